What follows belongs to an exercise in optimizing a design on an open flow for small area; a production flow would make more cautious choices.
Function was checked by simulation only, so behaviour that the tests miss may differ from the original.
Order is by start time. A run may have started before the one above it ended, and the first run may already hold edits.
The series may have gaps, and a smaller design here may also do less where the tests do not look.
No activity file was given, so power comes from the tool's default toggle rates.

==> design/flow/design.v <==
module tb_dp #(
    parameter BHT_ENTERIES    = 128,
    parameter BTB_ENTERIES    = 32,
    parameter INSTR_SIZE_BYTE = 4
) 
(
    clk,
    rst_n,
    in_fetch_pc,
    in_fetch_nop,
    in_exe_pc,
    in_exe_nop,
    in_exe_branch_taken,
    in_exe_branch_offset,
    out_pc_offset,
    out_fetch_branch_taken
);
input clk;
input rst_n;
input in_fetch_nop;
input [INSTR_SIZE_BYTE*8-1 :0] in_fetch_pc;
input in_exe_nop;
input [INSTR_SIZE_BYTE*8-1 :0] in_exe_pc;
input in_exe_branch_taken;
input [INSTR_SIZE_BYTE*8-1 :0] in_exe_branch_offset;
output [INSTR_SIZE_BYTE*8-1 :0] out_pc_offset;
output out_fetch_branch_taken;
reg [1:0] bht_entry [0:BHT_ENTERIES-1];
reg [INSTR_SIZE_BYTE*8-1 :0] btb_entry [0:BTB_ENTERIES-1];
reg [24:0] btb_tag [0:BTB_ENTERIES-1];
assign out_pc_offset = btb_entry[in_fetch_pc[6:2]];
assign out_fetch_branch_taken = bht_entry[in_fetch_pc[8:2]][1]&&(btb_tag[in_fetch_pc[6:2]]==in_fetch_pc[31:7]);
always@(posedge clk or negedge rst_n) begin
    if(rst_n) begin
        if(!in_exe_nop) begin
            if(in_exe_branch_taken) begin
                bht_entry[in_exe_pc[8:2]]  <= (bht_entry[in_exe_pc[8:2]]==2'b11) ? bht_entry[in_exe_pc[8:2]] : bht_entry[in_exe_pc[8:2]] + 1'b1   ;
                btb_entry[in_exe_pc[6:2]]  <=  in_exe_branch_offset;
                btb_tag[in_exe_pc[6:2]]    <=  in_exe_pc[31:7];
            end
            else if(!in_exe_branch_taken) begin
                bht_entry[in_exe_pc[8:2]]  <= (bht_entry[in_exe_pc[8:2]]==2'b00) ? bht_entry[in_exe_pc[8:2]] : bht_entry[in_exe_pc[8:2]] - 1'b1   ;
            end
        end
    end
    else if(!rst_n) begin
        bht_entry[0]  <=   0 ;bht_entry[1]  <=   0 ;bht_entry[2]  <=   0 ;bht_entry[3]  <=   0 ;bht_entry[4]  <=   0 ;bht_entry[5]  <=   0 ;bht_entry[6]  <=   0 ;bht_entry[7]  <=   0 ;bht_entry[8]  <=   0 ;bht_entry[9]  <=   0 ;
        bht_entry[10]  <=   0 ;bht_entry[11]  <=   0 ;bht_entry[12]  <=   0 ;bht_entry[13]  <=   0 ;bht_entry[14]  <=   0 ;bht_entry[15]  <=   0 ;bht_entry[16]  <=   0 ;bht_entry[17]  <=   0 ;bht_entry[18]  <=   0 ;bht_entry[19]  <=   0 ;
        bht_entry[20]  <=   0 ;bht_entry[21]  <=   0 ;bht_entry[22]  <=   0 ;bht_entry[23]  <=   0 ;bht_entry[24]  <=   0 ;bht_entry[25]  <=   0 ;bht_entry[26]  <=   0 ;bht_entry[27]  <=   0 ;bht_entry[28]  <=   0 ;bht_entry[29]  <=   0 ;
        bht_entry[30]  <=   0 ;bht_entry[31]  <=   0 ;bht_entry[32]  <=   0 ;bht_entry[33]  <=   0 ;bht_entry[34]  <=   0 ;bht_entry[35]  <=   0 ;bht_entry[36]  <=   0 ;bht_entry[37]  <=   0 ;bht_entry[38]  <=   0 ;bht_entry[39]  <=   0 ;
        bht_entry[40]  <=   0 ;bht_entry[41]  <=   0 ;bht_entry[42]  <=   0 ;bht_entry[43]  <=   0 ;bht_entry[44]  <=   0 ;bht_entry[45]  <=   0 ;bht_entry[46]  <=   0 ;bht_entry[47]  <=   0 ;bht_entry[48]  <=   0 ;bht_entry[49]  <=   0 ;
        bht_entry[50]  <=   0 ;bht_entry[51]  <=   0 ;bht_entry[52]  <=   0 ;bht_entry[53]  <=   0 ;bht_entry[54]  <=   0 ;bht_entry[55]  <=   0 ;bht_entry[56]  <=   0 ;bht_entry[57]  <=   0 ;bht_entry[58]  <=   0 ;bht_entry[59]  <=   0 ;
        bht_entry[60]  <=   0 ;bht_entry[61]  <=   0 ;bht_entry[62]  <=   0 ;bht_entry[63]  <=   0 ;bht_entry[64]  <=   0 ;bht_entry[65]  <=   0 ;bht_entry[66]  <=   0 ;bht_entry[67]  <=   0 ;bht_entry[68]  <=   0 ;bht_entry[69]  <=   0 ;
        bht_entry[70]  <=   0 ;bht_entry[71]  <=   0 ;bht_entry[72]  <=   0 ;bht_entry[73]  <=   0 ;bht_entry[74]  <=   0 ;bht_entry[75]  <=   0 ;bht_entry[76]  <=   0 ;bht_entry[77]  <=   0 ;bht_entry[78]  <=   0 ;bht_entry[79]  <=   0 ;
        bht_entry[80]  <=   0 ;bht_entry[81]  <=   0 ;bht_entry[82]  <=   0 ;bht_entry[83]  <=   0 ;bht_entry[84]  <=   0 ;bht_entry[85]  <=   0 ;bht_entry[86]  <=   0 ;bht_entry[87]  <=   0 ;bht_entry[88]  <=   0 ;bht_entry[89]  <=   0 ;
        bht_entry[90]  <=   0 ;bht_entry[91]  <=   0 ;bht_entry[92]  <=   0 ;bht_entry[93]  <=   0 ;bht_entry[94]  <=   0 ;bht_entry[95]  <=   0 ;bht_entry[96]  <=   0 ;bht_entry[97]  <=   0 ;bht_entry[98]  <=   0 ;bht_entry[99]  <=   0 ;
        bht_entry[100]  <=   0 ;bht_entry[101]  <=   0 ;bht_entry[102]  <=   0 ;bht_entry[103]  <=   0 ;bht_entry[104]  <=   0 ;bht_entry[105]  <=   0 ;bht_entry[106]  <=   0 ;bht_entry[107]  <=   0 ;bht_entry[108]  <=   0 ;bht_entry[109]  <=   0 ;
        bht_entry[110]  <=   0 ;bht_entry[111]  <=   0 ;bht_entry[112]  <=   0 ;bht_entry[113]  <=   0 ;bht_entry[114]  <=   0 ;bht_entry[115]  <=   0 ;bht_entry[116]  <=   0 ;bht_entry[117]  <=   0 ;bht_entry[118]  <=   0 ;bht_entry[119]  <=   0 ;
        bht_entry[120]  <=   0 ;bht_entry[121]  <=   0 ;bht_entry[122]  <=   0 ;bht_entry[123]  <=   0 ;bht_entry[124]  <=   0 ;bht_entry[125]  <=   0 ;bht_entry[126]  <=   0 ;bht_entry[127]  <=   0 ;
        btb_entry[0]  <=   0;
        btb_tag[0]    <=   0;
        btb_entry[1]  <=   0;
        btb_tag[1]    <=   0;
        btb_entry[2]  <=   0;
        btb_tag[2]    <=   0;
        btb_entry[3]  <=   0;
        btb_tag[3]    <=   0;
        btb_entry[4]  <=   0;
        btb_tag[4]    <=   0;
        btb_entry[5]  <=   0;
        btb_tag[5]    <=   0;
        btb_entry[6]  <=   0;
        btb_tag[6]    <=   0;
        btb_entry[7]  <=   0;
        btb_tag[7]    <=   0;
        btb_entry[8]  <=   0;
        btb_tag[8]    <=   0;
        btb_entry[9]  <=   0;
        btb_tag[9]    <=   0;
        btb_entry[10]  <=   0;
        btb_tag[10]    <=   0;
        btb_entry[11]  <=   0;
        btb_tag[11]    <=   0;
        btb_entry[12]  <=   0;
        btb_tag[12]    <=   0;
        btb_entry[13]  <=   0;
        btb_tag[13]    <=   0;
        btb_entry[14]  <=   0;
        btb_tag[14]    <=   0;
        btb_entry[15]  <=   0;
        btb_tag[15]    <=   0;
        btb_entry[16]  <=   0;
        btb_tag[16]    <=   0;
        btb_entry[17]  <=   0;
        btb_tag[17]    <=   0;
        btb_entry[18]  <=   0;
        btb_tag[18]    <=   0;
        btb_entry[19]  <=   0;
        btb_tag[19]    <=   0;
        btb_entry[20]  <=   0;
        btb_tag[20]    <=   0;
        btb_entry[21]  <=   0;
        btb_tag[21]    <=   0;
        btb_entry[22]  <=   0;
        btb_tag[22]    <=   0;
        btb_entry[23]  <=   0;
        btb_tag[23]    <=   0;
        btb_entry[24]  <=   0;
        btb_tag[24]    <=   0;
        btb_entry[25]  <=   0;
        btb_tag[25]    <=   0;
        btb_entry[26]  <=   0;
        btb_tag[26]    <=   0;
        btb_entry[27]  <=   0;
        btb_tag[27]    <=   0;
        btb_entry[28]  <=   0;
        btb_tag[28]    <=   0;
        btb_entry[29]  <=   0;
        btb_tag[29]    <=   0;
        btb_entry[30]  <=   0;
        btb_tag[30]    <=   0;
        btb_entry[31]  <=   0;
        btb_tag[31]    <=   0;
    end
end
endmodule
==> design/flow/run.sh <==
#!/bin/bash
# synth_recipe.tcl (not shown) runs the flow's synth.tcl, then flattens the netlist and writes it again
# the make line also repeats each setting of config.mk as NAME=value (left out here)
make -C /OpenROAD-flow-scripts/flow DESIGN_CONFIG=/design/flow/config.mk WORK_HOME=/design/flow/orfs CLKGATE_MAP_FILE= SYNTH_SCRIPT=/design/flow/synth_recipe.tcl finish
==> design/flow/config.mk <==
export PLATFORM = sky130hd
export DESIGN_NAME = tb_dp
export DESIGN_NICKNAME = tb_dp
export VERILOG_FILES = /design/flow/design.v
export SDC_FILE = /design/flow/constraint.sdc
export NUM_CORES = 4
export LEC_CHECK = 0
export CAP_MARGIN = 20
export CORE_MARGIN = 2
export CORE_UTILIZATION = 30
export SETUP_SLACK_MARGIN = 0.5
export SLEW_MARGIN = 20
==> design/flow/constraint.sdc <==
create_clock -name core_clock -period 10.0 [get_ports {clk}]
set_input_delay 2.0000 -clock core_clock [delete_from_list [all_inputs] [get_ports {clk}]]
set_output_delay 2.0000 -clock core_clock [all_outputs]
set_load 0.01 [all_outputs]
==> results of run 1 <==
layout make-up:
cell class | count | area, µm² | share of cell area
multi-input cells | 4773 | 38900 | 0.362
repair buffers | 398 | 3440 | 0.0320
well taps | 4120 | 5150 | 0.0480
clock inverters | 86 | 1350 | 0.0126
diodes | 11 | 27.5 | 0.000256
flip-flops and latches | 2080 | 52000 | 0.484
inverters | 24 | 90.1 | 0.000838
clock buffers | 320 | 6490 | 0.0604
logic make-up after synthesis:
kind of cell,Yosys count,synth area share
DFF,2080,0.559
muxes,1874,0.226
and+or+nand+nor,1476,0.0767
AOI/OAI and AO/OA,1413,0.105
buffers and inverters,737,0.0317
xor gates and xnor gates,9,0.000847
adders and majority gates,1,0.000107
synthesized netlist by cell type, types with 43 or more instances:
master	instances	share of area
a21oi_1	107	0.0058
nor3_1	50	0.0027
and3_1	126	0.0085
a22oi_1	702	0.057
nor2_1	144	0.0058
buf_2	74	0.0040
nand3_1	169	0.0091
dfrtp_1	2080	0.56
clkbuf_1	362	0.015
nand2_1	669	0.027
a2111oi_0	43	0.0040
o21ai_0	310	0.017
nor4_1	68	0.0046
nand4_1	103	0.0069
buf_1	253	0.010
mux2i_1	44	0.0047
mux2_2	1827	0.22
power by group through the flow:
| stage | Clock (W) | Combinational (W) | Sequential (W) |
|---|---|---|---|
| CTS | 0.00894 | 0.00214 | 0.0100 |
| floorplan | 0 | 0.00134 | 0.00998 |
| global route | 0.00929 | 0.00230 | 0.0101 |
| global placement | 0 | 0.00205 | 0.0101 |
| detailed placement | 0 | 0.00213 | 0.0102 |
| finish | 0.00888 | 0.00214 | 0.0100 |
metrics by stage:
step / cell area, µm² / utilization
finish: 107000 / 0.348
global route: 107000 / 0.348
CTS: 107000 / 0.348
detailed placement: 99600 / 0.322
global placement: 99500 / 0.322
floorplan: 93100 / -
cell usage in the layout (no fill, tap or decap), drive strengths merged, types with 19 or more instances in the layout:
cell type,Yosys,routed
dfrtp,2080,2080
mux2,1827,1827
a22oi,702,702
nand2,670,670
clkbuf,373,321
o21ai,313,313
buf,340,308
nand3,169,169
nor2,145,145
and3,127,127
a21oi,107,107
nand4,103,103
clkdlybuf4s50,0,89
nor4,68,68
nor3,50,50
mux2i,44,44
a2111oi,44,44
clkinv,0,42
a22o,40,40
a221oi,37,37
o22ai,35,35
inv,24,32
bufinv,0,31
nand3b,25,25
nor2b,25,25
a222oi,19,19
worst paths after layout:
path                       slack, ns                     startpoint                            end  cells after the start
min in group asynchronous       1.03                          rst_n  btb_entry[19][16]$_DFFE_PN0P_                      1
setup reg to reg                5.52    bht_entry[7][1]$_DFFE_PN0P_  bht_entry[120][1]$_DFFE_PN0P_                     10
hold / removal                  0.48  bht_entry[125][0]$_DFFE_PN0P_  bht_entry[125][0]$_DFFE_PN0P_                      2
hold reg to reg                 0.48  bht_entry[125][0]$_DFFE_PN0P_  bht_entry[125][0]$_DFFE_PN0P_                      2
max in group asynchronous       6.59                          rst_n    btb_tag[22][24]$_DFFE_PN0P_                      3
setup / recovery                0.45                 in_fetch_pc[6]         out_fetch_branch_taken                     13
worst max-delay path: stages:
cell             delay (ns)
clkbuf_4               0.36
or3b_1                 0.74
nor2_4                 0.95
buf_4                  0.48
a22oi_1                0.12
nand2_1                0.12
nor4_1                 0.05
a31oi_1                0.62
xor2_1                 0.12
or4_1                  0.54
nor4_2                 0.61
buf_4                  0.21
clkdlybuf4s50_1        0.53
per-layer routing:
metal,share of wire,up-vias,wire length [µm],global-route usage
met3,0.084,970,30900,0.0450
met1,0.40,36600,147000,0.296
met2,0.46,3600,171000,0.366
met4,0.053,16,19500,0.112
met5,0.00025,-,92,0
li1,-,27700,-,-
what timing repair did:
item | CTS | global route
hold buffers | 0 | 0
hold endpoints to repair | 0 | 0
setup buffers | 7 | 0
gates cloned | 0 | 0
gates resized for setup | 1 | 3
pin swaps | 3 | 0
setup endpoints to repair | 1 | 1
flip-flops by register name, summed over array words and instances (netlist names):
register   count
btb_entry   1024
btb_tag      800
bht_entry    256
==> results.yml, run 1 <==
global_routing:
  grtUsageTotal: 0.229
  grt_first_pass_wirelength_mm: 522
  grt_max_degree: 179
  grt_pass1_vias: 68800
  overflow: 0
  antenna_found_initial: 28
critical_path:
  worst_ep_arrival_time_ns: 7.55
  crit_required_ns: 8.00
  critPathLaunchType: "primary input"
  endpoint_kind: "output pin"
  worst-setup-path-type: "in2out"
  cp_max_fo: 29
placement:
  io_buffers: 128
  dp_hpwl_mm: 216
  dp_cells: 11400
  post-place-ws_ns: 0.216
  place.gp.congestion: 0.941
timing:
  relSlewSlack: 0.158
  skew_ns: 0.0355
  rsz0062_at_grt: "false"
  tns_ns: 0
  max_freq_mhz: 105
  setup_violations: 0
  period_share: 0.955
  period_needed_ns: 9.55
  slew_violations: 0
  hold_slack_ns: 0.475
  hold_viol: 0
  layout_setup_ws_ns: 0.451
  worstMarginPinSlew_ns: 1.26
power:
  p_seq_frac: 0.477
  p_int_w: 0.0158
  share_clk_of_total_power: 0.422
  power_w: 0.0210
  power.density_nw_per_um2: 196
  switchingPower_w: 0.00529
  p_sw_frac: 0.252
  ir_worst_vdd_v: 0.000170
  cellLeakagePower_nw: 48.9
  comb_power_share: 0.102
drt:
  routed_wl_mm: 369
  drc: 0
  drtAntennaViolNets: 0
  dr.pass1.iters: 8
  via_count: 68800
  routedWlPerCell_um: 31.2
  drt_iter0_markers: 7907
  via_per_inst: 5.83
yosys:
  ys_warn_count: 4
  syn_avg_cell_area_um2: 12.3
  ys_seq_area_frac: 0.559
  synth-async-reset-ratio: 1.00
  synth_nets: 7691
  netlist_area_um2: 93100
  synthCells: 7590
  ys_types: 83
  synth-edff-count: 0
  synth_seq_cells: 2080
  synth_flop_cell: "dfrtp_1"
finish:
  area_delta_synth_final_pct: 15.4
  final_layout_size_suffix_gt1_frac: 0.341
  nNetsFinal: 7597
  nFillCells: 30200
  final_cells: 11800
min_path:
  hp-class: "reg2reg"
floorplan:
  num_rows: 204
  die_area_um2: 315000
  coreArea_um2: 309000
  start_util: 0.302
  die_x_um: 561
  ios: 134
  die_h_um: 561
run_status:
  outcome: "finished clean"
clock_network:
  cts_buffer_depth: 3
  cts_tree: "yes"
  cts.sinks: 2080
  cts.reportedPaths.clkPinSlew_ns: 0.05
  root_buffer: "clkbuf_16"
  insertion_delay_ns: 0.90
  h-tree-depth: 4
  cts_buffers: 219
run:
  drv_cap: 0
==> inputs of run 2 (changes only) <==
==> design/flow/design.v (replaced) <==
module tb_dp (
    clk,
    rst_n,
    in_fetch_pc,
    in_fetch_nop,
    in_exe_pc,
    in_exe_nop,
    in_exe_branch_taken,
    in_exe_branch_offset,
    out_pc_offset,
    out_fetch_branch_taken
);
input clk;
input rst_n;
input in_fetch_nop;
input [31:0] in_fetch_pc;
input in_exe_nop;
input [31:0] in_exe_pc;
input in_exe_branch_taken;
input [31:0] in_exe_branch_offset;
output [31:0] out_pc_offset;
output out_fetch_branch_taken;
reg [1:0]  bht_entry [0:127];
reg [31:0] btb_entry [0:31];
reg [24:0] btb_tag   [0:31];
wire upd   = !in_exe_nop;
wire taken = in_exe_branch_taken;
genvar i;
generate
    for (i = 0; i < 128; i = i + 1) begin : g_bht
        wire sel = upd && (in_exe_pc[8:2] == i);
        always @(posedge clk or negedge rst_n) begin
            if (!rst_n)
                bht_entry[i] <= 2'b00;
            else if (sel) begin
                if (taken) begin
                    if (bht_entry[i] != 2'b11) bht_entry[i] <= bht_entry[i] + 2'b01;
                end else begin
                    if (bht_entry[i] != 2'b00) bht_entry[i] <= bht_entry[i] - 2'b01;
                end
            end
        end
    end
    for (i = 0; i < 32; i = i + 1) begin : g_btb
        wire we = upd && taken && (in_exe_pc[6:2] == i);
        always @(posedge clk) begin
            if (we) begin
                btb_entry[i] <= in_exe_branch_offset;
                btb_tag[i]   <= in_exe_pc[31:7];
            end
        end
    end
endgenerate
assign out_pc_offset = btb_entry[in_fetch_pc[6:2]];
assign out_fetch_branch_taken = bht_entry[in_fetch_pc[8:2]][1] && (btb_tag[in_fetch_pc[6:2]] == in_fetch_pc[31:7]);
endmodule
--- a/design/flow/config.mk
+++ b/design/flow/config.mk
@@ -8,5 +8,5 @@
 export CAP_MARGIN = 20
 export CORE_MARGIN = 2
-export CORE_UTILIZATION = 30
+export CORE_UTILIZATION = 60
 export SETUP_SLACK_MARGIN = 0.5
 export SLEW_MARGIN = 20
==> run 2 against run 1 <==
  * Still clean on timing, DRC and antenna
  * Global-route usage rose by 17 points
  * Fmax increased by 5.2%
  * Sequential share of layout area increased by 18 points
  * Critical path type unchanged
==> results.yml, run 2 <==
timing:
  max_freq_mhz: 110
  hold_viol: 0
  setup_violations: 0
  period_share: 0.908
  worstMarginPinSlew_ns: 1.25
  rsz0062_at_grt: "false"
  slew_violations: 0
  relSlewSlack: 0.163
  period_needed_ns: 9.08
  tns_ns: 0
  skew_ns: 0.0264
critical_path:
  worstPathCellList: "buf_4, or3b_2, nor2_4, buf_4, a22oi_1, o2111ai_1, or3_1, a2bb2o_1, a2111o_1, nor4_1, o2111a_1, clkdlybuf4s50_1"
  endpoint_kind: "output pin"
  cp_max_fo: 43
  worst_ep_arrival_time_ns: 7.08
  cpMostUsedCell: "buf_4"
  slowest_delay_ns: 0.69
  worst-setup-path-type: "in2out"
  r2r_end: "bht_entry[61][0]$_DFFE_PN0P_"
  rrSetupSlack_ns: 8.96
  critPathLaunchType: "primary input"
  slowest_stage: "or3b_2"
  reg2reg_from: "bht_entry[61][1]$_DFFE_PN0P_"
  crit_required_ns: 8.00
  rr_worst_depth: 3
power:
  comb_power_share: 0.048
  ir_worst_vdd_v: 0.000208
  share_clk_of_total_power: 0.417
  cellLeakagePower_nw: 30.4
  p_int_w: 0.0139
  power.density_nw_per_um2: 193
  p_seq_frac: 0.536
  p_sw_frac: 0.224
  switchingPower_w: 0.00399
finish:
  nNetsFinal: 6015
  largest_registers: "btb_entry: 1024 flops, btb_tag: 800 flops, bht_entry: 256 flops"
  multi_input_area_um2: 19700
  top_register: "btb_entry"
  largest_register_ffs: 1024
  postLayoutCellArea_um2: 92700
  mostFrequentLayoutCells: "edfxtp_1, a22oi_1, nand2_1"
  final_common_cell: "edfxtp_1"
  nFillCells: 9286
  seqCellArea_um2: 61200
  final_layout_size_suffix_gt1_frac: 0.107
  area_delta_synth_final_pct: 13.3
min_path:
  min_to: "bht_entry[73][1]$_DFFE_PN0P_"
  hp-class: "reg2reg"
  hold_path.startpoint: "bht_entry[73][0]$_DFFE_PN0P_"
  hold_depth: 2
global_routing:
  grt_pass1_vias: 52300
  overflow: 0
  busiest_layer: "met2"
  grtUsageTotal: 0.402
  grtUsageMet3: 0.0887
  gr-usage-met1: 0.573
  antenna_found_initial: 12
  grt_first_pass_wirelength_mm: 393
  met2_usage: 0.610
  grt_max_degree: 112
yosys:
  ys_top_cells_by_area: "edfxtp_1, dfrtp_1, a22oi_1"
  yosys.area.top_type: "edfxtp_1"
  synth-edff-count: 1824
  synthCells: 5680
  synthMuxAreaShare: 0.00979
  synth_common_cells: "edfxtp_1, a22oi_1, nand2_1"
  synth-async-reset-ratio: 0.123
  ys_seq_area_frac: 0.748
  synth_seq_cells: 2080
  synthAdderAreaFrac: 0
  synth_simple_gate_area_frac: 0.0836
  netlist_area_um2: 81800
  synth_top_family_by_area: "compound AO/OA/AOI/OAI gates"
  synth_xor_area_frac: 0.000964
  syn_avg_cell_area_um2: 14.4
  synth_nets: 5781
  synth.most_common_cell: "edfxtp_1"
  synth_compound_area_frac: 0.140
  synth_flop_cell: "edfxtp_1"
  synth_top_area_frac: 0.670
  ys_warn_count: 4
  ys_types: 80
floorplan:
  die_x_um: 373
  start_util: 0.604
  die_area_um2: 139000
  coreArea_um2: 135000
  num_rows: 135
  ios: 134
  die_h_um: 373
placement:
  io_buffers: 128
  place.gp.congestion: 0.918
  dpl_cell_area_um2: 86300
  dp_hpwl_mm: 155
drt:
  via_per_inst: 7.25
  routed_wl_mm: 283
  via_count: 57100
  drc: 0
  drt_iter0_markers: 9299
  routedWlPerCell_um: 35.9
  dr.pass1.iters: 6
  drtAntennaViolNets: 0
clock_network:
  cts_setup_buffers: 0
  cts-resized-gates: 0
  cts_buffers: 205
  cts.reportedPaths.clkPinSlew_ns: 0.06
  root_buffer: "clkbuf_16"
  cts.sinks: 2080
  insertion_delay_ns: 0.86
  cts_tree: "yes"
  cts_buffer_depth: 3
  hold_buffers: 0
  h-tree-depth: 4
run:
  drv_cap: 0
run_status:
  outcome: "finished clean"
[run 2: cell types whose count changed after synthesis, moves of 188 or more]
cell	before	now
nor2_1	144	334
dfrtp_1	2080	256
buf_1	253	65
mux2_2	1827	24
a21oi_1	107	342
edfxtp_1	0	1824
[run 2: layout make-up]
class,count,share of cell area
clock buffers,269,0.0591
repair buffers,355,0.0329
flip-flops and latches,2080,0.660
inverters,21,0.000905
multi-input cells,3251,0.213
well taps,1781,0.0241
diodes,5,0.000135
clock inverters,110,0.00983
[run 2: through the flow]
stage / util / hold WS [ns] / cells / worst slack [ns] / power [W]
detailed placement: 0.638 / 0.542 / 7487 / 1.22 / 0.0106
CTS: 0.685 / 0.556 / 7866 / 1.21 / 0.0178
global placement: 0.637 / 0.521 / 7483 / 1.24 / 0.0105
finish: 0.685 / 0.556 / 7872 / 0.919 / 0.0178
global route: 0.685 / 0.605 / 7869 / 1.06 / 0.0182
floorplan: - / 0.513 / 5680 / 3.51 / 0.0101
[run 2: critical path: cells and delay by family]
family,cells,cell delay (ns)
buf+inv,3,1.63
simple gates,4,2.03
compound gates,5,1.36
[run 2: cell families (layout without fill, tap and decap cells)]
kind of cell | Yosys count | after routing
DFF | 2080 | 2080
AOI/OAI and AO/OA | 1764 | 1764
and+or+nand+nor | 1401 | 1401
buffers and inverters | 349 | 755
muxes | 77 | 77
xor gates and xnor gates | 9 | 9
other | 0 | 5
[run 2: how the worst max path moves through the flow]
stage              startpoint                      to  slack [ns]  cells past startpoint
2_1_floorplan  in_fetch_pc[4]  out_fetch_branch_taken        3.51                     14
3_3_place_gp   in_fetch_pc[4]  out_fetch_branch_taken        1.24                     12
3_5_place_dp   in_fetch_pc[4]  out_fetch_branch_taken        1.22                     12
4_1_cts        in_fetch_pc[4]  out_fetch_branch_taken        1.21                     12
5_1_grt        in_fetch_pc[2]  out_fetch_branch_taken        1.06                     12
6_report       in_fetch_pc[4]  out_fetch_branch_taken        0.92                     12
[run 2: power by group through the flow]
stage | Clock (W) | Combinational (W) | Sequential (W)
global route | 0.00777 | 0.000881 | 0.00956
detailed placement | 0 | 0.000823 | 0.00974
CTS | 0.00743 | 0.000828 | 0.00956
global placement | 0 | 0.000814 | 0.00973
floorplan | 0 | 0.000338 | 0.00973
finish | 0.00744 | 0.000852 | 0.00956
[run 2: routing by layer]
| layer | up-vias | part of all wire |
|---|---|---|
| met1 | 28700 | 0.36 |
| met3 | 798 | 0.14 |
| li1 | 23000 | - |
| met4 | 8 | 0.046 |
| met5 | - | 0.00016 |
| met2 | 4558 | 0.45 |
==> inputs of run 3 (changes only) <==
==> design/flow/design.v (replaced) <==
module bp_dec5 (
    input  [4:0]  a,
    output [31:0] y
);
assign y = 32'd1 << a;
endmodule
module bp_aoi3 (
    input  [2:0] s,
    input  [2:0] d,
    output       y
);
assign y = ~|(s & d);
endmodule
module bp_aoi2 (
    input  [1:0] s,
    input  [1:0] d,
    output       y
);
assign y = ~|(s & d);
endmodule
module bp_ao32 (
    input  [31:0] s,
    input  [31:0] d,
    output        q
);
wire [10:0] n;
genvar g;
generate
    for (g = 0; g < 10; g = g + 1) begin : g_t
        bp_aoi3 u_t (.s(s[3*g +: 3]), .d(d[3*g +: 3]), .y(n[g]));
    end
endgenerate
bp_aoi2 u_l (.s(s[31:30]), .d(d[31:30]), .y(n[10]));
assign q = ~&n;
endmodule
module bp_bht_upd (
    input  [1:0] q,
    input        lo,
    input        hi,
    input  [1:0] hn,
    output [1:0] d
);
wire ns = ~(lo & hi);
assign d = (q & {2{ns}}) | ({2{lo}} & hn);
endmodule
module tb_dp (
    clk,
    rst_n,
    in_fetch_pc,
    in_fetch_nop,
    in_exe_pc,
    in_exe_nop,
    in_exe_branch_taken,
    in_exe_branch_offset,
    out_pc_offset,
    out_fetch_branch_taken
);
input clk;
input rst_n;
input in_fetch_nop;
input [31:0] in_fetch_pc;
input in_exe_nop;
input [31:0] in_exe_pc;
input in_exe_branch_taken;
input [31:0] in_exe_branch_offset;
output [31:0] out_pc_offset;
output out_fetch_branch_taken;
reg [1:0]  bht_entry [0:127];
reg [31:0] btb_entry [0:31];
reg [24:0] btb_tag   [0:31];
wire upd   = !in_exe_nop;
wire taken = in_exe_branch_taken;
wire [31:0] f_dec;
bp_dec5 u_fdec (.a(in_fetch_pc[6:2]), .y(f_dec));
wire [31:0] rd_tgt;
wire [24:0] rd_tag;
wire [3:0]  rd_bht;
genvar i, b;
generate
    for (b = 0; b < 32; b = b + 1) begin : g_rtgt
        wire [31:0] col;
        for (i = 0; i < 32; i = i + 1) begin : g_c
            assign col[i] = btb_entry[i][b];
        end
        bp_ao32 u_ao (.s(f_dec), .d(col), .q(rd_tgt[b]));
    end
    for (b = 0; b < 25; b = b + 1) begin : g_rtag
        wire [31:0] col;
        for (i = 0; i < 32; i = i + 1) begin : g_c
            assign col[i] = btb_tag[i][b];
        end
        bp_ao32 u_ao (.s(f_dec), .d(col), .q(rd_tag[b]));
    end
    for (b = 0; b < 4; b = b + 1) begin : g_rbht
        wire [31:0] col;
        for (i = 0; i < 32; i = i + 1) begin : g_c
            assign col[i] = bht_entry[b*32+i][1];
        end
        bp_ao32 u_ao (.s(f_dec), .d(col), .q(rd_bht[b]));
    end
endgenerate
assign out_pc_offset = rd_tgt;
assign out_fetch_branch_taken = rd_bht[in_fetch_pc[8:7]] && (rd_tag == in_fetch_pc[31:7]);
wire [31:0] e_dec;
bp_dec5 u_edec (.a(in_exe_pc[6:2]), .y(e_dec));
wire [7:0] e_grp;
generate
    for (b = 0; b < 8; b = b + 1) begin : g_ebht
        wire [31:0] col;
        for (i = 0; i < 32; i = i + 1) begin : g_c
            assign col[i] = bht_entry[(b>>1)*32+i][b&1];
        end
        bp_ao32 u_ao (.s(e_dec), .d(col), .q(e_grp[b]));
    end
endgenerate
wire [1:0] e_cnt = {e_grp[{in_exe_pc[8:7], 1'b1}], e_grp[{in_exe_pc[8:7], 1'b0}]};
wire [1:0] e_nxt = taken ? ((e_cnt == 2'b11) ? e_cnt : e_cnt + 2'b01)
                         : ((e_cnt == 2'b00) ? e_cnt : e_cnt - 2'b01);
wire [3:0] e_hi = {4{upd}} & (4'd1 << in_exe_pc[8:7]);
generate
    for (i = 0; i < 128; i = i + 1) begin : g_bht
        wire [1:0] d;
        bp_bht_upd u_upd (.q(bht_entry[i]), .lo(e_dec[i%32]), .hi(e_hi[i/32]),
                          .hn({2{e_hi[i/32]}} & e_nxt), .d(d));
        always @(posedge clk or negedge rst_n) begin
            if (!rst_n)
                bht_entry[i] <= 2'b00;
            else
                bht_entry[i] <= d;
        end
    end
    for (i = 0; i < 32; i = i + 1) begin : g_btb
        always @(posedge clk) begin
            if (upd && taken && e_dec[i]) begin
                btb_entry[i] <= in_exe_branch_offset;
                btb_tag[i]   <= in_exe_pc[31:7];
            end
        end
    end
endgenerate
endmodule
--- a/design/flow/config.mk
+++ b/design/flow/config.mk
@@ -9,4 +9,6 @@
 export CORE_MARGIN = 2
 export CORE_UTILIZATION = 60
-export SETUP_SLACK_MARGIN = 0.5
+export CTS_BUF_LIST = sky130_fd_sc_hd__clkbuf_4 sky130_fd_sc_hd__clkbuf_8
+export SETUP_SLACK_MARGIN = 0.1
 export SLEW_MARGIN = 20
+export SYNTH_HIERARCHICAL = 1
==> run 3 against run 2 <==
  * Wire length is 20% lower
  * Clock power down 7.3%
  * First-iteration DRC count is 3.1% higher
  * Global-route usage decreased by 4.7 points
  * Sequential share of layout area increased by 5.4 points
  * Design area is 7.6% lower
  * Critical endpoint unchanged
==> results.yml, run 3 <==
floorplan:
  die_x_um: 356
  die_area_um2: 127000
  start_util: 0.603
  ios: 134
  num_rows: 129
  die_h_um: 356
  coreArea_um2: 123000
clock_network:
  h-tree-depth: 5
  root_buffer: "clkbuf_8"
  cts.sinks: 2080
  cts-resized-gates: 0
  insertion_delay_ns: 0.98
  hold_buffers: 0
  cts_buffers: 335
  cts_buffer_depth: 4
  cts_tree: "yes"
  cts.reportedPaths.clkPinSlew_ns: 0.05
  cts_setup_buffers: 0
yosys:
  yosys.area.top_type: "edfxtp_1"
  ys_seq_area_frac: 0.822
  synth_top_area_frac: 0.736
  syn_avg_cell_area_um2: 20.2
  synth_common_cells: "edfxtp_1, a222oi_1, a22o_1, dfrtp_1, nand4_1"
  synth-async-reset-ratio: 0.123
  synth.most_common_cell: "edfxtp_1"
  synth-edff-count: 1824
  synth_nets: 3792
  ys_top_cells_by_area: "edfxtp_1, a222oi_1, dfrtp_1"
  ys_warn_count: 13
  synth_seq_cells: 2080
  ys_types: 28
  netlist_area_um2: 74400
  synth_flop_cell: "edfxtp_1"
  synthCells: 3691
drt:
  drt_iter0_markers: 9591
  dr.pass1.iters: 13
  routed_wl_mm: 225
  drtAntennaViolNets: 0
  drc: 0
  routedWlPerCell_um: 36.5
  via_per_inst: 7.44
  via_count: 45900
timing:
  period_share: 0.934
  hold_slack_ns: 0.498
  setup_violations: 0
  period_needed_ns: 9.34
  skew_ns: 0.0190
  max_freq_mhz: 107
  worstMarginPinSlew_ns: 1.12
  tns_ns: 0
  rsz0062_at_grt: "false"
  slew_violations: 0
  relSlewSlack: 0.254
  hold_viol: 0
critical_path:
  slowest_delay_ns: 0.80
  cp_max_fo: 16
  worstPathCellList: "clkdlybuf4s50_1, nand2b_1, nor2_4, buf_4, a222oi_1, nand4_1, or3_1, xor2_1, nor4_1, nand3_1, nor3_1, clkdlybuf4s50_1"
  slowest_stage: "nor4_1"
  worst_ep_arrival_time_ns: 7.34
  endpoint_kind: "output pin"
  cpMostUsedCell: "clkdlybuf4s50_1"
  critPathBufInv: 3
  worst-setup-path-type: "in2out"
  crit_required_ns: 8.00
  crit_family: "simple AND/OR/NAND/NOR gates"
  critPathLaunchType: "primary input"
placement:
  dp_cells: 5614
  io_buffers: 128
  place.gp.congestion: 0.916
  dp_hpwl_mm: 126
finish:
  largest_register_ffs: 1024
  final_common_cell: "edfxtp_1"
  final_cells: 6170
  utilization: 0.694
  nFillCells: 7862
  area_delta_synth_final_pct: 15.0
  nNetsFinal: 4415
  largest_registers: "btb_entry: 1024 flops, btb_tag: 800 flops, bht_entry: 256 flops"
  mostFrequentLayoutCells: "edfxtp_1, a222oi_1, clkbuf_8"
  top_register: "btb_entry"
  final_layout_size_suffix_gt1_frac: 0.184
global_routing:
  grt_max_degree: 95
  grt_first_pass_wirelength_mm: 317
  grt_pass1_vias: 44900
  antenna_found_initial: 13
  grtUsageTotal: 0.354
  overflow: 0
power:
  ir_worst_vdd_v: 0.000183
  cellLeakagePower_nw: 28.4
  power.density_nw_per_um2: 200
min_path:
  hp-class: "reg2reg"
run:
  drv_cap: 0
run_status:
  outcome: "finished clean"
-- run 3: cell types whose count changed in the layout (fill, tap and decap cells not counted), sizes merged, moves of 266 or more --
cell,change
a21oi,-339
a22oi,-581
nor2,-266
o21ai,-458
nand2,-353
a222oi,+677
-- run 3: final timing paths --
check,to,cells past startpoint,slack [ns],start
max,out_fetch_branch_taken,12,0.66,in_fetch_pc[6]
min,bht_entry[26][0]$_DFF_PN0_,1,0.50,bht_entry[26][0]$_DFF_PN0_
max reg2reg,bht_entry[27][1]$_DFF_PN0_,8,6.10,bht_entry[108][0]$_DFF_PN0_
min reg2reg,bht_entry[26][0]$_DFF_PN0_,1,0.50,bht_entry[26][0]$_DFF_PN0_
max in group asynchronous,bht_entry[123][0]$_DFF_PN0_,2,7.69,rst_n
min in group asynchronous,bht_entry[2][0]$_DFF_PN0_,1,1.01,rst_n
-- run 3: area by class of cell --
class                      count  area, µm²  area share
tap                         1637       2050      0.0239
clock inverter               102        616     0.00719
multi-input combinational   1596      13600       0.158
inverter                       6       22.5    0.000263
timing repair buffer         295       2590      0.0303
antenna                        3       7.51   0.0000877
clock buffer                 451       5570      0.0651
sequential                  2080      61200       0.715
-- run 3: where the power goes --
| group | internal (W) | switching [W] |
|---|---|---|
| clock | 0.00376 | 0.00314 |
| combinational | 0.000206 | 0.000434 |
| sequential | 0.00956 | 0.0000458 |
-- run 3: cells by family after synthesis --
| kind of cell | after synthesis | share of synthesized area |
|---|---|---|
| compound gates | 1019 | 0.135 |
| xor+xnor | 24 | 0.00282 |
| simple gates | 548 | 0.0383 |
| mux | 4 | 0.000891 |
| flops | 2080 | 0.822 |
| fa+ha+maj | 1 | 0.000151 |
| buf+inv | 15 | 0.000757 |
-- run 3: per-layer routing --
layer	wire length, µm	GRT usage	vias to the layer above
met4	8100	0.132	14
met2	103000	0.538	3628
li1	-	-	18300
met1	82400	0.502	23400
met5	92	0	-
met3	31300	0.0927	516
-- run 3: per-stage QoR --
step | cell area, µm² | setup WS (ns) | total power (W)
2_1_floorplan | 74400 | 0.991 | 0.0100
3_3_place_gp | 79400 | 0.947 | 0.0104
3_5_place_dp | 79500 | 0.830 | 0.0104
4_1_cts | 85700 | 0.783 | 0.0172
5_1_grt | 85600 | 0.668 | 0.0176
6_report | 85600 | 0.661 | 0.0171
-- run 3: modules after synthesis, one instance, submodules excluded --
module      cells inside  flops+latches  cell area, µm²
bp_bht_upd             3              0            21.3
bp_dec5               47              0             214
bp_ao32                4              0            23.8
bp_aoi3                1              0            10.0
bp_aoi2                1              0            12.5
tb_dp               2178           2080           61800
==> inputs of run 4 (changes only) <==
==> design/flow/flow/run.sh (new file) <==
#!/bin/bash
# Own layout flow: the standard flow (standard.sh) from synthesis to the
# final layout, with two changes passed to ORFS through its environment:
#  - port buffers use the smallest buffer cell (every port still gets one);
#  - clock tree synthesis uses clkbuf_16 only, larger sink clusters and no
#    dummy loads, which makes the clock tree much smaller.
# Each make/openroad run writes its own logs under orfs/logs; the full make
# output also goes to flow_make.log in the work folder.
set -euo pipefail
export BUFFER_PORTS_ARGS="-buffer_cell sky130_fd_sc_hd__buf_1"
export CTS_ARGS="-sink_clustering_enable -repair_clock_nets -dont_use_dummy_load -buf_list sky130_fd_sc_hd__clkbuf_16 -sink_clustering_size 30 -sink_clustering_max_diameter 60"
bash standard.sh > flow_make.log 2>&1
==> design/flow/standard.sh (new file) <==
#!/bin/bash
# synth_recipe.tcl (not shown) runs the flow's synth.tcl, then flattens the netlist and writes it again
# the make line also repeats each setting of config.mk as NAME=value (left out here)
make -C /OpenROAD-flow-scripts/flow DESIGN_CONFIG=/design/flow/config.mk WORK_HOME=/design/flow/orfs CLKGATE_MAP_FILE= SYNTH_SCRIPT=/design/flow/synth_recipe.tcl "${@:-finish}"
--- a/design/flow/config.mk
+++ b/design/flow/config.mk
@@ -9,5 +9,4 @@
 export CORE_MARGIN = 2
 export CORE_UTILIZATION = 60
-export CTS_BUF_LIST = sky130_fd_sc_hd__clkbuf_4 sky130_fd_sc_hd__clkbuf_8
 export SETUP_SLACK_MARGIN = 0.1
 export SLEW_MARGIN = 20
removed: design/flow/run.sh
==> run 4 against run 3 <==
  * Largest cell class unchanged
  * Highest routed layer unchanged
  * Utilization down 2.7 points
  * Worst setup slack better by 1.0 ns
  * First-iteration DRC count up 1.7%
  * Combinational power down 7.0%
  * Clock power down 26%
  * Clock skew up 0.032 ns
  * Sequential power about the same
==> results.yml, run 4 <==
power:
  cellLeakagePower_nw: 26.6
  p_int_w: 0.0122
  power_w: 0.0153
  comb_power_share: 0.039
  p_sw_frac: 0.203
  p_seq_frac: 0.627
  switchingPower_w: 0.00311
  power.density_nw_per_um2: 186
  share_clk_of_total_power: 0.334
  ir_worst_vdd_v: 0.000176
floorplan:
  ios: 134
  start_util: 0.603
  num_rows: 129
  die_area_um2: 127000
  die_h_um: 356
  coreArea_um2: 123000
  die_x_um: 356
clock_network:
  cts_buffers: 140
  cts_tree: "yes"
  cts.sinks: 2080
  cts-resized-gates: 0
  hold_buffers: 0
  insertion_delay_ns: 0.78
  cts.reportedPaths.clkPinSlew_ns: 0.06
  h-tree-depth: 4
  cts_buffer_depth: 3
  root_buffer: "clkbuf_16"
  cts_setup_buffers: 0
global_routing:
  overflow: 0
  antenna_found_initial: 16
  grtUsageTotal: 0.353
  grt_pass1_vias: 43200
  grt_max_degree: 75
  grt_first_pass_wirelength_mm: 314
critical_path:
  critPathBufInv: 3
  worst_ep_arrival_time_ns: 6.31
  crit_required_ns: 8.00
  worst-setup-path-type: "in2out"
  cp_max_fo: 24
  slowest_delay_ns: 0.72
  slowest_stage: "nor4_2"
  worstPathCellList: "buf_1, nand2b_1, nor2_4, buf_4, a222oi_1, nand4_1, or3_1, xor2_1, nor4_2, nand4_1, nor3_1, buf_1"
  critPathLaunchType: "primary input"
  endpoint_kind: "output pin"
  crit_family: "simple AND/OR/NAND/NOR gates"
finish:
  nFillCells: 8113
  nNetsFinal: 4224
  top_register: "btb_entry"
  area_delta_synth_final_pct: 10.6
  mostFrequentLayoutCells: "edfxtp_1, a222oi_1, a22o_1, dfrtp_1, buf_4"
  largest_registers: "btb_entry: 1024 flops, btb_tag: 800 flops, bht_entry: 256 flops"
  final_common_cell: "edfxtp_1"
  largest_register_ffs: 1024
  postLayoutCellArea_um2: 82300
  final_layout_size_suffix_gt1_frac: 0.126
  final_cells: 5763
timing:
  relSlewSlack: 0.168
  tns_ns: 0
  period_needed_ns: 8.31
  rsz0062_at_grt: "false"
  skew_ns: 0.0510
  slew_violations: 0
  worstMarginPinSlew_ns: 1.25
  max_freq_mhz: 120
  period_share: 0.831
  layout_setup_ws_ns: 1.69
  setup_violations: 0
  hold_viol: 0
yosys:
  synth_flop_cell: "edfxtp_1"
  synth.most_common_cell: "edfxtp_1"
  synth-edff-count: 1824
  ys_warn_count: 13
  synth_common_cells: "edfxtp_1, a222oi_1, a22o_1, dfrtp_1, nand4_1"
  synth_seq_cells: 2080
  ys_seq_area_frac: 0.822
  ys_top_cells_by_area: "edfxtp_1, a222oi_1, dfrtp_1"
  synth-async-reset-ratio: 0.123
  ys_types: 28
  netlist_area_um2: 74400
  synth_top_area_frac: 0.736
  synth_nets: 3792
  yosys.area.top_type: "edfxtp_1"
  synthCells: 3691
  syn_avg_cell_area_um2: 20.2
drt:
  routedWlPerCell_um: 39.2
  drt_iter0_markers: 9751
  dr.pass1.iters: 11
  via_per_inst: 7.77
  drc: 0
  drtAntennaViolNets: 0
  routed_wl_mm: 226
  via_count: 44800
placement:
  io_buffers: 128
  dpl_cell_area_um2: 78600
  place.gp.congestion: 0.833
  dp_hpwl_mm: 124
  dp_cells: 5615
  post-place-ws_ns: 1.52
run:
  drv_cap: 0
min_path:
  hp-class: "reg2reg"
run_status:
  outcome: "finished clean"
## run 4: cell count changes in the layout (fill, tap and decap cells not counted), moves of 7 or more
| cell | previous run | this run |
|---|---|---|
| clkinv_1 | 63 | 0 |
| buf_12 | 9 | 1 |
| clkbuf_4 | 102 | 1 |
| buf_2 | 22 | 0 |
| bufinv_16 | 7 | 0 |
| buf_4 | 154 | 163 |
| clkinv_2 | 30 | 0 |
| clkbuf_16 | 0 | 140 |
| buf_1 | 0 | 77 |
| clkdlybuf4s50_1 | 105 | 0 |
| clkbuf_2 | 0 | 50 |
| clkbuf_8 | 349 | 0 |
## run 4: power groups by stage
stage / Clock (W) / Sequential (W) / Combinational [W]
CTS: 0.00513 / 0.00959 / 0.000581
global route: 0.00543 / 0.00959 / 0.000627
global placement: 0 / 0.00977 / 0.000554
finish: 0.00510 / 0.00958 / 0.000595
detailed placement: 0 / 0.00978 / 0.000579
floorplan: 0 / 0.00976 / 0.000241
## run 4: worst paths after layout
kind / slack (ns) / start / depth (start not counted) / end
hold reg to reg: 0.50 / bht_entry[4][0]$_DFF_PN0_ / 1 / bht_entry[4][0]$_DFF_PN0_
hold / removal: 0.50 / bht_entry[4][0]$_DFF_PN0_ / 1 / bht_entry[4][0]$_DFF_PN0_
max in group asynchronous: 6.58 / rst_n / 3 / bht_entry[123][0]$_DFF_PN0_
min in group asynchronous: 1.37 / rst_n / 1 / bht_entry[48][0]$_DFF_PN0_
setup / recovery: 1.69 / in_fetch_pc[6] / 12 / out_fetch_branch_taken
setup reg to reg: 6.17 / bht_entry[79][0]$_DFF_PN0_ / 8 / bht_entry[21][0]$_DFF_PN0_
## run 4: per-layer routing
| layer | wire [µm] | part of all wire | track usage | up-vias |
|---|---|---|---|---|
| met5 | 134 | 0.00059 | 0 | - |
| met4 | 8600 | 0.038 | 0.126 | 22 |
| met3 | 30500 | 0.13 | 0.0797 | 515 |
| met2 | 106000 | 0.47 | 0.556 | 3512 |
| met1 | 81000 | 0.36 | 0.494 | 23000 |
| li1 | - | - | - | 17700 |
## run 4: cell type report
type,instances,area (µm²),share of cell area
Antenna cell,5,12.5,0.000152
Clock buffer,140,3500,0.0426
Inverter,6,22.5,0.000274
Multi-Input combinational cell,1596,13500,0.165
Sequential cell,2080,61200,0.744
Tap cell,1637,2050,0.0249
Timing Repair Buffer,299,1960,0.0238
## run 4: per-module statistics from Yosys (local to each module, per instance)
module	cells inside	area, µm²	times used
bp_aoi2	1	12.5	69
bp_bht_upd	3	21.3	128
bp_ao32	4	23.8	69
bp_dec5	47	214	2
tb_dp	2178	61800	1
bp_aoi3	1	10.0	690
## run 4: stage by stage
stage	util	hold WS [ns]
after floorplan	-	0.462
after CTS	0.666	0.497
after global routing	0.667	0.505
final	0.667	0.497
after global placement	0.637	0.478
after detailed placement	0.637	0.479
## run 4: cells by family (layout without fill, tap and decap cells)
| family | Yosys count | in the layout | share of synthesized area |
|---|---|---|---|
| buffers and inverters | 15 | 445 | 0.000757 |
| AOI/OAI and AO/OA | 1019 | 1019 | 0.135 |
| DFF | 2080 | 2080 | 0.822 |
| muxes | 4 | 4 | 0.000891 |
| and+or+nand+nor | 548 | 548 | 0.0383 |
| adders and majority gates | 1 | 1 | 0.000151 |
| other | 0 | 5 | 0 |
| xor gates and xnor gates | 24 | 24 | 0.00282 |
==> inputs of run 5 (changes only) <==
==> design/flow/flow/run.sh (replaced) <==
#!/bin/bash
# Own layout flow: the standard flow (standard.sh) from synthesis to the
# final layout, with two changes passed to ORFS through its environment:
#  - port buffers use the smallest buffer cell (every port still gets one);
#  - clock tree synthesis uses clkbuf_8 only, at most 14 sinks per leaf buffer and no
#    dummy loads, which makes the clock tree much smaller.
# Each make/openroad run writes its own logs under orfs/logs; the full make
# output also goes to flow_make.log in the work folder.
set -euo pipefail
export BUFFER_PORTS_ARGS="-buffer_cell sky130_fd_sc_hd__buf_1"
export CTS_ARGS="-sink_clustering_enable -repair_clock_nets -dont_use_dummy_load -buf_list sky130_fd_sc_hd__clkbuf_8 -sink_clustering_size 14 -sink_clustering_max_diameter 60"
bash standard.sh > flow_make.log 2>&1
==> run 5 against run 4 <==
  * Hold slack better by 0.0086 ns
  * Critical path depth is the same
  * First-iteration DRC count is 0.58% lower
  * Area after synthesis stayed put
  * Wire length up 0.15%
  * Highest routed layer unchanged
  * Sequential share of layout area is 1.0 points higher
  * Design area down 1.4%
  * Critical endpoint unchanged
  * Clock skew grew 0.0032 ns
  * Fmax shrank 2.1%
  * Critical path type unchanged
  * Combinational power barely moved
  * Still clean on timing, DRC and antenna
  * Count of clock-buffer cells in the layout rose by 31
  * Non-clock buffer count grew 2
==> results.yml, run 5 <==
global_routing:
  grt_max_degree: 75
  grt_pass1_vias: 43400
  antenna_found_initial: 18
  grtUsageTotal: 0.354
  grtUsageMet3: 0.0867
  met2_usage: 0.556
  gr-usage-met1: 0.492
  busiest_layer: "met2"
  overflow: 0
  grt_first_pass_wirelength_mm: 315
yosys:
  synth-async-reset-ratio: 0.123
  synth_seq_cells: 2080
  ys_top_cells_by_area: "edfxtp_1, a222oi_1, dfrtp_1"
  yosys.area.top_type: "edfxtp_1"
  synth.most_common_cell: "edfxtp_1"
  synth_top_area_frac: 0.736
  ys_seq_area_frac: 0.822
  synth-edff-count: 1824
  synth_common_cells: "edfxtp_1, a222oi_1, a22o_1, dfrtp_1, nand4_1"
  syn_avg_cell_area_um2: 20.2
  ys_types: 28
  netlist_area_um2: 74400
  synthCells: 3691
  ys_warn_count: 13
  synth_nets: 3792
  synth_flop_cell: "edfxtp_1"
floorplan:
  num_rows: 129
  die_h_um: 356
  die_area_um2: 127000
  ios: 134
  die_x_um: 356
  start_util: 0.603
  coreArea_um2: 123000
finish:
  utilization: 0.658
  area_delta_synth_final_pct: 9.07
  final_common_cell: "edfxtp_1"
  nNetsFinal: 4257
  top_register: "btb_entry"
  mostFrequentLayoutCells: "edfxtp_1, a222oi_1, a22o_1, dfrtp_1, clkbuf_8"
  largest_register_ffs: 1024
  largest_registers: "btb_entry: 1024 flops, btb_tag: 800 flops, bht_entry: 256 flops"
  final_layout_size_suffix_gt1_frac: 0.133
power:
  p_seq_frac: 0.673
  cellLeakagePower_nw: 26.1
  comb_power_share: 0.042
  power.density_nw_per_um2: 175
  ir_worst_vdd_v: 0.000162
  share_clk_of_total_power: 0.286
  switchingPower_w: 0.00302
  p_int_w: 0.0112
  p_sw_frac: 0.212
clock_network:
  cts.sinks: 2080
  h-tree-depth: 4
  hold_buffers: 0
  cts_buffers: 171
  cts-resized-gates: 0
  cts.reportedPaths.clkPinSlew_ns: 0.09
  root_buffer: "clkbuf_8"
  cts_tree: "yes"
  insertion_delay_ns: 0.90
  cts_buffer_depth: 3
  cts_setup_buffers: 0
timing:
  rsz0062_at_grt: "false"
  period_needed_ns: 8.49
  worstMarginPinSlew_ns: 1.23
  hold_viol: 0
  slew_violations: 0
  tns_ns: 0
  skew_ns: 0.0542
  max_freq_mhz: 118
  period_share: 0.849
  relSlewSlack: 0.181
  setup_violations: 0
critical_path:
  rr_worst_depth: 8
  crit_required_ns: 8.00
  crit_start: "in_fetch_pc[3]"
  reg2reg_from: "bht_entry[79][0]$_DFF_PN0_"
  slowest_delay_ns: 0.98
  crit_family: "simple AND/OR/NAND/NOR gates"
  critPathLaunchType: "primary input"
  cpMostUsedCell: "buf_1"
  cp_max_fo: 28
  worst-setup-path-type: "in2out"
  worstPathCellList: "buf_1, or3b_1, nor2_4, buf_4, a222oi_1, nand4_1, or3_1, xor2_1, nor4_1, nand3_1, nor3_1, buf_1"
  worst_ep_arrival_time_ns: 6.49
  cp.depth: 12
  slowest_stage: "nor2_4"
  critPathBufInv: 3
  endpoint_kind: "output pin"
  r2r_end: "bht_entry[22][0]$_DFF_PN0_"
  rrSetupSlack_ns: 6.20
  crit_end: "out_fetch_branch_taken"
placement:
  dp_hpwl_mm: 124
  place.gp.congestion: 0.833
  io_buffers: 128
run_status:
  outcome: "finished clean"
drt:
  dr.pass1.iters: 13
  via_count: 44700
  via_per_inst: 7.72
  drtAntennaViolNets: 0
  routed_wl_mm: 226
  drc: 0
  routedWlPerCell_um: 39.0
  drt_iter0_markers: 9694
min_path:
  hp-class: "reg2reg"
  hold_path.startpoint: "bht_entry[52][0]$_DFF_PN0_"
run:
  drv_cap: 0
## run 5: power by group through the flow
stage / combinational (W) / clock [W] / sequential (W)
after CTS: 0.000581 / 0.00411 / 0.00958
after global placement: 0.000554 / 0 / 0.00977
final: 0.000595 / 0.00407 / 0.00958
after detailed placement: 0.000579 / 0 / 0.00978
after floorplan: 0.000241 / 0 / 0.00976
after global routing: 0.000627 / 0.00441 / 0.00959
## run 5: cell type report
type                    count  area (µm²)
diodes                      6        15.0
clock buffers             171        2350
fillers                  8248       42200
inverters                   6        22.5
multi-input cells        1596       13500
flip-flops and latches   2080       61200
well taps                1637        2050
repair buffers            301        1990
## run 5: kinds of logic after synthesis
| family | Yosys count | share of synthesized area |
|---|---|---|
| AOI/OAI and AO/OA | 1019 | 0.135 |
| xor gates and xnor gates | 24 | 0.00282 |
| adders and majority gates | 1 | 0.000151 |
| buffers and inverters | 15 | 0.000757 |
| DFF | 2080 | 0.822 |
| muxes | 4 | 0.000891 |
| and+or+nand+nor | 548 | 0.0383 |
## run 5: stage by stage
step | cells | power [W] | cell area, µm² | setup WS, ns | hold WS, ns
final | 5797 | 0.0142 | 81200 | 1.51 | 0.506
after global routing | 5794 | 0.0146 | 81200 | 1.50 | 0.511
after CTS | 5786 | 0.0143 | 80900 | 1.51 | 0.501
after detailed placement | 5615 | 0.0104 | 78600 | 1.52 | 0.479
after global placement | 5611 | 0.0103 | 78500 | 1.51 | 0.478
after floorplan | 3691 | 0.0100 | 74400 | 0.991 | 0.462
## run 5: worst min path at each step
| stage | slack, ns | cells past startpoint | to |
|---|---|---|---|
| 4_1_cts | 0.50 | 1 | bht_entry[96][0]$_DFF_PN0_ |
| 3_3_place_gp | 0.48 | 1 | bht_entry[85][0]$_DFF_PN0_ |
| 2_1_floorplan | 0.46 | 1 | bht_entry[0][0]$_DFF_PN0_ |
| 6_report | 0.51 | 1 | bht_entry[52][0]$_DFF_PN0_ |
| 5_1_grt | 0.51 | 1 | bht_entry[96][0]$_DFF_PN0_ |
| 3_5_place_dp | 0.48 | 1 | bht_entry[58][0]$_DFF_PN0_ |
## run 5: worst register-to-register path, cell delays in order (launching register included)
cell and delay, ns:
dfrtp_1 0.39, a222oi_1 0.42, nand4_1 0.35, or3_1 0.54, mux4_2 0.52, maj3_2 0.39, nor2b_2 0.46, buf_4 0.41
a22o_1 0.22
## run 5: modules after synthesis (local to each module, per instance)
module,cells,area [µm²],copies in the design,flip-flops and latches
bp_ao32,4,23.8,69,0
bp_dec5,47,214,2,0
bp_aoi3,1,10.0,690,0
bp_aoi2,1,12.5,69,0
tb_dp,2178,61800,1,2080
bp_bht_upd,3,21.3,128,0
## run 5: routing by layer
| layer | up-vias | share of wire | wire length [µm] |
|---|---|---|---|
| met4 | 22 | 0.037 | 8310 |
| met2 | 3449 | 0.47 | 106000 |
| met1 | 23000 | 0.36 | 81200 |
| met3 | 524 | 0.14 | 30700 |
| li1 | 17800 | - | - |
| met5 | - | 0.00063 | 142 |
==> inputs of run 6 (changes only) <==
==> design/flow/flow/run.sh (replaced) <==
#!/bin/bash
# Own layout flow: the standard flow (standard.sh) from synthesis to the
# final layout, with two changes passed to ORFS through its environment:
#  - port buffers use the smallest buffer cell (every port still gets one);
#  - clock tree synthesis uses clkbuf_8 only, at most 17 sinks per leaf buffer and no
#    dummy loads, which makes the clock tree much smaller.
# Each make/openroad run writes its own logs under orfs/logs; the full make
# output also goes to flow_make.log in the work folder.
set -euo pipefail
export BUFFER_PORTS_ARGS="-buffer_cell sky130_fd_sc_hd__buf_1"
export CTS_ARGS="-sink_clustering_enable -repair_clock_nets -dont_use_dummy_load -buf_list sky130_fd_sc_hd__clkbuf_8 -sink_clustering_size 17 -sink_clustering_max_diameter 60"
bash standard.sh > flow_make.log 2>&1
==> run 6 against run 5 <==
  * Sequential share of layout area up 0.28 points
  * Worst setup slack improved by 0.071 ns
  * Area after synthesis stayed put
  * Utilization down 0.24 points
  * Clock skew grew 0.017 ns
  * First-iteration DRC count fell by 0.12%
  * Sequential power about the same
  * Wire length fell by 0.29%
  * Final cell count down 0.31%
  * Flip-flop and latch count stayed put
  * Hold slack worse by 0.0066 ns
  * Non-clock buffer count decreased by 2
==> results.yml, run 6 <==
timing:
  hold_viol: 0
  skew_ns: 0.0714
  slew_violations: 0
  relSlewSlack: 0.156
  setup_violations: 0
  period_needed_ns: 8.42
  worstMarginPinSlew_ns: 1.26
  tns_ns: 0
  max_freq_mhz: 119
  rsz0062_at_grt: "false"
  period_share: 0.842
clock_network:
  cts_setup_buffers: 0
  cts_buffer_depth: 3
  cts_tree: "yes"
  root_buffer: "clkbuf_8"
  insertion_delay_ns: 0.92
  cts-resized-gates: 0
  cts.reportedPaths.clkPinSlew_ns: 0.07
  hold_buffers: 0
  cts.sinks: 2080
  h-tree-depth: 4
  cts_buffers: 152
global_routing:
  overflow: 0
  grt_first_pass_wirelength_mm: 313
  antenna_found_initial: 20
  grtUsageTotal: 0.353
  grt_pass1_vias: 43200
  grt_max_degree: 75
finish:
  largest_registers: "btb_entry: 1024 flops, btb_tag: 800 flops, bht_entry: 256 flops"
  area_delta_synth_final_pct: 8.67
  final_cells: 5779
  final_layout_size_suffix_gt1_frac: 0.128
  top_register: "btb_entry"
  nNetsFinal: 4236
  largest_register_ffs: 1024
  final_common_cell: "edfxtp_1"
  mostFrequentLayoutCells: "edfxtp_1, a222oi_1, a22o_1, dfrtp_1, buf_4"
power:
  cellLeakagePower_nw: 26.0
  power_w: 0.0140
  p_int_w: 0.0111
  comb_power_share: 0.042
  p_seq_frac: 0.683
  ir_worst_vdd_v: 0.000155
  power.density_nw_per_um2: 173
  share_clk_of_total_power: 0.275
  p_sw_frac: 0.212
  switchingPower_w: 0.00297
yosys:
  synthCells: 3691
  netlist_area_um2: 74400
  synth-edff-count: 1824
  synth.most_common_cell: "edfxtp_1"
  synth_nets: 3792
  ys_top_cells_by_area: "edfxtp_1, a222oi_1, dfrtp_1"
  syn_avg_cell_area_um2: 20.2
  ys_warn_count: 13
  ys_seq_area_frac: 0.822
  yosys.area.top_type: "edfxtp_1"
  synth_top_area_frac: 0.736
  synth_common_cells: "edfxtp_1, a222oi_1, a22o_1, dfrtp_1, nand4_1"
  ys_types: 28
  synth_flop_cell: "edfxtp_1"
  synth-async-reset-ratio: 0.123
  synth_seq_cells: 2080
floorplan:
  die_area_um2: 127000
  die_x_um: 356
  num_rows: 129
  coreArea_um2: 123000
  ios: 134
  start_util: 0.603
  die_h_um: 356
drt:
  routed_wl_mm: 226
  dr.pass1.iters: 10
  via_count: 44600
  via_per_inst: 7.72
  routedWlPerCell_um: 39.0
  drtAntennaViolNets: 0
  drc: 0
  drt_iter0_markers: 9682
min_path:
  hp-class: "reg2reg"
placement:
  place.gp.congestion: 0.833
  io_buffers: 128
  dp_cells: 5615
  dp_hpwl_mm: 124
critical_path:
  slowest_delay_ns: 0.99
  crit_family: "simple AND/OR/NAND/NOR gates"
  worst_ep_arrival_time_ns: 6.42
  critPathLaunchType: "primary input"
  cp_max_fo: 28
  worstPathCellList: "buf_1, or3b_1, nor2_4, buf_4, a222oi_1, nand4_1, or3_1, xor2_1, nor4_1, nand3_1, nor3_1, buf_1"
  slowest_stage: "nor2_4"
  critPathBufInv: 3
  worst-setup-path-type: "in2out"
  cpMostUsedCell: "buf_1"
  crit_required_ns: 8.00
  endpoint_kind: "output pin"
run_status:
  outcome: "finished clean"
run:
  drv_cap: 0
==> run 6: cell counts after synthesis <==
No cell type changed its count.
==> run 6: path summary, 6_finish.rpt <==
kind                                             from                    endpoint  slack [ns]  cells after the start
max                                    in_fetch_pc[3]      out_fetch_branch_taken        1.58                     12
max reg2reg                bht_entry[79][0]$_DFF_PN0_  bht_entry[21][0]$_DFF_PN0_        6.22                      8
min in group asynchronous                       rst_n  bht_entry[48][0]$_DFF_PN0_        1.23                      1
min                        bht_entry[68][0]$_DFF_PN0_  bht_entry[68][0]$_DFF_PN0_        0.50                      1
max in group asynchronous                       rst_n  bht_entry[77][0]$_DFF_PN0_        6.74                      3
min reg2reg                bht_entry[68][0]$_DFF_PN0_  bht_entry[68][0]$_DFF_PN0_        0.50                      1
==> run 6: power groups by stage <==
stage | registers (W) | logic (W) | clock network [W]
floorplan | 0.00976 | 0.000241 | 0
CTS | 0.00958 | 0.000581 | 0.00389
finish | 0.00958 | 0.000595 | 0.00385
detailed placement | 0.00978 | 0.000579 | 0
global route | 0.00959 | 0.000627 | 0.00419
global placement | 0.00977 | 0.000554 | 0
==> run 6: cell type report <==
class,instances,area (µm²)
multi-input cells,1596,13500
repair buffers,299,1950
flip-flops and latches,2080,61200
diodes,9,22.5
well taps,1637,2050
inverters,6,22.5
clock buffers,152,2090
fillers,8247,42400
==> run 6: logic make-up (layout without fill, tap and decap cells) <==
group,count (synthesis),in the layout,share of synthesized area
AO/OA/AOI/OAI,1019,1019,0.135
XOR/XNOR,24,24,0.00282
adder cells (fa/ha/maj),1,1,0.000151
buffers and inverters,15,457,0.000757
flip-flops,2080,2080,0.822
multiplexers,4,4,0.000891
other,0,9,0
AND/OR/NAND/NOR,548,548,0.0383
==> run 6: through the flow <==
step | utilization | worst slack [ns] | hold slack (ns) | area (µm²)
after floorplan | - | 0.991 | 0.462 | 74400
after global placement | 0.637 | 1.51 | 0.478 | 78500
after detailed placement | 0.637 | 1.52 | 0.479 | 78600
after CTS | 0.654 | 1.51 | 0.499 | 80700
after global routing | 0.656 | 1.50 | 0.510 | 80900
final | 0.656 | 1.58 | 0.499 | 80900
==> run 6: per-module statistics from Yosys (local to each module, per instance) <==
module      flops+latches  cells  copies in the design  cell area [µm²]
bp_bht_upd              0      3                   128             21.3
tb_dp                2080   2178                     1            61800
bp_aoi2                 0      1                    69             12.5
bp_ao32                 0      4                    69             23.8
bp_aoi3                 0      1                   690             10.0
bp_dec5                 0     47                     2              214
==> run 6: layer usage <==
layer	GRT usage	up-vias	routed length, µm
met4	0.122	26	7980
met2	0.556	3515	106000
li1	-	17700	-
met1	0.494	22800	80800
met5	0	-	158
met3	0.0827	503	30600
==> inputs of run 7 (changes only) <==
--- a/design/flow/config.mk
+++ b/design/flow/config.mk
@@ -8,5 +8,6 @@
 export CAP_MARGIN = 20
 export CORE_MARGIN = 2
-export CORE_UTILIZATION = 60
+export CORE_UTILIZATION = 70
+export PLACE_DENSITY = 0.9
 export SETUP_SLACK_MARGIN = 0.1
 export SLEW_MARGIN = 20
==> run 7 against run 6 <==
  * Wire length grew 0.76%
  * Synthesized cell count stayed put
  * Clock power about the same
  * Via count grew 7.0%
  * Non-clock buffer count fell by 14
  * Critical path depth unchanged
  * Critical path type unchanged
  * Highest routed layer unchanged
==> results.yml, run 7 <==
yosys:
  yosys.area.top_type: "edfxtp_1"
  synth_simple_gate_area_frac: 0.0383
  synth_compound_area_frac: 0.135
  synth_xor_area_frac: 0.00282
  synth_flop_cell: "edfxtp_1"
  synthAdderAreaFrac: 0.000151
  synth-async-reset-ratio: 0.123
  synth.most_common_cell: "edfxtp_1"
  ys_seq_area_frac: 0.822
  synth_top_family_by_area: "compound AO/OA/AOI/OAI gates"
  synth_common_cells: "edfxtp_1, a222oi_1, a22o_1, dfrtp_1, nand4_1"
  synth_top_area_frac: 0.736
  synth_seq_cells: 2080
  netlist_area_um2: 74400
  synthMuxAreaShare: 0.000891
  synth_nets: 3792
  ys_types: 28
  ys_top_cells_by_area: "edfxtp_1, a222oi_1, dfrtp_1"
  ys_warn_count: 13
  synthCells: 3691
  syn_avg_cell_area_um2: 20.2
  synth-edff-count: 1824
drt:
  drt_iter0_markers: 14100
  routed_wl_mm: 227
  dr.pass1.iters: 22
  routedWlPerCell_um: 41.2
  drtAntennaViolNets: 0
  via_per_inst: 8.66
  drc: 0
  via_count: 47700
finish:
  largest_register_ffs: 1024
  largest_registers: "btb_entry: 1024 flops, btb_tag: 800 flops, bht_entry: 256 flops"
  final_layout_size_suffix_gt1_frac: 0.122
  top_register: "btb_entry"
  multi_input_area_um2: 13500
  nNetsFinal: 4212
  final_cells: 5514
  area_delta_synth_final_pct: 8.06
  nFillCells: 5146
  final_common_cell: "edfxtp_1"
  seqCellArea_um2: 61200
  mostFrequentLayoutCells: "edfxtp_1, a222oi_1, a22o_1, dfrtp_1, clkbuf_8"
global_routing:
  grtUsageTotal: 0.411
  antenna_found_initial: 21
  overflow: 0
  grt_first_pass_wirelength_mm: 315
  grt_max_degree: 83
  grt_pass1_vias: 46900
critical_path:
  cp_max_fo: 37
  crit_required_ns: 8.00
  worst-setup-path-type: "in2out"
  crit_end: "out_fetch_branch_taken"
  critPathLaunchType: "primary input"
  worst_ep_arrival_time_ns: 7.38
  worstPathCellList: "buf_1, nand2b_1, nor2_4, buf_4, a222oi_1, nand4_1, or3_1, xor2_1, nor4_1, nand4_1, nor3_1, buf_1"
  slowest_stage: "nor2_4"
  slowest_delay_ns: 1.18
  r2r_end: "bht_entry[42][0]$_DFF_PN0_"
  crit_start: "in_fetch_pc[4]"
  reg2reg_from: "bht_entry[15][0]$_DFF_PN0_"
  rr_worst_depth: 8
  endpoint_kind: "output pin"
  rrSetupSlack_ns: 5.82
timing:
  setup_violations: 0
  tns_ns: 0
  hold_viol: 0
  period_needed_ns: 9.38
  slew_violations: 0
  rsz0062_at_grt: "false"
  skew_ns: 0.0599
  max_freq_mhz: 107
  relSlewSlack: 0.136
  period_share: 0.938
  worstMarginPinSlew_ns: 1.29
clock_network:
  cts_setup_buffers: 0
  cts_buffer_depth: 3
  cts_tree: "yes"
  root_buffer: "clkbuf_8"
  h-tree-depth: 4
  insertion_delay_ns: 0.88
  cts-resized-gates: 0
  cts_buffers: 142
  cts.reportedPaths.clkPinSlew_ns: 0.08
  cts.sinks: 2080
  hold_buffers: 0
run:
  drv_cap: 0
power:
  power.density_nw_per_um2: 174
  cellLeakagePower_nw: 25.9
  ir_worst_vdd_v: 0.000157
min_path:
  hp-class: "reg2reg"
floorplan:
  coreArea_um2: 105000
  num_rows: 119
  ios: 134
  die_h_um: 330
  start_util: 0.706
  die_x_um: 330
  die_area_um2: 109000
placement:
  dp_hpwl_mm: 117
  io_buffers: 128
  dp_cells: 5350
  place.gp.congestion: 0.907
run_status:
  outcome: "finished clean"
run 7: cell count changes in the layout (fill, tap and decap cells not counted), sizes merged:
cell,delta
buf,-16
diode,+5
inv,-3
clkbuf,-8
clkinv,+3
run 7: Yosys stat by module (local to each module, per instance):
module | copies in the design | flip-flops and latches
bp_bht_upd | 128 | 0
bp_aoi3 | 690 | 0
bp_dec5 | 2 | 0
bp_ao32 | 69 | 0
bp_aoi2 | 69 | 0
tb_dp | 1 | 2080
run 7: worst max-delay path, delay by kind of cell:
| family | cells | cell delay (ns) |
|---|---|---|
| AOI/OAI and AO/OA | 1 | 0.25 |
| and+or+nand+nor | 7 | 3.52 |
| buffers and inverters | 3 | 1.45 |
| xor gates and xnor gates | 1 | 0.13 |
run 7: cell type report:
class / count / share of cell area
inverters: 6 / 0.000280
flip-flops and latches: 2080 / 0.761
diodes: 14 / 0.000436
clock buffers: 142 / 0.0243
repair buffers: 285 / 0.0243
multi-input cells: 1596 / 0.168
well taps: 1391 / 0.0216
run 7: through the flow:
step	util	setup WS (ns)	cell area, µm²	power [W]	hold WS, ns
floorplan	-	0.991	74400	0.0100	0.462
global placement	0.741	1.57	78100	0.0103	0.478
detailed placement	0.741	1.37	78200	0.0103	0.482
CTS	0.760	1.26	80100	0.0139	0.506
global route	0.763	0.853	80400	0.0142	0.515
finish	0.763	0.620	80400	0.0140	0.504
run 7: worst min-delay path by stage:
| stage | startpoint | end | slack (ns) | cells after the start |
|---|---|---|---|---|
| after floorplan | bht_entry[0][0]$_DFF_PN0_ | bht_entry[0][0]$_DFF_PN0_ | 0.46 | 1 |
| after global placement | bht_entry[27][0]$_DFF_PN0_ | bht_entry[27][0]$_DFF_PN0_ | 0.48 | 1 |
| after detailed placement | bht_entry[0][0]$_DFF_PN0_ | bht_entry[0][0]$_DFF_PN0_ | 0.48 | 1 |
| after CTS | bht_entry[65][0]$_DFF_PN0_ | bht_entry[65][0]$_DFF_PN0_ | 0.51 | 1 |
| after global routing | bht_entry[21][0]$_DFF_PN0_ | bht_entry[21][0]$_DFF_PN0_ | 0.51 | 1 |
| final | bht_entry[65][0]$_DFF_PN0_ | bht_entry[65][0]$_DFF_PN0_ | 0.50 | 1 |
run 7: logic make-up (layout without fill, tap and decap cells):
group | Yosys count | count (layout)
buf+inv | 15 | 433
xor+xnor | 24 | 24
compound gates | 1019 | 1019
flops | 2080 | 2080
mux | 4 | 4
fa+ha+maj | 1 | 1
simple gates | 548 | 548
other cells | 0 | 14
run 7: layer usage:
layer,vias up,track usage,part of all wire
li1,17700,-,-
met2,6220,0.609,0.44
met4,20,0.247,0.081
met1,22400,0.523,0.28
met5,-,0.00652,0.00057
met3,1429,0.156,0.20
run 7: where the power goes:
group | switching, W | internal [W]
Combinational | 0.000446 | 0.000161
Clock | 0.00254 | 0.00128
Sequential | 0.0000512 | 0.00954

-- afterwards: timing with drivers on the ports --
The flow's constraints put no driver on any port. The routed layouts listed below were extracted and timed again, unchanged, in two steps.
Step 1: set_driving_cell puts a clkbuf_16 on clk and a buf_2 on each other input, an assumption about the parent block.
Step 2 moves the port delays by t, midway between the first and last clock arrival at a register: inputs arrive t later, outputs are due t later. That takes back most of the time a late clock gives input paths.
a / b / c = no drivers / after step 1 / after step 2; a / b = the first two.
run	t, ns	setup slack, ns	hold WS [ns]	worst setup path after step 2	latest minus earliest clock arrival (ns)
run 1	0.981	0.451 / 0.374 / 0.374	0.475 / 0.475 / 0.475	input to output	0.046 / 0.046
run 2	0.939	0.919 / 0.886 / 0.886	0.556 / 0.556 / 0.556	input to output	0.034 / 0.035
run 3	1.061	0.661 / 0.502 / 0.502	0.498 / 0.498 / 0.498	input to output	0.050 / 0.050
run 4	0.848	1.688 / 1.555 / 1.555	0.497 / 0.497 / 0.497	input to output	0.076 / 0.077
run 5	0.962	1.510 / 1.386 / 1.386	0.506 / 0.506 / 0.506	input to output	0.098 / 0.098
run 6	0.971	1.580 / 1.443 / 1.443	0.499 / 0.499 / 0.499	input to output	0.092 / 0.092
run 7	0.933	0.620 / 0.597 / 0.597	0.504 / 0.504 / 0.504	input to output	0.109 / 0.109
After both steps setup and hold are still met in every run listed. For run 3, which loses most, drivers alone change the setup slack by -0.159 ns; drivers and shift together by -0.159 ns.
